This is an optimization exercise on Yosys and OpenROAD, whose aim is small area and a short achievable clock period, not a production implementation. Function was checked by simulation only, so behaviour that the tests miss may differ from the original. The runs stand in the order in which they began. Some may have run side by side, so a run need not build on the results above it, and the first need not be the original design. The series may have gaps, and a smaller design here may also do less where the tests do not look. Power is estimated from default activity; no workload was simulated.

[design/flow/run.sh]
#!/bin/bash
# synth_recipe.tcl (not shown) runs the flow's synth.tcl, then flattens the netlist and writes it again
# the make line also repeats each setting of config.mk as NAME=value (left out here)
make -C /OpenROAD-flow-scripts/flow DESIGN_CONFIG=/design/flow/config.mk WORK_HOME=/design/flow/orfs CLKGATE_MAP_FILE= SYNTH_SCRIPT=/design/flow/synth_recipe.tcl finish
[design/flow/config.mk]
export PLATFORM = sky130hd
export DESIGN_NAME = spll
export DESIGN_NICKNAME = spll
export VERILOG_FILES = /design/flow/design.v
export SDC_FILE = /design/flow/constraint.sdc
export NUM_CORES = 4
export LEC_CHECK = 0
export CAP_MARGIN = 20
export CORE_MARGIN = 2
export CORE_UTILIZATION = 40
export SLEW_MARGIN = 20
[design/flow/constraint.sdc]
create_clock -name core_clock -period 6.0 [get_ports {i_clk}]
set_input_delay 1.2000 -clock core_clock [delete_from_list [all_inputs] [get_ports {i_clk}]]
set_output_delay 1.2000 -clock core_clock [all_outputs]
set_load 0.01 [all_outputs]
[design/flow/design.v]
module spll 
#(
		parameter	                  PHASE_BITS = 32,
		parameter	[0:0]	          OPT_TRACK_FREQUENCY = 1'b1,
		parameter	[PHASE_BITS-1:0]  INITIAL_PHASE_STEP  = 0,
		parameter	[0:0]	          OPT_GLITCHLESS      = 1'b1,
		localparam	                  MSB=PHASE_BITS-1
	)
(
		input	wire			       i_clk,
		input	wire			       i_reset,
		input	wire			       i_ld,
		input	wire [(MSB-1):0]       i_step,
		input	wire			       i_ce,
		input	wire			       i_input,
		input	wire [4:0]		       i_lgcoeff,
		output	wire [PHASE_BITS-1:0]  o_phase,
		output	reg	 [1:0]		       o_err,
		output	wire	 		       o_freq
	);
	reg		agreed_output, lead;	 
	wire		phase_err;
	reg	[MSB:0]	ctr, phase_correction, freq_correction, r_step;
	always @(posedge i_clk)
	if (i_reset)
		agreed_output <= 1'b0;
	else if (i_ce)
	begin
		if ((i_input)&&(ctr[MSB]))
			agreed_output <= 1'b1;
		else if ((!i_input)&&(!ctr[MSB]))
			agreed_output <= 1'b0;
	end
	always @(*)
	if (agreed_output)
		lead = (!ctr[MSB])&&(i_input);
	else
		lead = (ctr[MSB])&&(!i_input);
	assign	phase_err = (ctr[MSB] != i_input);
	always @(posedge i_clk)
		phase_correction <= {1'b1,{(MSB){1'b0}}} >> i_lgcoeff;
	always @(posedge i_clk)
	if (i_reset)
		ctr <= 0;
	else if (i_ce)
	begin
		if (!phase_err)
			ctr <= ctr + r_step;
		else if (lead)
		begin
			if (!OPT_GLITCHLESS || r_step > phase_correction)
				ctr <= ctr + r_step - phase_correction;
		end
		else  
			ctr <= ctr + r_step + phase_correction;
	end
	assign	o_phase = ctr;
	assign  o_freq  = ctr[31];
	always @(posedge i_clk)
		freq_correction <= { 3'b001, {(MSB-2){1'b0}} } >> (2*i_lgcoeff);
	always @(posedge i_clk)
	if (i_reset)
		r_step <= INITIAL_PHASE_STEP;
	else if (i_ld)
		r_step <= { 1'b0, i_step };
	else if ((i_ce)&&(OPT_TRACK_FREQUENCY)&&(phase_err))
	begin
		if (lead)
			r_step <= r_step - freq_correction;
		else
			r_step <= r_step + freq_correction;
	end
	always @(posedge i_clk)
	if (i_reset)
		o_err <= 2'h0;
	else if (i_ce)
		o_err <= (!phase_err) ? 2'b00 : ((lead) ? 2'b11 : 2'b01);
endmodule
==> results_dict.tcl, run 1 <==
set metrics [dict create \
    status "no timing/DRC/antenna violations" \
    p_per_area_nw_per_um2 466 \
    critPathKind "reg2reg" \
    report.final.slew_viol_count 0 \
    core_um2 25000 \
    hold_viol 0 \
    drtAntennaViolNets 0 \
    die_area_um2 26700 \
    overflow 0 \
    n_antenna_cell 0 \
    synth-edff-count 0 \
    crit_fanout 6 \
    cts_made_buffers 9 \
    dpl_cell_area_um2 11200 \
    avgSynthCellArea_um2 7.59 \
    clk_latency_ns 0.37 \
    rsz0062_at_grt "no" \
    cts_root_buf "clkbuf_16" \
    r2r.worst_path.cells 21 \
    grt_usage_pct 24.0 \
    n_fill_cell 2559 \
    period_share_pct 94.7 \
    post-route-cell-area_um2 11600 \
    fin_tns_setup_ns 0 \
    async_reset_ff_share_pct 0 \
    crit_required_ns 6.26 \
    post-route-min-period_ns 5.68 \
    cp.arrival_ns 5.94 \
    crit_path_start_kind "flop" \
    wl_mm 31.7 \
    ys_ff_latch 99 \
    drt-pass1-iter-count 5 \
    ir_drop_uv 198 \
    vias_per_cell 5.74 \
    drc 0 \
    vias 9894 \
    final_nets 1561 \
    post-cts-setup-buffers 0 \
    wl_per_cell_um 18.4 \
    synth_cells 1337 \
    hpwl_mm 25.1 \
    io_pins 76 \
    cts_hold_buf 0 \
    cts_sinks 99 \
    yosys_warnings 1 \
    htreeDepth 3 \
    max_freq_mhz 176 \
    max_slew_margin_pct 31.9 \
    tightest_slew_ns 1.02 \
    grt_pass1_vias 9316 \
    ff2ff_setup_slack_ns 0.32 \
    setup_violations 0 \
    worstSetupStartpoint "r_step[1]" \
    clk_path_buf_depth 2 \
    r2r_start "r_step[1]" \
    grt_start_max_net_pins 59 \
    start_util_pct 40.5 \
    cp-end-kind "flop" \
    die_h_um 163 \
    syn_nets 1510 \
    r2r_end "ctr[31]" \
    seq_area_frac_synth_pct 19.5 \
    antenna_found_initial 0 \
    port_buffers 75 \
    path_clk_slew_ns 0.08 \
    grt_pass1_wl_mm 50.5 \
    drtIter0Drc 524 \
    tritoncts "built" \
    post_cts_resized 0 \
    hold_path.class "reg2reg" \
    endpoint "ctr[31]" \
    row_count 58 \
    max_cap_violations 0 \
    area_growth_pct 14.2 \
    synth_area_um2 10100 \
    synth_flop_cell "dfxtp_1" \
    routabilityCongestion 0.916 \
    drive_gt1_share_pct 4.31 \
    ys_types 74 \
    dieWidth_um 163 \
    p_leak_nw 5.14 \
    skew_ns 0.0105 \
]
## flip-flops by register name (all words and copies together) (netlist names)
register	count
freq_correction	1
ctr	32
phase_correction	31
r_step	32
agreed_output	1
o_err	2
## stage by stage
stage / std cells / hold WS, ns / setup slack, ns / util (%) / power [mW]
after floorplan: 1337 / 0.467 / 0.917 / - / 3.70
after global placement: 1707 / 0.504 / 0.317 / 44.9 / 4.67
after detailed placement: 1707 / 0.508 / 0.346 / 44.9 / 4.67
after CTS: 1723 / 0.522 / 0.373 / 46.3 / 5.40
after global routing: 1723 / 0.534 / 0.0492 / 46.3 / 5.89
final: 1723 / 0.517 / 0.316 / 46.3 / 5.40
## routing by layer
layer / track usage (%) / up-vias / wire length, um
met3: 2.92 / 47 / 1270
met1: 31.0 / 4634 / 14400
li1: - / 4974 / -
met5: 0 / - / 0
met4: 7.56 / 0 / 838
met2: 41.5 / 239 / 15100
## kinds of logic after synthesis
logic type      count (synthesis)  synth area share, %
flops                          99                 19.5
simple gates                  435                 20.3
fa+ha+maj                     132                 16.4
mux                            16                 1.62
buf+inv                       111                 4.22
xor+xnor                      116                 10.2
compound gates                428                 27.7
## synth_stat cells (19+ instances only)
cell	n	area, um2
inv_1	56	210
nor3_1	25	125
ha_1	130	1630
nor2b_1	19	119
a21o_1	69	518
nor2_1	160	601
dfxtp_1	99	1980
nand2_1	100	375
a211oi_1	28	210
nand4_1	20	125
xnor2_1	85	744
nand3_1	28	140
xor2_1	29	254
a21oi_1	139	696
o21ai_0	62	310
clkbuf_1	48	180
## how the worst min path moves through the flow
| stage | start | endpoint | slack [ns] | cells after the start |
|---|---|---|---|---|
| global route | ctr[27] | ctr[27] | 0.53 | 2 |
| global placement | ctr[27] | ctr[27] | 0.50 | 2 |
| floorplan | agreed_output | agreed_output | 0.47 | 2 |
| CTS | ctr[27] | ctr[27] | 0.52 | 2 |
| finish | ctr[15] | ctr[15] | 0.52 | 2 |
| detailed placement | ctr[2] | ctr[2] | 0.51 | 2 |
## cell type report
class                      instances  area (um2)  share of cell area, %
multi-input combinational       1127        7750                   66.9
sequential                        99        1980                   17.1
timing repair buffer              94         888                   7.67
tap                              330         413                   3.56
clock buffer                      10         239                   2.06
inverter                          57         214                   1.85
clock inverter                     6         103                  0.885
## worst max-delay path: stages (launching register included)
cell	delay [ns]
dfxtp_1	0.52
ha_1	0.32
a211oi_1	0.29
o21ai_0	0.24
a2111oi_0	0.62
nor3_1	0.20
o21ai_0	0.31
buf_4	0.20
nand2_1	0.10
a31oi_1	0.22
xnor2_1	0.14
ha_1	0.32
nand2_1	0.05
o21ai_0	0.24
nor2_1	0.10
a21oi_1	0.20
o31ai_1	0.14
a211oi_1	0.37
mux2i_1	0.27
xnor3_1	0.32
nand2_1	0.08
mux2_1	0.32
## report_power, final
group | leakage, nW | switching (mW) | internal [mW]
combinational | 4.15 | 2.13 | 1.65
sequential | 0.814 | 0.152 | 0.768
clock | 0.169 | 0.310 | 0.389
## cells in the final DEF (no fill, tap or decap), types with 5 or more instances in the layout
master           count
inv_1               56
xor2_1              29
buf_4               19
nand2b_1            15
a21oi_1            139
clkbuf_16            9
nor2_1             160
or2_2                6
mux2i_1             12
a311oi_1            13
xnor2_1             85
nand3b_1             7
o21ai_0             62
and3_1              14
nand3_1             28
o211ai_1             8
o41ai_1              5
and4_1               5
o21bai_1             8
a31o_2               5
nand2_1            100
o21a_1              15
ha_1               130
a31oi_1             15
a21o_1              69
o211a_1             10
o31ai_1              9
nor3_1              25
a211oi_1            28
nand4_1             20
or3_1               12
dfxtp_1             99
and2_1               5
clkdlybuf4s50_1     74
nor2b_1             19
==> run 2, diff against run 1 <==
==> design/flow/design.v (replaced) <==
module spll
#(
		parameter	                  PHASE_BITS = 32,
		parameter	[0:0]	          OPT_TRACK_FREQUENCY = 1'b1,
		parameter	[PHASE_BITS-1:0]  INITIAL_PHASE_STEP  = 0,
		parameter	[0:0]	          OPT_GLITCHLESS      = 1'b1,
		localparam	                  MSB=PHASE_BITS-1
	)
(
		input	wire			       i_clk,
		input	wire			       i_reset,
		input	wire			       i_ld,
		input	wire [(MSB-1):0]       i_step,
		input	wire			       i_ce,
		input	wire			       i_input,
		input	wire [4:0]		       i_lgcoeff,
		output	wire [PHASE_BITS-1:0]  o_phase,
		output	reg	 [1:0]		       o_err,
		output	wire	 		       o_freq
	);
	reg	[4:0]	lg;
	reg		agreed_output;
	reg	[31:0]	ctr, r_step;
	always @(posedge i_clk)
		lg <= i_lgcoeff;
	wire	lead_e    = agreed_output ^ ctr[31];
	wire	phase_err = ctr[31] ^ i_input;
	wire	[31:0]	pc  = 32'h8000_0000 >> lg;
	wire	[31:0]	pcm = 32'hffff_ffff << (5'd31 - lg);
	wire	[31:0]	fc  = 32'h2000_0000 >> {lg, 1'b0};
	wire	[31:0]	sum0 = ctr + r_step;
	wire	[31:0]	sum1 = ctr + r_step + (lead_e ? pcm : pc);
	wire		hold = lead_e && !(r_step > pc);
	wire	[31:0]	alt  = hold ? ctr : sum1;
	always @(posedge i_clk)
	if (i_reset)
		ctr <= 0;
	else if (i_ce)
		ctr <= phase_err ? alt : sum0;
	wire	[31:0]	step1 = lead_e ? (r_step - fc) : (r_step + fc);
	always @(posedge i_clk)
	if (i_reset)
		r_step <= INITIAL_PHASE_STEP;
	else if (i_ld)
		r_step <= { 1'b0, i_step };
	else if (i_ce && phase_err)
		r_step <= step1;
	always @(posedge i_clk)
	if (i_reset)
		agreed_output <= 1'b0;
	else if (i_ce && !phase_err)
		agreed_output <= i_input;
	always @(posedge i_clk)
	if (i_reset)
		o_err <= 2'h0;
	else if (i_ce)
		o_err <= { phase_err && lead_e, phase_err };
	assign	o_phase = ctr;
	assign	o_freq  = ctr[31];
endmodule
==> results_dict.tcl, run 2 <==
set metrics [dict create \
    hold_path.class "reg2reg" \
    status "no timing/DRC/antenna violations" \
    cts_sinks 72 \
    syn_nets 1470 \
    cts_root_buf "clkbuf_16" \
    crit_path_start_kind "flop" \
    tritoncts "built" \
    synth_flop_cell "dfxtp_1" \
    htreeDepth 3 \
    r2r_end "ctr[28]" \
    critPathKind "reg2reg" \
    row_count 55 \
    crit_required_ns 6.22 \
    fin_tns_setup_ns 0 \
    final_nets 1511 \
    hpwl_mm 23.8 \
    tightest_slew_ns 0.936 \
    seqCellArea_um2 1440 \
    p_leak_nw 4.68 \
    yosysMostFrequentCell "nand2_1" \
    mostFrequentLayoutCell "nand2_1" \
    area_growth_pct 14.5 \
    cp-end-kind "flop" \
    die_h_um 157 \
    start_util_pct 41.1 \
    synth_simple_gate_area_share_pct 21.9 \
    crit_path_top_delay_cell "o31ai_2" \
    ff2ff_setup_slack_ns 0.78 \
    final_cells 1662 \
    max_freq_mhz 192 \
    multi_input_area_um2 7520 \
    synth_top_area_share_pct 16.6 \
    ys_types 84 \
    yosys.area.top_type "ha_1" \
    io_pins 76 \
    grt_pass1_wl_mm 48.3 \
    r2r_start "r_step[0]" \
    wl_mm 30.5 \
    n_antenna_cell 0 \
    period_share_pct 87.0 \
    cp_cell_sequence "ha_1 > inv_1 > fa_1 > nand2b_1 > a21o_1 > and2_1 > o21ai_0 > a21boi_0 > o21bai_1 > a21oi_1 > xnor2_1 > ha_1 > nand3_1 > or2_2 > o21ai_0 > nand2_1 > o31ai_2 > a31oi_1 > o31ai_1 > a21oi_1 > xor2_1 > o22ai_1" \
    ir_drop_uv 160 \
    n_fill_cell 2350 \
    dpl.cell_count 1646 \
    p_per_area_nw_per_um2 359 \
    clk_latency_ns 0.36 \
    crit_fanout 5 \
    port_buffers 75 \
    cp.arrival_ns 5.44 \
    drt-pass1-iter-count 7 \
    post-route-min-period_ns 5.22 \
    layout_common_cells "170 x nand2_1, 145 x a21oi_1, 130 x nor2_1" \
    post-cts-setup-buffers 0 \
    seq_area_frac_synth_pct 15.4 \
    report.final.slew_viol_count 0 \
    synthXorXnorAreaFrac_pct 9.20 \
    grt_usage_pct 24.9 \
    grt_pass1_vias 8755 \
    max_cap_violations 0 \
    hold_end "o_err[1]" \
    routabilityCongestion 0.957 \
    r2r.worst_path.cells 22 \
    synth_fa_ha_area_share_pct 17.1 \
    async_reset_ff_share_pct 0 \
    cts_hold_buf 0 \
    avgSynthCellArea_um2 7.18 \
    grt_start_max_net_pins 58 \
    synth_area_um2 9360 \
    rsz0062_at_grt "no" \
    synth_top_family_by_area "compound AO/OA/AOI/OAI gates" \
    hold_start "o_err[1]" \
    drtIter0Drc 534 \
    synthTopCellsByArea "ha_1 17%, dfxtp_1 15%, a21oi_1 7.8%" \
    synthMuxAreaShare_pct 0.882 \
    setup_violations 0 \
    synth-compound-area-share_pct 31.0 \
    vias 9545 \
    synth_cells 1303 \
    vias_per_cell 5.74 \
    drive_gt1_share_pct 5.26 \
    yosys_warnings 1 \
    cp_slowest_stage_delay_ns 0.42 \
    overflow 0 \
    wl_per_cell_um 18.4 \
    ys_top_cells_by_count "170 x nand2_1, 145 x a21oi_1, 130 x nor2_1" \
    antenna_found_initial 0 \
    reg.largest.list "ctr: 32 flops, r_step: 32 flops, lg: 5 flops" \
    skew_ns 0.00741 \
    drtAntennaViolNets 0 \
    max_slew_margin_pct 37.3 \
    die_area_um2 24600 \
    clk_path_buf_depth 2 \
    hold_viol 0 \
    p_total_mw 3.84 \
    cts_made_buffers 9 \
    synth-edff-count 0 \
    path_clk_slew_ns 0.06 \
    core_um2 22800 \
    dieWidth_um 157 \
    drc 0 \
    ys_ff_latch 72 \
    post_cts_resized 0 \
    holdPathStages 2 \
]
==> run 2: cell count changes in the layout (fill, tap and decap cells not counted), moves of 12 or more <==
cell	change
dfxtp_1	-27
inv_1	-16
xnor2_1	-31
nor2_1	-30
nand2_1	+70
o21ai_0	+18
a21o_1	-33
o21ai_1	+12
==> run 2: final cells by class <==
cell class	count	share of cell area [%]
well taps	313	3.65
clock inverters	6	0.864
multi-input cells	1124	70.1
flip-flops and latches	72	13.4
repair buffers	95	8.31
inverters	42	1.47
clock buffers	10	2.14
==> run 2: cells by family after synthesis <==
logic type      Yosys count
fa+ha+maj               127
buf+inv                 107
xor+xnor                 94
simple gates            453
flops                    72
mux                       7
compound gates          443
==> run 2: per-stage QoR <==
step | util (%) | setup slack (ns) | hold slack, ns | instance area, um2
after floorplan | - | 1.31 | 0.481 | 9360
after global placement | 45.6 | 0.988 | 0.453 | 10400
after detailed placement | 45.6 | 0.823 | 0.459 | 10400
after CTS | 47.1 | 0.808 | 0.468 | 10700
after global routing | 47.1 | 0.363 | 0.475 | 10700
final | 47.1 | 0.780 | 0.468 | 10700
==> run 2: where the power goes <==
part	leakage (nW)	internal [mW]	switching, mW	total, mW
sequential	0.596	0.574	0.138	0.711
combinational	3.93	1.06	1.45	2.51
clock	0.149	0.367	0.253	0.620
total	4.68	2.01	1.84	3.84
==> run 2: worst max path at each step <==
stage	startpoint	to	slack, ns	depth (start not counted)
after floorplan	lg[3]	ctr[25]	1.31	20
after CTS	r_step[0]	ctr[20]	0.81	21
after global routing	ctr[0]	ctr[24]	0.36	22
after detailed placement	r_step[0]	ctr[20]	0.82	21
final	r_step[0]	ctr[28]	0.78	22
after global placement	ctr[0]	ctr[31]	0.99	22
==> run 2: per-layer routing <==
| layer | GRT usage (%) | up-vias | routed length (um) |
|---|---|---|---|
| li1 | - | 4830 | - |
| met1 | 34.8 | 4458 | 14800 |
| met2 | 40.6 | 226 | 13800 |
| met3 | 2.31 | 31 | 1270 |
| met4 | 7.47 | 0 | 665 |
| met5 | 0 | - | 0 |
==> run 2: critical path: cells and delay by family, from the launching register on <==
kind	cells	cell delay (ns)
adder cells (fa/ha/maj)	3	0.98
XOR/XNOR	2	0.30
buffers and inverters	1	0.06
AND/OR/NAND/NOR	5	0.94
flip-flops	1	0.36
AO/OA/AOI/OAI	11	2.43
==> run 3, diff against run 2 <==
--- a/design/flow/design.v
+++ b/design/flow/design.v
@@ -26,10 +26,25 @@
 	wire	lead_e    = agreed_output ^ ctr[31];
 	wire	phase_err = ctr[31] ^ i_input;
-	wire	[31:0]	pc  = 32'h8000_0000 >> lg;
-	wire	[31:0]	pcm = 32'hffff_ffff << (5'd31 - lg);
-	wire	[31:0]	fc  = 32'h2000_0000 >> {lg, 1'b0};
-	wire	[31:0]	sum0 = ctr + r_step;
-	wire	[31:0]	sum1 = ctr + r_step + (lead_e ? pcm : pc);
-	wire		hold = lead_e && !(r_step > pc);
+	wire	[31:0]	pc, pm, fm;
+	genvar i;
+	generate for (i = 0; i < 32; i = i + 1) begin : g_dec
+		assign pc[i] = (lg == 31 - i);
+		assign pm[i] = (lg >= 31 - i);
+		if (i >= 29)
+			assign fm[i] = (lg <= 14);
+		else
+			assign fm[i] = (lg >= (30 - i) / 2) && (lg <= 14);
+	end endgenerate
+	wire	[31:0]	sum0;
+	prefix_add32 u_add (.a(ctr), .b(r_step), .s(sum0));
+	wire	[31:0]	sum1;
+	pm_step u_ps (.x(sum0), .m(pm), .d(lead_e), .y(sum1));
+	wire	[31:0]	step1;
+	pm_step u_fs (.x(r_step), .m(fm), .d(lead_e), .y(step1));
+	wire	rk    = |(r_step & pc);
+	wire	above = |(r_step & pm & ~pc);
+	wire	other = |(r_step & ~pc);
+	wire	gl    = rk ? other : above;
+	wire	hold  = lead_e && !gl;
 	wire	[31:0]	alt  = hold ? ctr : sum1;
 	always @(posedge i_clk)
@@ -38,5 +53,4 @@
 	else if (i_ce)
 		ctr <= phase_err ? alt : sum0;
-	wire	[31:0]	step1 = lead_e ? (r_step - fc) : (r_step + fc);
 	always @(posedge i_clk)
 	if (i_reset)
@@ -59,2 +73,46 @@
 	assign	o_freq  = ctr[31];
 endmodule
+module prefix_add32 (
+		input	wire	[31:0]	a, b,
+		output	wire	[31:0]	s
+	);
+	wire	[31:0]	g [0:5];
+	wire	[31:0]	p [0:5];
+	assign	g[0] = a & b;
+	assign	p[0] = a ^ b;
+	genvar l, i;
+	generate for (l = 0; l < 5; l = l + 1) begin : g_lvl
+		for (i = 0; i < 32; i = i + 1) begin : g_bit
+			if ((i >> l) & 1) begin
+				localparam integer j = ((i >> l) << l) - 1;
+				assign g[l+1][i] = g[l][i] | (p[l][i] & g[l][j]);
+				assign p[l+1][i] = p[l][i] & p[l][j];
+			end else begin
+				assign g[l+1][i] = g[l][i];
+				assign p[l+1][i] = p[l][i];
+			end
+		end
+	end endgenerate
+	assign	s = p[0] ^ { g[5][30:0], 1'b0 };
+endmodule
+module pm_step (
+		input	wire	[31:0]	x, m,
+		input	wire		d,
+		output	wire	[31:0]	y
+	);
+	wire	[31:0]	u = ~m | (x ^ {32{d}});
+	wire	[31:0]	a [0:5];
+	assign	a[0] = u;
+	genvar l, i;
+	generate for (l = 0; l < 5; l = l + 1) begin : g_lvl
+		for (i = 0; i < 32; i = i + 1) begin : g_bit
+			if ((i >> l) & 1) begin
+				localparam integer j = ((i >> l) << l) - 1;
+				assign a[l+1][i] = a[l][i] & a[l][j];
+			end else begin
+				assign a[l+1][i] = a[l][i];
+			end
+		end
+	end endgenerate
+	assign	y = x ^ (m & { a[5][30:0], 1'b1 });
+endmodule
==> results_dict.tcl, run 3 <==
set metrics [dict create \
    post_cts_resized 0 \
    area_growth_pct 15.7 \
    tightest_slew_ns 1.13 \
    synth_flop_cell "dfxtp_1" \
    drive_gt1_share_pct 6.03 \
    synth_simple_gate_area_share_pct 28.3 \
    synthMuxAreaShare_pct 3.93 \
    drt-pass1-iter-count 5 \
    yosys.area.top_type "dfxtp_1" \
    cts_root_buf "clkbuf_16" \
    syn_nets 1157 \
    status "no timing/DRC/antenna violations" \
    n_antenna_cell 0 \
    hold_start "ctr[7]" \
    cts_hold_buf 0 \
    routabilityCongestion 0.945 \
    cts_sinks 72 \
    max_freq_mhz 189 \
    hpwl_mm 20.2 \
    post-cts-setup-buffers 0 \
    synthXorXnorAreaFrac_pct 11.9 \
    hold_path.class "reg2reg" \
    worstSetupStartpoint "r_step[1]" \
    crit_fanout 8 \
    final_cells 1372 \
    cp-end-kind "flop" \
    n_fill_cell 1948 \
    drtAntennaViolNets 0 \
    grt_start_max_net_pins 69 \
    clk_path_buf_depth 2 \
    setup_violations 0 \
    period_share_pct 88.0 \
    synth_top_area_share_pct 18.6 \
    crit_required_ns 6.23 \
    drtIter0Drc 584 \
    grt_pass1_vias 7350 \
    dieWidth_um 143 \
    crit_path_start_kind "flop" \
    clk_latency_ns 0.35 \
    grt_usage_pct 26.2 \
    final_nets 1183 \
    port_buffers 75 \
    cts_made_buffers 9 \
    synth_area_um2 7770 \
    r2r_start "r_step[1]" \
    synthTopCellsByArea "dfxtp_1 19%, xnor2_1 7.9%, nor2_1 7.3%" \
    synth_cells 1081 \
    hold_viol 0 \
    critPathKind "reg2reg" \
    synth_fa_ha_area_share_pct 6.12 \
    post-route-min-period_ns 5.28 \
    ys_ff_latch 72 \
    wl_per_cell_um 19.6 \
    p_total_mw 2.42 \
    report.final.slew_viol_count 0 \
    mostFrequentLayoutCell "nor2_1" \
    synth-edff-count 0 \
    vias_per_cell 5.81 \
    antenna_found_initial 0 \
    dpl_cell_area_um2 8680 \
    tritoncts "built" \
    skew_ns 0.00663 \
    cp.arrival_ns 5.51 \
    yosys_warnings 3 \
    rsz0062_at_grt "no" \
    p_leak_nw 3.37 \
    post-route-cell-area_um2 8980 \
    reg.largest.list "ctr: 32 flops, r_step: 32 flops, lg: 5 flops" \
    die_area_um2 20500 \
    synth-compound-area-share_pct 25.5 \
    grt_pass1_wl_mm 41.8 \
    fin_tns_setup_ns 0 \
    p_per_area_nw_per_um2 269 \
    row_count 50 \
    htreeDepth 3 \
    path_clk_slew_ns 0.06 \
    fin_ws_ns 0.720 \
    core_um2 18900 \
    dpl.cell_count 1356 \
    synth_top_family_by_area "simple AND/OR/NAND/NOR gates" \
    start_util_pct 41.1 \
    wl_mm 26.8 \
    ir_drop_uv 138 \
    layout_common_cells "152 x nor2_1, 87 x nand2_1, 80 x a21oi_1" \
    drc 0 \
    overflow 0 \
    pre_cts_slack_ns 0.759 \
    async_reset_ff_share_pct 0 \
    io_pins 76 \
    max_cap_violations 0 \
    yosysMostFrequentCell "nor2_1" \
    ys_top_cells_by_count "152 x nor2_1, 87 x nand2_1, 80 x a21oi_1" \
    avgSynthCellArea_um2 7.18 \
    die_h_um 143 \
    max_slew_margin_pct 24.8 \
    vias 7973 \
    seq_area_frac_synth_pct 18.6 \
    ys_types 91 \
]
-- run 3: cell count changes after synthesis, sizes merged, moves of 14 or more --
cell   before  now
a21o       36   12
a21oi     153   80
ha        124   30
mux2i       6   26
nand2     170   87
nor2      130  153
nor3       26   54
o21ai      94   41
xnor2      57   71
-- run 3: per-stage QoR --
step                hold slack [ns]  utilization, %
floorplan                     0.492               -
global placement              0.473            46.0
detailed placement            0.474            46.0
CTS                           0.483            47.5
global route                  0.514            47.5
finish                        0.480            47.5
-- run 3: worst paths after layout --
check,to,slack [ns],depth (start not counted)
worst max-delay path,ctr[31],0.72,18
worst min-delay path,ctr[7],0.48,2
worst max register to register,ctr[31],0.72,18
worst min register to register,ctr[7],0.48,2
-- run 3: final cells by class --
cell class	count	area (um2)	area share (%)
well taps	260	325	3.62
clock inverters	5	56.3	0.627
clock buffers	11	243	2.70
multi-input cells	897	5900	65.7
inverters	31	116	1.30
repair buffers	96	898	10.0
flip-flops and latches	72	1440	16.0
-- run 3: where the power goes --
group | switching, mW | internal (mW)
Clock | 0.230 | 0.333
Sequential | 0.0841 | 0.525
Combinational | 0.719 | 0.528
-- run 3: logic make-up after synthesis --
logic type / Yosys count
flip-flops: 72
multiplexers: 28
XOR/XNOR: 101
adder cells (fa/ha/maj): 35
buffers and inverters: 112
AO/OA/AOI/OAI: 286
AND/OR/NAND/NOR: 447
-- run 3: critical path, stage by stage, from the launching register on --
cell	delay, ns
dfxtp_1	0.41
inv_1	0.13
fa_1	0.45
nand2b_1	0.24
a21oi_1	0.30
nor2_1	0.17
o21bai_1	0.15
a21oi_1	0.10
fa_1	0.39
xnor2_1	0.26
xnor2_1	0.16
o21ai_0	0.12
a211o_1	0.38
a2111o_1	0.38
nor4_4	0.52
nand4_4	0.21
nor2_4	0.16
mux2i_1	0.09
or4_1	0.52
-- run 3: metal layers --
metal | wire length, um | track usage [%]
met5 | 0 | 0
met4 | 459 | 7.43
met2 | 12200 | 41.5
met1 | 12600 | 37.3
met3 | 1580 | 3.57
==> run 4, diff against run 3 <==
--- a/design/flow/config.mk
+++ b/design/flow/config.mk
@@ -9,3 +9,4 @@
 export CORE_MARGIN = 2
 export CORE_UTILIZATION = 40
+export SETUP_SLACK_MARGIN = 3.5
 export SLEW_MARGIN = 20
==> results_dict.tcl, run 4 <==
set metrics [dict create \
    cp-end-kind "flop" \
    p_per_area_nw_per_um2 256 \
    rsz0062_at_grt "yes" \
    pre_cts_slack_ns 0.894 \
    yosys_warnings 3 \
    area_growth_pct 39.9 \
    vias_per_cell 6.07 \
    worstSetupStartpoint "r_step[0]" \
    overflow 0 \
    cts_root_buf "clkbuf_16" \
    clk_latency_ns 0.36 \
    start_util_pct 41.1 \
    antenna_found_initial 0 \
    setup_violations 0 \
    post-route-cell-area_um2 10900 \
    fin_util_pct 57.5 \
    p_leak_nw 4.37 \
    synth_top_area_share_pct 18.6 \
    r2r_start "r_step[0]" \
    die_h_um 143 \
    io_pins 76 \
    grt_pass1_vias 8019 \
    sequentialPowerShare_pct 21.8 \
    avgSynthCellArea_um2 7.18 \
    row_count 50 \
    max_slew_margin_pct 44.2 \
    synth_flop_cell "dfxtp_1" \
    grt_usage_pct 29.0 \
    holdWs_ns 0.493 \
    wl_mm 31.2 \
    yosys.area.top_type "dfxtp_1" \
    path_clk_slew_ns 0.06 \
    crit_fanout 4 \
    dpl.cell_count 1353 \
    drtAntennaViolNets 0 \
    drive_gt1_share_pct 25.8 \
    cts_made_buffers 9 \
    report.final.slew_viol_count 0 \
    cts_sinks 72 \
    tightest_slew_ns 0.837 \
    crit_path_start_kind "flop" \
    final_nets 1257 \
    wl_met1_mm 13.5 \
    grt_start_max_net_pins 69 \
    async_reset_ff_share_pct 0 \
    final_cells 1446 \
    synthTopCellsByArea "dfxtp_1 19%, xnor2_1 7.9%, nor2_1 7.3%" \
    ys_ff_latch 72 \
    hpwl_mm 20.4 \
    die_area_um2 20500 \
    reg.largest.list "ctr: 32 flops, r_step: 32 flops, lg: 5 flops" \
    ys_top_cells_by_count "152 x nor2_1, 87 x nand2_1, 80 x a21oi_1" \
    fin_ws_ns 1.39 \
    wl_met2_mm 14.4 \
    synth_cells 1081 \
    critPathKind "reg2reg" \
    port_buffers 75 \
    mostFrequentLayoutCell "nor2_1" \
    fin_tns_setup_ns 0 \
    max_cap_violations 0 \
    seq_area_frac_synth_pct 18.6 \
    core_um2 18900 \
    switching_share_pct 44.7 \
    drt-pass1-iter-count 6 \
    routabilityCongestion 0.975 \
    synth_area_um2 7770 \
    n_fill_cell 1815 \
    layout_common_cells "135 x nor2_1, 78 x nand2_1, 64 x a21oi_1" \
    synth-edff-count 0 \
    syn_nets 1157 \
    clk_path_buf_depth 2 \
    p_total_mw 2.78 \
    power.share.clock_pct 20.2 \
    dieWidth_um 143 \
    post-route-min-period_ns 4.61 \
    p_int_mw 1.54 \
    skew_ns 0.00461 \
    wl_per_cell_um 21.6 \
    cp.arrival_ns 4.85 \
    hold_path.class "reg2reg" \
    yosysMostFrequentCell "nor2_1" \
    tritoncts "built" \
    hold_viol 0 \
    htreeDepth 3 \
    drc 0 \
    status "no timing/DRC/antenna violations" \
    max_freq_mhz 217 \
    ys_types 91 \
    ir_drop_uv 222 \
    wl_met3_mm 2.34 \
    vias 8780 \
    power.switching_mw 1.24 \
    hold_start "o_err[0]" \
    dpl_cell_area_um2 8890 \
    highest_layer "met4" \
    drtIter0Drc 835 \
    crit_required_ns 6.24 \
    period_share_pct 76.9 \
    grt_pass1_wl_mm 45.9 \
    combPwrFrac_pct 57.9 \
    n_antenna_cell 0 \
]
==> run 4: cell count changes in the layout (fill, tap and decap cells not counted), moves of 13 or more <==
cell and delta:
buf_4 +35, nor2_1 -17, dfxtp_1 -19, a21oi_1 -16, dlymetal6s2s_1 +20, buf_6 +20, nor3_1 -13, clkdlybuf4s50_1 -31
==> run 4: final cells by class <==
cell class                      count  area [um2]  share of cell area, %
Timing Repair Buffer              169        1780                   16.4
Multi-Input combinational cell    898        6850                   63.1
Clock buffer                        9         225                   2.07
Inverter                           31         121                   1.12
Tap cell                          260         325                   2.99
Sequential cell                    72        1490                   13.7
Clock inverter                      7        72.6                  0.668
==> run 4: repair_timing <==
| action | CTS | global route |
|---|---|---|
| pin swaps | 47 | 62 |
| resized for setup | 146 | 118 |
| endpoints found under the setup margin | 73 | 83 |
| hold buffers | 0 | 0 |
| setup buffers | 34 | 36 |
| cloned | 4 | 3 |
==> run 4: metal layers <==
metal	vias up	track usage (%)
met1	4142	40.3
met3	75	4.33
met2	431	45.8
met5	-	0
li1	4132	-
met4	0	10.3
==> run 4: final timing paths <==
| check | to | cells past startpoint | slack (ns) |
|---|---|---|---|
| worst max-delay path | ctr[31] | 20 | 1.39 |
| worst min-delay path | o_err[0] | 2 | 0.49 |
| worst max register to register | ctr[31] | 20 | 1.39 |
| worst min register to register | o_err[0] | 2 | 0.49 |
==> run 4: power groups by stage <==
stage,Clock [mW],Combinational [mW],Sequential [mW]
after floorplan,0,0.991,0.587
after global placement,0,1.27,0.622
after detailed placement,0,1.28,0.622
after CTS,0.573,1.46,0.610
after global routing,0.594,1.73,0.615
final,0.562,1.61,0.607
==> run 4: cells by family (layout without fill, tap and decap cells) <==
logic type                 Yosys count  in the layout  share of synthesized area (%)
AOI/OAI and AO/OA                  286            286                           25.5
adders and majority gates           35             35                           6.12
xor gates and xnor gates           101            102                           11.9
and+or+nand+nor                    447            447                           28.3
muxes                               28             28                           3.93
DFF                                 72             72                           18.6
buffers and inverters              112            216                           5.66
==> run 4: critical path: stages (launching register included) <==
cell,delay [ns]
dfxtp_2,0.35
ha_4,0.13
inv_2,0.03
fa_2,0.39
nand2b_4,0.18
a21oi_4,0.19
nor2_4,0.07
o21bai_1,0.20
a21oi_2,0.10
fa_2,0.40
xnor2_2,0.21
xnor2_1,0.14
o21ai_1,0.10
a211o_1,0.34
a2111o_1,0.42
nor4_4,0.14
buf_4,0.18
nand4_4,0.15
nor2_4,0.20
nor4b_2,0.07
or4_1,0.50
==> run 5, diff against run 4 <==
==> design/flow/flow/run.sh (new file) <==
#!/bin/bash
# Own flow: the standard layout (standard.sh), but synthesis maps the logic
# with a plain delay-driven ABC script and without the full/half adder cells.
set -euo pipefail
export MY_WORK=$PWD
export MY_ABC_SCRIPT=$PWD/flow/abc.script
EXTRA=$(cat flow/extra.txt 2>/dev/null || true)
bash standard.sh SYNTH_SCRIPT=$PWD/flow/synth.tcl ADDER_MAP_FILE= $EXTRA finish > flow_make.log 2>&1
==> design/flow/flow/abc.script (new file) <==
strash
dch
map
topo
buffer -c
upsize -c
dnsize -c
==> design/flow/flow/extra.txt (new file) <==
ABC_CLOCK_PERIOD_IN_PS=2500
==> design/flow/flow/synth.tcl (new file) <==
# The standard synthesis (synth_recipe.tcl), with the ABC mapping script
# replaced by flow/abc.script
proc abc {args} {
  set i [lsearch -exact $args -script]
  if { $i >= 0 } { set args [lreplace $args [expr {$i+1}] [expr {$i+1}] $::env(MY_ABC_SCRIPT)] }
  yosys abc {*}$args
}
source $::env(MY_WORK)/synth_recipe.tcl
==> design/flow/standard.sh (new file) <==
#!/bin/bash
# synth_recipe.tcl (not shown) runs the flow's synth.tcl, then flattens the netlist and writes it again
# the make line also repeats each setting of config.mk as NAME=value (left out here)
make -C /OpenROAD-flow-scripts/flow DESIGN_CONFIG=/design/flow/config.mk WORK_HOME=/design/flow/orfs CLKGATE_MAP_FILE= SYNTH_SCRIPT=/design/flow/synth_recipe.tcl "${@:-finish}"
removed: design/flow/run.sh
==> results_dict.tcl, run 5 <==
set metrics [dict create \
    yosys_warnings 3 \
    drt-pass1-iter-count 6 \
    grt_usage_pct 33.6 \
    ys_types 73 \
    crit_fanout 11 \
    mostFrequentLayoutCell "nand2_1" \
    tritoncts "built" \
    clk_latency_ns 0.37 \
    wl_mm 41.6 \
    rsz0062_at_grt "yes" \
    core_um2 20400 \
    cts_made_buffers 9 \
    synth_cells 1394 \
    die_area_um2 22000 \
    area_growth_pct 63.7 \
    status "no timing/DRC/antenna violations" \
    cp_slowest_stage_delay_ns 0.36 \
    grt_pass1_wl_mm 58.0 \
    critPathTopFamily "simple AND/OR/NAND/NOR gates" \
    power.switching_mw 1.08 \
    layout_common_cells "199 x nand2_1, 157 x buf_4, 124 x nand3_1" \
    crit_path_start_kind "flop" \
    path_clk_slew_ns 0.07 \
    multi_input_area_um2 7580 \
    avgSynthCellArea_um2 5.98 \
    critical_path_buf_inv_count 5 \
    sequentialPowerShare_pct 24.0 \
    routabilityCongestion 0.986 \
    io_pins 76 \
    p_leak_nw 5.63 \
    p_int_mw 1.40 \
    start_util_pct 40.9 \
    tightest_slew_ns 0.498 \
    max_freq_mhz 328 \
    p_total_mw 2.48 \
    htreeDepth 3 \
    syn_nets 1435 \
    critPathKind "reg2reg" \
    crit_path_top_delay_cell "dfxtp_4" \
    die_h_um 148 \
    max_cap_violations 0 \
    cts_hold_buf 0 \
    cts_sinks 72 \
    max_slew_margin_pct 66.5 \
    setup_violations 0 \
    cp_cell_sequence "buf_6 > nor2_4 > inv_1 > nor2_4 > nor2_1 > nand2_1 > o2111ai_1 > nor4_4 > a31oi_2 > nor2_2 > a21oi_4 > buf_12 > buf_6 > buf_12 > o21ai_0 > a31oi_1" \
    cp-end-kind "flop" \
    ir_drop_uv 139 \
    skew_ns 0.0100 \
    crit_required_ns 6.25 \
    yosysMostFrequentCell "nand2_1" \
    period_share_pct 50.9 \
    combPwrFrac_pct 52.0 \
    grt_pass1_vias 10400 \
    synth_flop_cell "dfxtp_1" \
    antenna_found_initial 0 \
    wl_per_cell_um 21.7 \
    cts_root_buf "clkbuf_16" \
    n_antenna_cell 0 \
    report.final.slew_viol_count 0 \
    overflow 0 \
    grt_start_max_net_pins 40 \
    fin_tns_setup_ns 0 \
    port_buffers 75 \
    synth-edff-count 0 \
    vias 12000 \
    drc 0 \
    hold_viol 0 \
    switching_share_pct 43.6 \
    ys_ff_latch 72 \
    synth_area_um2 8330 \
    yosys.area.top_type "dfxtp_1" \
    synthTopCellsByArea "dfxtp_1 17%, nand2_1 11%, nand3_1 9.7%" \
    reg.largest.list "ctr: 32 flops, r_step: 32 flops, lg: 5 flops" \
    async_reset_ff_share_pct 0 \
    hpwl_mm 23.9 \
    drive_gt1_share_pct 38.4 \
    n_fill_cell 1628 \
    power.share.clock_pct 24.0 \
    ys_top_cells_by_count "247 x nand2_1, 162 x nand3_1, 140 x nor2_1" \
    row_count 52 \
    seq_area_frac_synth_pct 17.3 \
    dieWidth_um 148 \
    hold_path.class "reg2reg" \
    vias_per_cell 6.26 \
    synth_top_area_share_pct 17.3 \
    clk_path_buf_depth 2 \
    post-route-min-period_ns 3.05 \
    p_per_area_nw_per_um2 182 \
    cp.arrival_ns 3.31 \
    seqCellArea_um2 1580 \
    drtIter0Drc 1499 \
    final_nets 1682 \
    drtAntennaViolNets 0 \
]
-- run 5: cell count changes after synthesis, sizes merged, moves of 33 or more --
| cell | delta |
|---|---|
| xnor2 | -58 |
| nand2 | +167 |
| clkbuf | -40 |
| a21oi | +37 |
| inv | +115 |
| o21ai | +76 |
| nand3 | +134 |
| nand4 | +33 |
-- run 5: logic make-up (layout without fill, tap and decap cells) --
logic type / after synthesis / count (layout) / synth area share (%)
AO/OA/AOI/OAI: 387 / 388 / 29.1
XOR/XNOR: 44 / 44 / 4.90
buffers and inverters: 215 / 466 / 11.0
flip-flops: 72 / 72 / 17.3
AND/OR/NAND/NOR: 676 / 676 / 37.7
-- run 5: worst paths after layout --
| check | from | to | slack (ns) | cells after the start |
|---|---|---|---|---|
| max | lg[0] | ctr[22] | 2.95 | 16 |
| max reg2reg | lg[0] | ctr[22] | 2.95 | 16 |
| min reg2reg | r_step[8] | r_step[8] | 0.52 | 2 |
| min | r_step[8] | r_step[8] | 0.52 | 2 |
-- run 5: cell type report --
class / count / area share, %
well taps: 270 / 2.48
flip-flops and latches: 72 / 11.6
repair inverters: 1 / 0.0550
inverters: 146 / 4.69
multi-input cells: 1108 / 55.5
repair buffers: 303 / 23.4
clock buffers: 9 / 1.65
clock inverters: 7 / 0.578
-- run 5: per-layer routing --
layer / GRT usage [%] / vias to the layer above / routed length [um]
met2: 53.2 / 867 / 18400
met4: 17.2 / 0 / 2930
met5: 0 / - / 0
met1: 44.4 / 5483 / 15700
li1: - / 5400 / -
met3: 5.09 / 249 / 4510
-- run 5: power by group through the flow --
stage	clock [mW]	sequential (mW)	combinational, mW
6_report	0.596	0.594	1.29
5_1_grt	0.617	0.602	1.36
4_1_cts	0.592	0.587	1.06
3_5_place_dp	0	0.597	0.771
3_3_place_gp	0	0.596	0.770
2_1_floorplan	0	0.571	0.563
-- run 5: metrics by stage --
stage	setup WS (ns)	hold slack (ns)	util, %	cells	instance area, um2
final	2.95	0.518	67.0	1916	13600
after global routing	2.86	0.547	67.0	1916	13600
after CTS	3.08	0.510	59.6	1841	12100
after detailed placement	1.69	0.511	45.0	1680	9170
after global placement	1.69	0.489	45.0	1680	9170
after floorplan	3.51	0.488	-	1394	8360
-- run 5: worst min-delay path: cells and delay by family (launching register included) --
kind / cells / cell delay, ns
DFF: 1 / 0.36
and+or+nand+nor: 1 / 0.06
AOI/OAI and AO/OA: 1 / 0.06
-- run 5: what timing repair did --
item / CTS / global route
pin swaps: 80 / 119
gates cloned: 10 / 5
setup endpoints to repair: 93 / 73
hold endpoints to repair: 0 / 0
setup buffers: 135 / 70
gates resized for setup: 395 / 211
==> run 6, diff against run 5 <==
--- a/design/flow/config.mk
+++ b/design/flow/config.mk
@@ -9,4 +9,3 @@
 export CORE_MARGIN = 2
 export CORE_UTILIZATION = 40
-export SETUP_SLACK_MARGIN = 3.5
 export SLEW_MARGIN = 20
==> results_dict.tcl, run 6 <==
set metrics [dict create \
    status "no timing/DRC/antenna violations" \
    post-cts-setup-buffers 0 \
    post_cts_resized 0 \
    tritoncts "built" \
    htreeDepth 3 \
    synthTopCellsByArea "dfxtp_1 17%, nand2_1 11%, nand3_1 9.7%" \
    crit_path_start_kind "flop" \
    grt_usage_pct 27.9 \
    wl_per_cell_um 18.1 \
    yosys_warnings 3 \
    syn_nets 1435 \
    cts_made_buffers 9 \
    cts_root_buf "clkbuf_16" \
    combPwrFrac_pct 39.9 \
    max_slew_margin_pct 40.9 \
    layout_common_cells "247 x nand2_1, 162 x nand3_1, 139 x nor2_1" \
    synth_cells 1394 \
    ir_drop_uv 129 \
    vias 9998 \
    grt_pass1_wl_mm 48.8 \
    avgSynthCellArea_um2 5.98 \
    max_cap_violations 0 \
    vias_per_cell 5.89 \
    report.final.slew_viol_count 0 \
    async_reset_ff_share_pct 0 \
    overflow 0 \
    cp-end-kind "flop" \
    tightest_slew_ns 0.884 \
    crit_required_ns 6.25 \
    grt_pass1_vias 8900 \
    synth_top_area_share_pct 17.3 \
    hold_path.class "reg2reg" \
    seq_area_frac_synth_pct 17.3 \
    start_util_pct 40.9 \
    io_pins 76 \
    path_clk_slew_ns 0.07 \
    area_growth_pct 13.6 \
    row_count 52 \
    p_per_area_nw_per_um2 207 \
    ys_ff_latch 72 \
    drt-pass1-iter-count 5 \
    switching_share_pct 42.2 \
    setup_violations 0 \
    drc 0 \
    cts_hold_buf 0 \
    n_fill_cell 2144 \
    hpwl_mm 22.9 \
    max_freq_mhz 228 \
    drive_gt1_share_pct 7.99 \
    dieWidth_um 148 \
    ys_types 73 \
    drtIter0Drc 842 \
    yosys.area.top_type "dfxtp_1" \
    port_buffers 75 \
    antenna_found_initial 0 \
    mostFrequentLayoutCell "nand2_1" \
    core_um2 20400 \
    n_antenna_cell 0 \
    skew_ns 0.0132 \
    power.switching_mw 0.825 \
    die_area_um2 22000 \
    rsz0062_at_grt "no" \
    p_int_mw 1.13 \
    grt_start_max_net_pins 49 \
    clk_latency_ns 0.36 \
    synth-edff-count 0 \
    yosysMostFrequentCell "nand2_1" \
    power.share.clock_pct 30.1 \
    fin_util_pct 46.5 \
    clk_path_buf_depth 2 \
    hold_viol 0 \
    p_leak_nw 3.70 \
    fin_ws_ns 1.61 \
    reg.largest.list "ctr: 32 flops, r_step: 32 flops, lg: 5 flops" \
    period_share_pct 73.2 \
    die_h_um 148 \
    sequentialPowerShare_pct 30.0 \
    fin_tns_setup_ns 0 \
    final_nets 1463 \
    synth_flop_cell "dfxtp_1" \
    synth_area_um2 8330 \
    cp.arrival_ns 4.64 \
    cts_sinks 72 \
    post-route-min-period_ns 4.39 \
    drtAntennaViolNets 0 \
    crit_fanout 16 \
    critPathKind "reg2reg" \
    pre_cts_slack_ns 1.53 \
    ys_top_cells_by_count "247 x nand2_1, 162 x nand3_1, 140 x nor2_1" \
    routabilityCongestion 0.976 \
    wl_mm 30.8 \
]
run 6: power by group through the flow:
| stage | clock network (mW) | logic, mW | registers, mW |
|---|---|---|---|
| floorplan | 0 | 0.560 | 0.571 |
| detailed placement | 0 | 0.762 | 0.597 |
| CTS | 0.593 | 0.767 | 0.586 |
| finish | 0.589 | 0.780 | 0.587 |
| global placement | 0 | 0.759 | 0.597 |
| global route | 0.616 | 0.863 | 0.594 |
run 6: final cells by class:
cell class,count,area (um2),share of cell area [%]
Inverter,146,548,5.79
Multi-Input combinational cell,1107,6000,63.4
Tap cell,270,338,3.57
Sequential cell,72,1440,15.2
Clock buffer,9,225,2.38
Timing Repair Buffer,86,833,8.80
Clock inverter,7,78.8,0.833
run 6: critical path, stage by stage (launching register included):
cell and delay [ns]:
dfxtp_1 0.74, inv_2 0.24, nor2_2 0.28, nand2_1 0.18, nand2_2 0.31, inv_2 0.15
nand2_1 0.16, o21ai_1 0.13, nor3b_2 0.47, nand2_1 0.50, inv_1 0.41, nand3_1 0.24
nor2_1 0.18, nand3_1 0.11, o21ai_1 0.13, a21oi_1 0.05
run 6: metrics by stage:
| step | power [mW] | hold WS [ns] | instances | area (um2) |
|---|---|---|---|---|
| after floorplan | 1.13 | 0.488 | 1394 | 8330 |
| after global placement | 1.36 | 0.509 | 1681 | 9150 |
| after detailed placement | 1.36 | 0.488 | 1681 | 9150 |
| after CTS | 1.95 | 0.510 | 1697 | 9460 |
| after global routing | 2.07 | 0.518 | 1697 | 9460 |
| final | 1.96 | 0.502 | 1697 | 9460 |
run 6: metal layers:
layer  wire [um]  global-route usage, %  vias up  share of wire, %
met4        1000                   10.4        0               3.3
li1            -                      -     4918                 -
met2       13500                   42.6      423                44
met1       13900                   39.2     4593                45
met3        2420                   5.12       64               7.9
met5           0                      0        -                 0
run 6: cells by family after synthesis:
group	count (synthesis)	share of synthesized area [%]
AOI/OAI and AO/OA	387	29.1
xor gates and xnor gates	44	4.90
buffers and inverters	215	11.0
DFF	72	17.3
and+or+nand+nor	676	37.7
run 6: worst paths after layout:
check | cells past startpoint | from | end | slack [ns]
setup / recovery | 15 | lg[0] | r_step[31] | 1.61
hold / removal | 2 | o_err[0] | o_err[0] | 0.50
setup reg to reg | 15 | lg[0] | r_step[31] | 1.61
hold reg to reg | 2 | o_err[0] | o_err[0] | 0.50
==> run 7, diff against run 6 <==
==> design/flow/flow/run.sh (replaced) <==
#!/bin/bash
# Own flow: the standard layout (standard.sh) with these changes:
#  - synthesis maps the logic with a plain delay-driven ABC script
#    (flow/abc.script, via flow/synth.tcl) and without full/half adder cells;
#  - the delay cells are kept out of the design, so that the port buffers
#    are plain buffers.
set -euo pipefail
export MY_WORK=$PWD
export MY_ABC_SCRIPT=$PWD/flow/abc.script
DU="sky130_fd_sc_hd__probe_p_8 sky130_fd_sc_hd__probec_p_8 sky130_fd_sc_hd__lpflow_bleeder_1 sky130_fd_sc_hd__lpflow_clkbufkapwr_1 sky130_fd_sc_hd__lpflow_clkbufkapwr_16 sky130_fd_sc_hd__lpflow_clkbufkapwr_2 sky130_fd_sc_hd__lpflow_clkbufkapwr_4 sky130_fd_sc_hd__lpflow_clkbufkapwr_8 sky130_fd_sc_hd__lpflow_clkinvkapwr_1 sky130_fd_sc_hd__lpflow_clkinvkapwr_16 sky130_fd_sc_hd__lpflow_clkinvkapwr_2 sky130_fd_sc_hd__lpflow_clkinvkapwr_4 sky130_fd_sc_hd__lpflow_clkinvkapwr_8 sky130_fd_sc_hd__lpflow_decapkapwr_12 sky130_fd_sc_hd__lpflow_decapkapwr_3 sky130_fd_sc_hd__lpflow_decapkapwr_4 sky130_fd_sc_hd__lpflow_decapkapwr_6 sky130_fd_sc_hd__lpflow_decapkapwr_8 sky130_fd_sc_hd__lpflow_inputiso0n_1 sky130_fd_sc_hd__lpflow_inputiso0p_1 sky130_fd_sc_hd__lpflow_inputiso1n_1 sky130_fd_sc_hd__lpflow_inputiso1p_1 sky130_fd_sc_hd__lpflow_inputisolatch_1 sky130_fd_sc_hd__lpflow_isobufsrc_1 sky130_fd_sc_hd__lpflow_isobufsrc_16 sky130_fd_sc_hd__lpflow_isobufsrc_2 sky130_fd_sc_hd__lpflow_isobufsrc_4 sky130_fd_sc_hd__lpflow_isobufsrc_8 sky130_fd_sc_hd__lpflow_isobufsrckapwr_16 sky130_fd_sc_hd__lpflow_lsbuf_lh_hl_isowell_tap_1 sky130_fd_sc_hd__lpflow_lsbuf_lh_hl_isowell_tap_2 sky130_fd_sc_hd__lpflow_lsbuf_lh_hl_isowell_tap_4 sky130_fd_sc_hd__lpflow_lsbuf_lh_isowell_4 sky130_fd_sc_hd__lpflow_lsbuf_lh_isowell_tap_1 sky130_fd_sc_hd__lpflow_lsbuf_lh_isowell_tap_2 sky130_fd_sc_hd__lpflow_lsbuf_lh_isowell_tap_4  sky130_fd_sc_hd__clkdlybuf4s15_1 sky130_fd_sc_hd__clkdlybuf4s15_2 sky130_fd_sc_hd__clkdlybuf4s18_1 sky130_fd_sc_hd__clkdlybuf4s18_2 sky130_fd_sc_hd__clkdlybuf4s25_1 sky130_fd_sc_hd__clkdlybuf4s25_2 sky130_fd_sc_hd__clkdlybuf4s50_1 sky130_fd_sc_hd__clkdlybuf4s50_2 sky130_fd_sc_hd__dlygate4sd1_1 sky130_fd_sc_hd__dlygate4sd2_1 sky130_fd_sc_hd__dlygate4sd3_1 sky130_fd_sc_hd__dlymetal6s2s_1 sky130_fd_sc_hd__dlymetal6s4s_1 sky130_fd_sc_hd__dlymetal6s6s_1"
bash standard.sh SYNTH_SCRIPT=$PWD/flow/synth.tcl ADDER_MAP_FILE= ABC_CLOCK_PERIOD_IN_PS=2500 "DONT_USE_CELLS=$DU" finish > flow_make.log 2>&1
==> design/flow/flow/abc.script (replaced) <==
strash
dch
map -D 2500
topo
buffer -c
upsize -c
dnsize -c
--- a/design/flow/config.mk
+++ b/design/flow/config.mk
@@ -8,4 +8,4 @@
 export CAP_MARGIN = 20
 export CORE_MARGIN = 2
-export CORE_UTILIZATION = 40
+export CORE_UTILIZATION = 60
 export SLEW_MARGIN = 20
removed: design/flow/flow/extra.txt
==> results_dict.tcl, run 7 <==
set metrics [dict create \
    critical_path_buf_inv_count 4 \
    synth_area_um2 7460 \
    clk_latency_ns 0.35 \
    grt_usage_pct 38.1 \
    p_leak_nw 3.17 \
    worstSetupStartpoint "lg[4]" \
    mostFrequentLayoutCell "nor2_1" \
    hold_path.class "reg2reg" \
    n_antenna_cell 0 \
    routabilityCongestion 1.00 \
    r2r_start "lg[4]" \
    area_growth_pct 8.35 \
    post-cts-setup-buffers 0 \
    crit_fanout 50 \
    synth_cells 1224 \
    tritoncts "built" \
    r2r.worst_path.cells 15 \
    endpoint "ctr[11]" \
    max_slew_margin_pct 26.8 \
    synth_top_area_share_pct 19.3 \
    grt_pass1_vias 7817 \
    dpl_cell_area_um2 7780 \
    synth_flop_cell "dfxtp_1" \
    post_cts_resized 0 \
    vias_per_cell 5.91 \
    wl_per_cell_um 17.2 \
    grt_pass1_wl_mm 39.9 \
    seq_area_frac_synth_pct 19.3 \
    wl_mm 24.9 \
    start_util_pct 61.9 \
    async_reset_ff_share_pct 0 \
    final_cells 1445 \
    layout_common_cells "216 x nor2_1, 183 x nand2_1, 143 x inv_1" \
    p_per_area_nw_per_um2 221 \
    cts_hold_buf 0 \
    synth-edff-count 0 \
    io_pins 76 \
    drt-pass1-iter-count 5 \
    cp-end-kind "flop" \
    die_h_um 116 \
    setup_violations 0 \
    hold_viol 0 \
    port_buffers 75 \
    rsz0062_at_grt "no" \
    grt_start_max_net_pins 55 \
    ys_top_cells_by_count "217 x nor2_1, 183 x nand2_1, 144 x inv_1" \
    core_um2 12100 \
    cts_made_buffers 9 \
    report.final.slew_viol_count 0 \
    path_clk_slew_ns 0.06 \
    dpl.cell_count 1429 \
    crit_required_ns 6.21 \
    ff2ff_setup_slack_ns 1.10 \
    ys_types 75 \
    path_depth 15 \
    cp.arrival_ns 5.11 \
    crit_path_start_kind "flop" \
    clk_path_buf_depth 2 \
    reg.largest.list "ctr: 32 flops, r_step: 32 flops, lg: 5 flops" \
    critPathKind "reg2reg" \
    yosys.area.top_type "dfxtp_1" \
    ys_ff_latch 72 \
    drtAntennaViolNets 0 \
    max_freq_mhz 204 \
    fin_tns_setup_ns 0 \
    critPathTopFamily "simple AND/OR/NAND/NOR gates" \
    overflow 0 \
    cp_slowest_stage_delay_ns 0.69 \
    yosysMostFrequentCell "nor2_1" \
    ir_drop_uv 200 \
    cts_root_buf "clkbuf_16" \
    avgSynthCellArea_um2 6.10 \
    syn_nets 1265 \
    drtIter0Drc 895 \
    drive_gt1_share_pct 9.48 \
    max_cap_violations 0 \
    post-route-cell-area_um2 8090 \
    dieWidth_um 116 \
    vias 8533 \
    post-route-min-period_ns 4.90 \
    row_count 40 \
    htreeDepth 3 \
    die_area_um2 13300 \
    final_nets 1313 \
    synthTopCellsByArea "dfxtp_1 19%, nor2_1 11%, nand2_1 9.2%" \
    crit_path_top_delay_cell "dfxtp_1" \
    yosys_warnings 3 \
    period_share_pct 81.6 \
    hpwl_mm 18.6 \
    cts_sinks 72 \
    tightest_slew_ns 1.10 \
    antenna_found_initial 0 \
    status "no timing/DRC/antenna violations" \
    drc 0 \
    cp_cell_sequence "inv_1 > nor2_1 > inv_2 > nor2_1 > inv_1 > o21ai_0 > o2111ai_1 > nor4_1 > nand4_1 > a21oi_1 > nand3_1 > nand2_1 > inv_2 > o21ai_0 > a21oi_1" \
    r2r_end "ctr[11]" \
    skew_ns 0.0115 \
]
run 7: worst register-to-register path, cell delays in order (launching register included):
cell and delay (ns):
dfxtp_1 0.69, inv_1 0.37, nor2_1 0.64, inv_2 0.17
nor2_1 0.24, inv_1 0.13, o21ai_0 0.23, o2111ai_1 0.18
nor4_1 0.22, nand4_1 0.14, a21oi_1 0.17, nand3_1 0.09
nand2_1 0.56, inv_2 0.54, o21ai_0 0.34, a21oi_1 0.06
run 7: power breakdown:
group          total, mW  internal [mW]  switching, mW
Sequential         0.574          0.518         0.0561
Combinational      0.644          0.207          0.437
Clock              0.571          0.343          0.227
run 7: logic make-up after synthesis:
kind of cell	synth area share, %
DFF	19.3
buffers and inverters	11.6
and+or+nand+nor	34.0
adders and majority gates	0.184
AOI/OAI and AO/OA	25.3
xor gates and xnor gates	9.55
run 7: metal layers:
metal	global-route usage, %	share of wire [%]	vias up
met5	0	0	-
met4	15.3	2.9	0
met3	5.44	6.7	54
met2	63.7	47	379
met1	49.6	44	3931
li1	-	-	4169
run 7: area by class of cell:
cell class                 instances  area [um2]
inverter                         172         647
sequential                        72        1440
tap                              168         210
fill                            1165        3970
multi-input combinational        935        5170
clock inverter                     5        55.1
timing repair buffer              82         314
clock buffer                      11         253
run 7: through the flow:
step | worst slack, ns | power [mW] | util [%] | hold WS [ns]
3_5_place_dp | 1.31 | 1.21 | 64.5 | 0.486
6_report | 1.10 | 1.79 | 67.1 | 0.491
4_1_cts | 1.18 | 1.78 | 67.1 | 0.500
5_1_grt | 0.637 | 1.88 | 67.1 | 0.546
2_1_floorplan | 3.03 | 1.06 | - | 0.481
3_3_place_gp | 1.29 | 1.20 | 64.5 | 0.473
run 7: worst min path at each step:
stage | endpoint | from | cells past startpoint
after global placement | o_err[0] | o_err[0] | 2
after CTS | o_err[0] | o_err[0] | 2
after floorplan | r_step[22] | r_step[22] | 2
after global routing | ctr[29] | ctr[29] | 2
after detailed placement | o_err[0] | o_err[0] | 2
final | o_err[0] | o_err[0] | 2
==> run 8, diff against run 7 <==
--- a/design/flow/config.mk
+++ b/design/flow/config.mk
@@ -9,3 +9,4 @@
 export CORE_MARGIN = 2
 export CORE_UTILIZATION = 60
+export SETUP_SLACK_MARGIN = 2.5
 export SLEW_MARGIN = 20
==> results_dict.tcl, run 8 <==
set metrics [dict create \
    crit_required_ns 6.28 \
    syn_nets 1265 \
    holdWs_ns 0.493 \
    row_count 40 \
    overflow 0 \
    max_slew_margin_pct 25.3 \
    report.final.slew_viol_count 0 \
    period_share_pct 58.4 \
    grt_pass1_wl_mm 40.7 \
    r2r_end "ctr[24]" \
    vias_per_cell 5.98 \
    wl_per_cell_um 17.7 \
    p_leak_nw 3.47 \
    rsz0062_at_grt "yes" \
    yosys_warnings 3 \
    ff2ff_setup_slack_ns 2.50 \
    use_met3_pct 6.96 \
    wl_mm 26.7 \
    yosys.area.top_type "dfxtp_1" \
    port_buffers 75 \
    crit_path_start_kind "flop" \
    synth_flop_cell "dfxtp_1" \
    reg.largest.list "ctr: 32 flops, r_step: 32 flops, lg: 5 flops" \
    use_met1_pct 49.6 \
    synth-edff-count 0 \
    ys_ff_latch 72 \
    clk_path_buf_depth 2 \
    n_antenna_cell 0 \
    die_area_um2 13300 \
    drc 0 \
    ys_types 75 \
    drive_gt1_share_pct 17.4 \
    clk_latency_ns 0.36 \
    post-route-cell-area_um2 8910 \
    core_um2 12100 \
    die_h_um 116 \
    ys_top_cells_by_count "217 x nor2_1, 183 x nand2_1, 144 x inv_1" \
    max_cap_violations 0 \
    hold_end "o_err[0]" \
    n_fill_cell 1054 \
    grt_usage_pct 39.1 \
    setup_violations 0 \
    critPathKind "reg2reg" \
    antenna_found_initial 0 \
    crit_fanout 54 \
    synth_cells 1224 \
    cp.arrival_ns 3.79 \
    r2r_start "agreed_output" \
    layout_common_cells "195 x nor2_1, 178 x nand2_1, 139 x inv_1" \
    path_clk_slew_ns 0.07 \
    hpwl_mm 18.6 \
    async_reset_ff_share_pct 0 \
    cts_root_buf "clkbuf_16" \
    grt_start_max_net_pins 55 \
    seq_area_frac_synth_pct 19.3 \
    worstSetupStartpoint "agreed_output" \
    r2r.worst_path.cells 19 \
    post-route-min-period_ns 3.50 \
    start_util_pct 61.9 \
    holdPathStages 2 \
    synth_area_um2 7460 \
    fin_tns_setup_ns 0 \
    htreeDepth 3 \
    final_nets 1378 \
    p_total_mw 1.89 \
    gr-max-usage-layer "met2" \
    hold_path.class "reg2reg" \
    tightest_slew_ns 1.12 \
    dpl_cell_area_um2 7780 \
    yosysMostFrequentCell "nor2_1" \
    drtAntennaViolNets 0 \
    ir_drop_uv 201 \
    vias 9025 \
    p_per_area_nw_per_um2 212 \
    met2_usage_pct 64.4 \
    area_growth_pct 19.3 \
    dieWidth_um 116 \
    cts_sinks 72 \
    synthTopCellsByArea "dfxtp_1 19%, nor2_1 11%, nand2_1 9.2%" \
    max_freq_mhz 285 \
    io_pins 76 \
    hold_start "o_err[0]" \
    hold_viol 0 \
    cts_hold_buf 0 \
    synth_top_area_share_pct 19.3 \
    drtIter0Drc 1053 \
    tritoncts "built" \
    avgSynthCellArea_um2 6.10 \
    cts_made_buffers 9 \
    skew_ns 0.0120 \
    routabilityCongestion 1.00 \
    cp-end-kind "flop" \
    drt-pass1-iter-count 7 \
    status "no timing/DRC/antenna violations" \
    mostFrequentLayoutCell "nor2_1" \
    grt_pass1_vias 8001 \
]
run 8: changes by cell type in the layout (fill, tap and decap cells not counted), moves of 6 or more:
cell,delta
buf_2,+24
nor2_4,+12
dfxtp_1,-13
buf_6,+7
xnor2_2,+7
buf_1,+29
a21oi_2,+9
xnor2_1,-6
dfxtp_4,+6
a21oi_1,-10
nor2_1,-21
nor2_2,+9
dfxtp_2,+7
run 8: where the power goes:
part           leakage, nW  internal, mW  total, mW  switching, mW
registers            0.601         0.518      0.577         0.0589
logic                 2.72         0.248      0.735          0.487
clock network        0.148         0.343      0.575          0.232
total                 3.47          1.11       1.89          0.778
run 8: metrics by stage:
| stage | setup slack [ns] | std cells | util [%] |
|---|---|---|---|
| 2_1_floorplan | 3.03 | 1224 | - |
| 3_3_place_gp | 1.29 | 1429 | 64.5 |
| 3_5_place_dp | 1.31 | 1429 | 64.5 |
| 4_1_cts | 2.50 | 1456 | 68.5 |
| 5_1_grt | 2.33 | 1510 | 73.9 |
| 6_report | 2.50 | 1510 | 73.9 |
run 8: cell families after synthesis:
family | synth area share, %
flip-flops | 19.3
AND/OR/NAND/NOR | 34.0
XOR/XNOR | 9.55
buffers and inverters | 11.6
AO/OA/AOI/OAI | 25.3
adder cells (fa/ha/maj) | 0.184
run 8: final cells by class:
cell class                      instances  area [um2]  share of cell area [%]
Sequential cell                        72        1470                    16.5
Inverter                              172         674                    7.57
Clock inverter                          5        55.1                   0.618
Clock buffer                           11         253                    2.84
Timing Repair Buffer                  146         659                    7.40
Tap cell                              168         210                    2.36
Multi-Input combinational cell        936        5580                    62.7
run 8: how the worst max path moves through the flow:
stage	endpoint	slack [ns]
final	ctr[24]	2.50
after global routing	ctr[30]	2.33
after detailed placement	ctr[20]	1.31
after floorplan	ctr[27]	3.03
after CTS	ctr[31]	2.50
after global placement	ctr[23]	1.29
run 8: worst max-delay path, stage by stage, from the launching register on:
cell and delay [ns]:
dfxtp_2 0.39, xnor2_4 0.28, inv_8 0.16, o21ai_1 0.29, a21oi_1 0.17, a311oi_4 0.32, nand2_1 0.11, a21oi_2 0.14
a21boi_2 0.19, o21a_2 0.17, nand2_2 0.07, nor2_4 0.15, nand3_4 0.10, nor2_4 0.15, nand2_4 0.10, nor2_4 0.15
buf_6 0.13, buf_1 0.09, nand4_1 0.08, a21oi_1 0.16
run 8: what timing repair did:
item / 4_1_cts / 5_1_grt
cloned: 1 / 0
resized for setup: 30 / 106
setup buffers: 10 / 54
setup endpoints to repair: 56 / 44
pin swaps: 4 / 28
run 8: routing by layer:
metal,vias to the layer above,share of wire (%)
li1,4294,-
met5,-,0
met2,476,46
met3,111,8.4
met4,0,4.6
met1,4144,41
==> run 9, diff against run 8 <==
--- a/design/flow/design.v
+++ b/design/flow/design.v
@@ -20,9 +20,10 @@
 	);
 	reg	[4:0]	lg;
-	reg		agreed_output;
+	reg		lead_r;
 	reg	[31:0]	ctr, r_step;
 	always @(posedge i_clk)
 		lg <= i_lgcoeff;
-	wire	lead_e    = agreed_output ^ ctr[31];
+	wire	lead_e    = lead_r;
+	wire	agreed_output = lead_r ^ ctr[31];
 	wire	phase_err = ctr[31] ^ i_input;
 	wire	[31:0]	pc, pm, fm;
@@ -48,9 +49,7 @@
 	wire	hold  = lead_e && !gl;
 	wire	[31:0]	alt  = hold ? ctr : sum1;
+	wire	[31:0]	ctr_n = i_reset ? 32'h0 : (!i_ce) ? ctr : phase_err ? alt : sum0;
 	always @(posedge i_clk)
-	if (i_reset)
-		ctr <= 0;
-	else if (i_ce)
-		ctr <= phase_err ? alt : sum0;
+		ctr <= ctr_n;
 	always @(posedge i_clk)
 	if (i_reset)
@@ -60,9 +59,7 @@
 	else if (i_ce && phase_err)
 		r_step <= step1;
+	wire	agreed_n = i_reset ? 1'b0 : (i_ce && !phase_err) ? i_input : agreed_output;
 	always @(posedge i_clk)
-	if (i_reset)
-		agreed_output <= 1'b0;
-	else if (i_ce && !phase_err)
-		agreed_output <= i_input;
+		lead_r <= agreed_n ^ ctr_n[31];
 	always @(posedge i_clk)
 	if (i_reset)
--- a/design/flow/config.mk
+++ b/design/flow/config.mk
@@ -9,4 +9,4 @@
 export CORE_MARGIN = 2
 export CORE_UTILIZATION = 60
-export SETUP_SLACK_MARGIN = 2.5
+export SETUP_SLACK_MARGIN = 2.25
 export SLEW_MARGIN = 20
==> results_dict.tcl, run 9 <==
set metrics [dict create \
    drt-pass1-iter-count 6 \
    die_area_um2 13000 \
    antenna_found_initial 0 \
    cp_cell_sequence "nor2_4 > inv_1 > nor2_4 > inv_1 > nor2_2 > inv_1 > nand2_1 > o211ai_1 > nor4_1 > a31o_1 > nand3_1 > o21ai_1 > inv_1 > clkbuf_4 > o21ai_0 > a21oi_1" \
    wl_mm 25.5 \
    yosys_warnings 3 \
    skew_ns 0.00652 \
    row_count 40 \
    routabilityCongestion 1.04 \
    period_share_pct 60.7 \
    hold_path.class "reg2reg" \
    drive_gt1_share_pct 12.2 \
    io_pins 76 \
    clk_latency_ns 0.35 \
    crit_required_ns 6.23 \
    fin_util_pct 70.1 \
    hpwl_mm 18.5 \
    final_nets 1360 \
    cts_made_buffers 9 \
    avgSynthCellArea_um2 5.81 \
    hold_viol 0 \
    fin_tns_setup_ns 0 \
    synth_top_family_by_area "simple AND/OR/NAND/NOR gates" \
    cp-end-kind "flop" \
    vias 8798 \
    grt_usage_pct 38.2 \
    synth_fa_ha_area_share_pct 0 \
    report.final.slew_viol_count 0 \
    async_reset_ff_share_pct 0 \
    wl_per_cell_um 17.3 \
    status "no timing/DRC/antenna violations" \
    synth-edff-count 0 \
    drc 0 \
    cts_sinks 72 \
    die_h_um 114 \
    ys_ff_latch 72 \
    r2r.worst_path.cells 16 \
    p_leak_nw 3.45 \
    n_fill_cell 1106 \
    overflow 0 \
    crit_path_top_delay_cell "dfxtp_4" \
    area_growth_pct 14.6 \
    synth_simple_gate_area_share_pct 34.9 \
    port_buffers 75 \
    crit_path_start_kind "flop" \
    drtIter0Drc 895 \
    rsz0062_at_grt "yes" \
    cts_root_buf "clkbuf_16" \
    ys_top_cells_by_count "259 x nor2_1, 179 x nand2_1, 149 x inv_1" \
    ys_types 59 \
    dieWidth_um 114 \
    synth_flop_cell "dfxtp_1" \
    synth-compound-area-share_pct 24.0 \
    holdWs_ns 0.512 \
    vias_per_cell 5.98 \
    tightest_slew_ns 0.947 \
    holdPathStages 2 \
    max_slew_margin_pct 36.8 \
    grt_pass1_vias 7717 \
    cp.arrival_ns 3.87 \
    core_um2 11900 \
    ir_drop_uv 132 \
    max_freq_mhz 275 \
    tritoncts "built" \
    synth_area_um2 7290 \
    seq_area_frac_synth_pct 19.8 \
    reg.largest.list "ctr: 32 flops, r_step: 32 flops, lg: 5 flops" \
    synth_top_area_share_pct 19.8 \
    post-route-min-period_ns 3.64 \
    crit_fanout 23 \
    n_antenna_cell 0 \
    syn_nets 1294 \
    setup_violations 0 \
    grt_pass1_wl_mm 39.3 \
    critical_path_buf_inv_count 5 \
    layout_common_cells "244 x nor2_1, 176 x nand2_1, 146 x inv_1" \
    cp_slowest_stage_delay_ns 0.40 \
    synthTopCellsByArea "dfxtp_1 20%, nor2_1 13%, nand2_1 9.2%" \
    cts_hold_buf 0 \
    start_util_pct 61.2 \
    path_clk_slew_ns 0.06 \
    cp_common_cell "inv_1" \
    synth_cells 1253 \
    yosys.area.top_type "dfxtp_1" \
    critPathKind "reg2reg" \
    p_per_area_nw_per_um2 239 \
    yosysMostFrequentCell "nor2_1" \
    mostFrequentLayoutCell "nor2_1" \
    critPathTopFamily "simple AND/OR/NAND/NOR gates" \
    clk_path_buf_depth 2 \
    synthXorXnorAreaFrac_pct 9.72 \
    max_cap_violations 0 \
    drtAntennaViolNets 0 \
    grt_start_max_net_pins 37 \
    path_depth 16 \
    synthMuxAreaShare_pct 0 \
    htreeDepth 3 \
]
-- run 9: cell types whose count changed in the layout (fill, tap and decap cells not counted), sizes merged, moves of 6 or more --
cell,before,now
a21boi,4,11
buf,146,98
o21ai,80,93
nor2,240,273
a21oi,116,94
nand2,189,183
-- run 9: worst paths after layout --
path / from / endpoint / slack [ns]
setup / recovery: lg[4] / ctr[24] / 2.36
hold / removal: ctr[2] / ctr[2] / 0.51
setup reg to reg: lg[4] / ctr[24] / 2.36
hold reg to reg: ctr[2] / ctr[2] / 0.51
-- run 9: cell type report --
class	instances	area (um2)	area share (%)
Timing Repair Buffer	102	424	5.08
Inverter	173	663	7.94
Clock buffer	11	253	3.03
Sequential cell	72	1480	17.7
Clock inverter	5	78.8	0.944
Tap cell	147	184	2.20
Multi-Input combinational cell	961	5270	63.1
-- run 9: cell families (layout without fill, tap and decap cells) --
logic type / Yosys count / count (layout)
DFF: 72 / 72
AOI/OAI and AO/OA: 289 / 289
buffers and inverters: 220 / 291
and+or+nand+nor: 592 / 592
xor gates and xnor gates: 80 / 80
-- run 9: report_power, final --
part / switching (mW) / internal, mW / total (mW)
combinational: 0.527 / 0.259 / 0.787
clock: 0.228 / 0.386 / 0.614
sequential: 0.0711 / 0.523 / 0.594
total: 0.827 / 1.17 / 2.00
-- run 9: per-stage QoR --
stage               instance area, um2  cells  total power [mW]  setup WS, ns
finish                            8350   1471              2.00          2.36
global route                      8350   1471              2.10          2.19
CTS                               8010   1459              1.93          2.24
detailed placement                7620   1440              1.31          1.46
global placement                  7620   1440              1.31          1.40
floorplan                         7290   1253              1.14          2.90
-- run 9: worst reg2reg max path, delay by kind of cell, from the launching register on --
kind / cells / cell delay, ns
AND/OR/NAND/NOR: 6 / 1.27
AO/OA/AOI/OAI: 5 / 0.96
buffers and inverters: 5 / 0.88
flip-flops: 1 / 0.40
-- run 9: per-layer routing --
layer | share of wire [%] | track usage [%] | vias to the layer above
met3 | 9.7 | 4.92 | 85
met2 | 45 | 61.5 | 499
li1 | - | - | 4256
met5 | 0 | 0 | -
met4 | 4.3 | 17.9 | 0
met1 | 41 | 51.0 | 3958
-- run 9: what timing repair did --
item | in CTS | in global routing
setup endpoints to repair | 40 | 46
setup buffers | 3 | 12
resized for setup | 15 | 86
pin swaps | 1 | 14
==> run 10, diff against run 9 <==
--- a/design/flow/design.v
+++ b/design/flow/design.v
@@ -27,8 +27,7 @@
 	wire	agreed_output = lead_r ^ ctr[31];
 	wire	phase_err = ctr[31] ^ i_input;
-	wire	[31:0]	pc, pm, fm;
+	wire	[31:0]	pm, fm;
 	genvar i;
 	generate for (i = 0; i < 32; i = i + 1) begin : g_dec
-		assign pc[i] = (lg == 31 - i);
 		assign pm[i] = (lg >= 31 - i);
 		if (i >= 29)
@@ -43,8 +42,8 @@
 	wire	[31:0]	step1;
 	pm_step u_fs (.x(r_step), .m(fm), .d(lead_e), .y(step1));
-	wire	rk    = |(r_step & pc);
-	wire	above = |(r_step & pm & ~pc);
-	wire	other = |(r_step & ~pc);
-	wire	gl    = rk ? other : above;
+	wire	above = |(r_step & { pm[30:0], 1'b0 });	 
+	wire	atup  = |(r_step & pm);			 
+	wire	below = |(r_step & ~pm);		 
+	wire	gl    = above | (atup & below);
 	wire	hold  = lead_e && !gl;
 	wire	[31:0]	alt  = hold ? ctr : sum1;
--- a/design/flow/config.mk
+++ b/design/flow/config.mk
@@ -9,4 +9,6 @@
 export CORE_MARGIN = 2
 export CORE_UTILIZATION = 60
+export CTS_BUF_LIST = sky130_fd_sc_hd__clkbuf_8
+export CTS_CLUSTER_SIZE = 20
 export SETUP_SLACK_MARGIN = 2.25
 export SLEW_MARGIN = 20
==> results_dict.tcl, run 10 <==
set metrics [dict create \
    status "no timing/DRC/antenna violations" \
    grt_pass1_wl_mm 37.2 \
    start_util_pct 60.8 \
    grt_start_max_net_pins 45 \
    synth_top_area_share_pct 19.9 \
    seq_area_frac_synth_pct 19.9 \
    ir_drop_uv 125 \
    mostFrequentLayoutCell "nand2_1" \
    core_um2 11900 \
    crit_required_ns 6.27 \
    row_count 40 \
    crit_path_start_kind "flop" \
    yosysMostFrequentCell "nand2_1" \
    vias_per_cell 5.95 \
    p_total_mw 1.75 \
    p_leak_nw 3.28 \
    pre_cts_slack_ns 1.93 \
    cp_cell_sequence "inv_4 > nor2_8 > nor2_2 > a31oi_1 > o21ai_1 > nor2_2 > inv_2 > nand2_1 > nand2_4 > nand3_1 > nand2_1 > xnor2_1 > nand2_1 > nand3b_1 > nand2_1 > nor2_2 > nand4_2 > nand2b_4 > nor3_4 > nand4_1 > xor2_1 > a21oi_1" \
    cts_root_buf "clkbuf_8" \
    dpl.cell_count 1327 \
    crit_path_top_delay_cell "dfxtp_2" \
    synth_flop_cell "dfxtp_1" \
    grt_usage_pct 36.2 \
    antenna_found_initial 0 \
    p_per_area_nw_per_um2 219 \
    layout_common_cells "195 x nand2_1, 152 x nor2_1, 123 x inv_1" \
    cts_sinks 72 \
    routabilityCongestion 0.977 \
    critPathTopFamily "simple AND/OR/NAND/NOR gates" \
    crit_fanout 7 \
    synthTopCellsByArea "dfxtp_1 20%, nand2_1 10%, nor2_1 8.7%" \
    tritoncts "built" \
    die_area_um2 13000 \
    port_buffers 75 \
    max_freq_mhz 285 \
    die_h_um 114 \
    rsz0062_at_grt "no" \
    syn_nets 1187 \
    final_nets 1247 \
    synth-edff-count 0 \
    cp.arrival_ns 3.78 \
    fin_ws_ns 2.49 \
    wl_mm 23.5 \
    cts_made_buffers 9 \
    cp-end-kind "flop" \
    async_reset_ff_share_pct 0 \
    grt_pass1_vias 7454 \
    path_clk_slew_ns 0.08 \
    path_depth 22 \
    overflow 0 \
    max_cap_violations 0 \
    n_fill_cell 1193 \
    holdPathStages 2 \
    hpwl_mm 17.2 \
    critical_path_buf_inv_count 2 \
    avgSynthCellArea_um2 6.32 \
    critPathKind "reg2reg" \
    synth_cells 1146 \
    synth_area_um2 7240 \
    drc 0 \
    reg.largest.list "ctr: 32 flops, r_step: 32 flops, lg: 5 flops" \
    fin_util_pct 67.0 \
    cp_common_cell "nand2_1" \
    vias 8081 \
    ys_top_cells_by_count "195 x nand2_1, 167 x nor2_1, 122 x inv_1" \
    final_cells 1358 \
    area_growth_pct 10.2 \
    clk_latency_ns 0.39 \
    hold_viol 0 \
    ys_types 76 \
    drive_gt1_share_pct 13.4 \
    yosys.area.top_type "dfxtp_1" \
    fin_tns_setup_ns 0 \
    drtAntennaViolNets 0 \
    htreeDepth 3 \
    seqCellArea_um2 1470 \
    ys_ff_latch 72 \
    clk_path_buf_depth 2 \
    period_share_pct 58.5 \
    drt-pass1-iter-count 6 \
    io_pins 76 \
    setup_violations 0 \
    report.final.slew_viol_count 0 \
    dieWidth_um 114 \
    hold_path.class "reg2reg" \
    skew_ns 0.0164 \
    yosys_warnings 3 \
    n_antenna_cell 0 \
    drtIter0Drc 753 \
    cp_slowest_stage_delay_ns 0.45 \
    post-route-min-period_ns 3.51 \
    wl_per_cell_um 17.3 \
    multi_input_area_um2 5210 \
    r2r.worst_path.cells 22 \
    tightest_slew_ns 1.11 \
    max_slew_margin_pct 25.9 \
]
[run 10: kinds of logic (layout without fill, tap and decap cells)]
| kind of cell | after synthesis | count (layout) | synth area share [%] |
|---|---|---|---|
| flip-flops | 72 | 72 | 19.9 |
| XOR/XNOR | 100 | 100 | 13.4 |
| AO/OA/AOI/OAI | 261 | 261 | 23.3 |
| AND/OR/NAND/NOR | 525 | 525 | 33.1 |
| buffers and inverters | 188 | 253 | 10.4 |
[run 10: layout make-up]
cell class	instances	area share (%)
repair inverters	1	0.0940
well taps	147	2.30
flip-flops and latches	72	18.4
multi-input cells	886	65.3
clock buffers	10	1.72
inverters	138	6.65
clock inverters	6	0.361
repair buffers	98	5.19
[run 10: routing by layer]
metal | routed length, um | up-vias | GRT usage [%]
met4 | 794 | 0 | 16.1
li1 | - | 3934 | -
met1 | 9830 | 3710 | 47.1
met5 | 0 | - | 0
met2 | 11100 | 374 | 60.1
met3 | 1720 | 63 | 4.52
[run 10: final timing paths]
| kind | startpoint | endpoint | slack [ns] |
|---|---|---|---|
| worst max-delay path | r_step[5] | ctr[29] | 2.49 |
| worst min-delay path | ctr[8] | ctr[8] | 0.53 |
| worst max register to register | r_step[5] | ctr[29] | 2.49 |
| worst min register to register | ctr[8] | ctr[8] | 0.53 |
[run 10: repair_timing]
item,in CTS,in global routing
cloned,1,0
resized for setup,11,53
buffers inserted,1,13
endpoints found under the hold margin,0,0
pin swaps,0,4
hold buffers,0,0
setup endpoints to repair,33,45
[run 10: worst min-delay path: stages, from the launching register on]
cell      delay (ns)
dfxtp_1         0.33
inv_1           0.07
a221oi_1        0.07
[run 10: report_power, final]
group	switching, mW	internal [mW]	total (mW)
clock network	0.205	0.156	0.361
registers	0.0853	0.520	0.605
logic	0.508	0.274	0.781
[run 10: through the flow]
stage | area (um2) | hold WS (ns)
floorplan | 7240 | 0.485
global placement | 7520 | 0.511
detailed placement | 7520 | 0.516
CTS | 7730 | 0.531
global route | 7980 | 0.568
finish | 7980 | 0.530
==> run 11, diff against run 10 <==
--- a/design/flow/config.mk
+++ b/design/flow/config.mk
@@ -11,4 +11,4 @@
 export CTS_BUF_LIST = sky130_fd_sc_hd__clkbuf_8
 export CTS_CLUSTER_SIZE = 20
-export SETUP_SLACK_MARGIN = 2.25
+export SETUP_SLACK_MARGIN = 2.5
 export SLEW_MARGIN = 20
==> results_dict.tcl, run 11 <==
set metrics [dict create \
    yosys_warnings 3 \
    cts_made_buffers 9 \
    drtAntennaViolNets 0 \
    cp.arrival_ns 3.60 \
    setup_violations 0 \
    met2_usage_pct 60.5 \
    port_buffers 75 \
    n_antenna_cell 0 \
    area_growth_pct 15.9 \
    io_pins 76 \
    cts_root_buf "clkbuf_8" \
    report.final.slew_viol_count 0 \
    mostFrequentLayoutCell "nand2_1" \
    seq_area_frac_synth_pct 19.9 \
    avgSynthCellArea_um2 6.32 \
    use_met3_pct 4.46 \
    p_leak_nw 3.40 \
    drt-pass1-iter-count 5 \
    wl_per_cell_um 17.4 \
    dieWidth_um 114 \
    die_h_um 114 \
    gr-max-usage-layer "met2" \
    htreeDepth 3 \
    synth-edff-count 0 \
    core_um2 11900 \
    start_util_pct 60.8 \
    use_met1_pct 47.2 \
    row_count 40 \
    max_slew_margin_pct 36.4 \
    hold_path.class "reg2reg" \
    grt_pass1_wl_mm 37.4 \
    ir_drop_uv 126 \
    ys_types 76 \
    ys_ff_latch 72 \
    p_per_area_nw_per_um2 215 \
    vias_per_cell 5.95 \
    cts_sinks 72 \
    antenna_found_initial 0 \
    reg.largest.list "ctr: 32 flops, r_step: 32 flops, lg: 5 flops" \
    grt_pass1_vias 7497 \
    ys_top_cells_by_count "195 x nand2_1, 167 x nor2_1, 122 x inv_1" \
    grt_start_max_net_pins 45 \
    die_area_um2 13000 \
    fin_tns_setup_ns 0 \
    crit_fanout 21 \
    yosysMostFrequentCell "nand2_1" \
    synth_cells 1146 \
    post-route-cell-area_um2 8400 \
    drive_gt1_share_pct 19.0 \
    rsz0062_at_grt "yes" \
    max_cap_violations 0 \
    tightest_slew_ns 0.955 \
    syn_nets 1187 \
    path_clk_slew_ns 0.08 \
    hold_viol 0 \
    yosys.area.top_type "dfxtp_1" \
    synthTopCellsByArea "dfxtp_1 20%, nand2_1 10%, nor2_1 8.7%" \
    drtIter0Drc 747 \
    wl_mm 24.0 \
    final_nets 1270 \
    crit_path_start_kind "input port" \
    tritoncts "built" \
    holdWs_ns 0.519 \
    hpwl_mm 17.2 \
    critPathKind "in2reg" \
    cp-end-kind "flop" \
    synth_top_area_share_pct 19.9 \
    skew_ns 0.0188 \
    cp_common_cell "nor2_1" \
    status "no timing/DRC/antenna violations" \
    async_reset_ff_share_pct 0 \
    overflow 0 \
    max_freq_mhz 297 \
    cp_slowest_stage_delay_ns 0.56 \
    post-route-min-period_ns 3.37 \
    synth_flop_cell "dfxtp_1" \
    dpl_cell_area_um2 7520 \
    cp_cell_sequence "buf_1 > or2_2 > nand2_1 > nor2_1 > nor2_2 > buf_2 > nor2_1 > o21ai_0 > a21oi_1" \
    routabilityCongestion 0.977 \
    period_share_pct 56.1 \
    critical_path_buf_inv_count 2 \
    synth_area_um2 7240 \
    crit_path_top_delay_cell "buf_2" \
    drc 0 \
    grt_usage_pct 36.3 \
    layout_common_cells "186 x nand2_1, 135 x nor2_1, 118 x inv_1" \
    critPathTopFamily "simple AND/OR/NAND/NOR gates" \
    crit_required_ns 6.23 \
    clk_latency_ns 0.39 \
    vias 8222 \
    clk_path_buf_depth 2 \
]
[run 11: cell types whose count changed in the layout (fill, tap and decap cells not counted), sizes merged]
cell / before / now
clkinv: 4 / 3
clkbuf: 13 / 14
clkinvlp: 4 / 5
buf: 95 / 117
[run 11: final cells by class]
cell class / count / area (um2)
clock buffers: 10 / 138
clock inverters: 6 / 28.8
fillers: 1111 / 3510
inverters: 138 / 539
multi-input cells: 886 / 5450
flip-flops and latches: 72 / 1520
well taps: 147 / 184
repair buffers: 121 / 532
repair inverters: 1 / 7.51
[run 11: timing repair]
| action | in CTS | in global routing |
|---|---|---|
| resized for setup | 23 | 136 |
| buffers inserted | 4 | 33 |
| hold buffers | 0 | 0 |
| setup endpoints to repair | 51 | 46 |
| cloned | 1 | 0 |
| pin swaps | 1 | 32 |
[run 11: worst reg2reg max path, stage by stage (launching register included)]
cell and delay, ns:
dfxtp_4 0.38, nand2_2 0.08, o21ai_2 0.15, nand2_2 0.09, nand3_2 0.07, nand2_2 0.10
nor2_4 0.14, nor2_4 0.07, inv_4 0.09, nand3_4 0.09, a31oi_4 0.26, o21bai_4 0.10
xor2_2 0.18, nand2_1 0.09, nand3_1 0.11, nand3_2 0.12, nor3_4 0.27, buf_6 0.15
nand2b_4 0.07, nor3_4 0.20, nand4_1 0.13, xor2_1 0.24, a21oi_1 0.08
[run 11: path summary, 6_finish.rpt]
path	cells after the start	from	end	slack, ns
min reg2reg	2	r_step[10]	r_step[10]	0.52
min	2	r_step[10]	r_step[10]	0.52
max	9	i_input	r_step[13]	2.63
max reg2reg	22	r_step[0]	ctr[29]	2.65
[run 11: logic make-up (layout without fill, tap and decap cells)]
group | count (synthesis) | count (layout) | synth area share (%)
DFF | 72 | 72 | 19.9
xor gates and xnor gates | 100 | 100 | 13.4
AOI/OAI and AO/OA | 261 | 261 | 23.3
buffers and inverters | 188 | 276 | 10.4
and+or+nand+nor | 525 | 525 | 33.1
[run 11: where the power goes]
part / leakage [nW] / internal, mW / total [mW] / switching [mW]
Combinational: 2.70 / 0.302 / 0.850 / 0.548
Clock: 0.0958 / 0.156 / 0.358 / 0.203
Sequential: 0.610 / 0.520 / 0.594 / 0.0743
[run 11: per-stage QoR]
| step | setup WS, ns | std cells | util, % | power (mW) |
|---|---|---|---|---|
| floorplan | 2.87 | 1146 | - | 1.17 |
| detailed placement | 1.93 | 1327 | 63.2 | 1.34 |
| CTS | 2.48 | 1348 | 65.4 | 1.71 |
| finish | 2.63 | 1381 | 70.5 | 1.80 |
| global placement | 1.93 | 1327 | 63.2 | 1.33 |
| global route | 2.40 | 1381 | 70.5 | 1.92 |
[run 11: layer usage]
metal,vias to the layer above,share of wire [%]
met4,0,4.2
met5,-,0
met2,350,46
met1,3806,42
met3,79,7.1
li1,3987,-
==> run 12, diff against run 11 <==
--- a/design/flow/design.v
+++ b/design/flow/design.v
@@ -42,8 +42,5 @@
 	wire	[31:0]	step1;
 	pm_step u_fs (.x(r_step), .m(fm), .d(lead_e), .y(step1));
-	wire	above = |(r_step & { pm[30:0], 1'b0 });	 
-	wire	atup  = |(r_step & pm);			 
-	wire	below = |(r_step & ~pm);		 
-	wire	gl    = above | (atup & below);
+	wire	gl    = |(r_step & pm);
 	wire	hold  = lead_e && !gl;
 	wire	[31:0]	alt  = hold ? ctr : sum1;
==> design/flow/flow/run.sh (replaced) <==
#!/bin/bash
# Own flow: the standard layout (standard.sh) with these changes:
#  - synthesis maps the logic with a plain delay-driven ABC script
#    (flow/abc.script, via flow/synth.tcl) and without full/half adder cells;
#  - the delay cells are kept out of the design, so that the port buffers
#    are plain buffers;
#  - slow high-stack NOR/OR and wide AOI/OAI cells are kept out of
#    synthesis, so that ABC maps the adders to faster gates.
set -euo pipefail
export MY_WORK=$PWD
export MY_ABC_SCRIPT=$PWD/flow/abc.script
DU="sky130_fd_sc_hd__probe_p_8 sky130_fd_sc_hd__probec_p_8 sky130_fd_sc_hd__lpflow_bleeder_1 sky130_fd_sc_hd__lpflow_clkbufkapwr_1 sky130_fd_sc_hd__lpflow_clkbufkapwr_16 sky130_fd_sc_hd__lpflow_clkbufkapwr_2 sky130_fd_sc_hd__lpflow_clkbufkapwr_4 sky130_fd_sc_hd__lpflow_clkbufkapwr_8 sky130_fd_sc_hd__lpflow_clkinvkapwr_1 sky130_fd_sc_hd__lpflow_clkinvkapwr_16 sky130_fd_sc_hd__lpflow_clkinvkapwr_2 sky130_fd_sc_hd__lpflow_clkinvkapwr_4 sky130_fd_sc_hd__lpflow_clkinvkapwr_8 sky130_fd_sc_hd__lpflow_decapkapwr_12 sky130_fd_sc_hd__lpflow_decapkapwr_3 sky130_fd_sc_hd__lpflow_decapkapwr_4 sky130_fd_sc_hd__lpflow_decapkapwr_6 sky130_fd_sc_hd__lpflow_decapkapwr_8 sky130_fd_sc_hd__lpflow_inputiso0n_1 sky130_fd_sc_hd__lpflow_inputiso0p_1 sky130_fd_sc_hd__lpflow_inputiso1n_1 sky130_fd_sc_hd__lpflow_inputiso1p_1 sky130_fd_sc_hd__lpflow_inputisolatch_1 sky130_fd_sc_hd__lpflow_isobufsrc_1 sky130_fd_sc_hd__lpflow_isobufsrc_16 sky130_fd_sc_hd__lpflow_isobufsrc_2 sky130_fd_sc_hd__lpflow_isobufsrc_4 sky130_fd_sc_hd__lpflow_isobufsrc_8 sky130_fd_sc_hd__lpflow_isobufsrckapwr_16 sky130_fd_sc_hd__lpflow_lsbuf_lh_hl_isowell_tap_1 sky130_fd_sc_hd__lpflow_lsbuf_lh_hl_isowell_tap_2 sky130_fd_sc_hd__lpflow_lsbuf_lh_hl_isowell_tap_4 sky130_fd_sc_hd__lpflow_lsbuf_lh_isowell_4 sky130_fd_sc_hd__lpflow_lsbuf_lh_isowell_tap_1 sky130_fd_sc_hd__lpflow_lsbuf_lh_isowell_tap_2 sky130_fd_sc_hd__lpflow_lsbuf_lh_isowell_tap_4  sky130_fd_sc_hd__clkdlybuf4s15_1 sky130_fd_sc_hd__clkdlybuf4s15_2 sky130_fd_sc_hd__clkdlybuf4s18_1 sky130_fd_sc_hd__clkdlybuf4s18_2 sky130_fd_sc_hd__clkdlybuf4s25_1 sky130_fd_sc_hd__clkdlybuf4s25_2 sky130_fd_sc_hd__clkdlybuf4s50_1 sky130_fd_sc_hd__clkdlybuf4s50_2 sky130_fd_sc_hd__dlygate4sd1_1 sky130_fd_sc_hd__dlygate4sd2_1 sky130_fd_sc_hd__dlygate4sd3_1 sky130_fd_sc_hd__dlymetal6s2s_1 sky130_fd_sc_hd__dlymetal6s4s_1 sky130_fd_sc_hd__dlymetal6s6s_1 sky130_fd_sc_hd__nor3_1 sky130_fd_sc_hd__nor3_2 sky130_fd_sc_hd__nor3_4 sky130_fd_sc_hd__nor3b_1 sky130_fd_sc_hd__nor3b_2 sky130_fd_sc_hd__nor3b_4 sky130_fd_sc_hd__nor4_1 sky130_fd_sc_hd__nor4_2 sky130_fd_sc_hd__nor4_4 sky130_fd_sc_hd__nor4b_1 sky130_fd_sc_hd__nor4b_2 sky130_fd_sc_hd__nor4b_4 sky130_fd_sc_hd__nor4bb_1 sky130_fd_sc_hd__nor4bb_2 sky130_fd_sc_hd__nor4bb_4 sky130_fd_sc_hd__or4_1 sky130_fd_sc_hd__or4_2 sky130_fd_sc_hd__or4_4 sky130_fd_sc_hd__or4b_1 sky130_fd_sc_hd__or4b_2 sky130_fd_sc_hd__or4b_4 sky130_fd_sc_hd__or4bb_1 sky130_fd_sc_hd__or4bb_2 sky130_fd_sc_hd__or4bb_4 sky130_fd_sc_hd__a2111oi_0 sky130_fd_sc_hd__a2111oi_1 sky130_fd_sc_hd__a2111oi_2 sky130_fd_sc_hd__a2111oi_4 sky130_fd_sc_hd__o2111ai_1 sky130_fd_sc_hd__o2111ai_2 sky130_fd_sc_hd__o2111ai_4 sky130_fd_sc_hd__a2111o_1 sky130_fd_sc_hd__a2111o_2 sky130_fd_sc_hd__a2111o_4 sky130_fd_sc_hd__o41ai_1 sky130_fd_sc_hd__o41ai_2 sky130_fd_sc_hd__o41ai_4 sky130_fd_sc_hd__o41a_1 sky130_fd_sc_hd__o41a_2 sky130_fd_sc_hd__o41a_4 sky130_fd_sc_hd__o311ai_0 sky130_fd_sc_hd__o311ai_1 sky130_fd_sc_hd__o311ai_2 sky130_fd_sc_hd__o311ai_4"
bash standard.sh SYNTH_SCRIPT=$PWD/flow/synth.tcl ADDER_MAP_FILE= ABC_CLOCK_PERIOD_IN_PS=2500 "DONT_USE_CELLS=$DU" finish > flow_make.log 2>&1
==> results_dict.tcl, run 12 <==
set metrics [dict create \
    skew_ns 0.00739 \
    holdWs_ns 0.512 \
    async_reset_ff_share_pct 0 \
    r2r.worst_path.cells 20 \
    synth_cells 1115 \
    grt_start_max_net_pins 50 \
    antenna_found_initial 0 \
    n_antenna_cell 0 \
    die_area_um2 12500 \
    cp.arrival_ns 3.63 \
    routabilityCongestion 0.938 \
    cts_root_buf "clkbuf_8" \
    path_clk_slew_ns 0.08 \
    ys_top_cells_by_count "203 x nand2_1, 172 x nor2_1, 105 x inv_1" \
    synth_flop_cell "dfxtp_1" \
    setup_violations 0 \
    status "no timing/DRC/antenna violations" \
    avgSynthCellArea_um2 6.23 \
    pre_cts_slack_ns 1.61 \
    grt_pass1_vias 7069 \
    combPwrFrac_pct 41.7 \
    tritoncts "built" \
    use_met3_pct 5.17 \
    drt-pass1-iter-count 5 \
    p_leak_nw 3.15 \
    hold_viol 0 \
    wl_mm 23.0 \
    post-route-cell-area_um2 7870 \
    r2r_end "lead_r" \
    vias 7884 \
    cts_hold_buf 0 \
    synth_top_area_share_pct 20.8 \
    syn_nets 1156 \
    wl_per_cell_um 17.3 \
    ys_types 62 \
    sequentialPowerShare_pct 32.6 \
    crit_required_ns 6.27 \
    cts_made_buffers 9 \
    use_met1_pct 49.8 \
    met2_usage_pct 57.4 \
    synth-edff-count 0 \
    power.share.clock_pct 25.7 \
    report.final.slew_viol_count 0 \
    r2r_start "ctr[7]" \
    seq_area_frac_synth_pct 20.8 \
    crit_path_start_kind "flop" \
    hpwl_mm 16.2 \
    vias_per_cell 5.92 \
    fin_tns_setup_ns 0 \
    p_per_area_nw_per_um2 229 \
    power.switching_mw 0.767 \
    rsz0062_at_grt "yes" \
    crit_fanout 4 \
    ir_drop_uv 206 \
    synthTopCellsByArea "dfxtp_1 21%, nand2_1 11%, nor2_1 9.3%" \
    port_buffers 75 \
    worstSetupStartpoint "ctr[7]" \
    critPathKind "reg2reg" \
    hold_path.class "reg2reg" \
    drive_gt1_share_pct 17.6 \
    switching_share_pct 42.5 \
    area_growth_pct 13.4 \
    clk_path_buf_depth 2 \
    overflow 0 \
    drc 0 \
    ff2ff_setup_slack_ns 2.64 \
    htreeDepth 3 \
    tightest_slew_ns 1.10 \
    hold_end "r_step[7]" \
    dieWidth_um 112 \
    die_h_um 112 \
    io_pins 76 \
    start_util_pct 61.1 \
    max_slew_margin_pct 26.6 \
    holdPathStages 2 \
    fin_ws_ns 2.64 \
    core_um2 11400 \
    p_total_mw 1.80 \
    max_cap_violations 0 \
    drtAntennaViolNets 0 \
    max_freq_mhz 298 \
    dpl_cell_area_um2 7230 \
    ys_ff_latch 72 \
    yosys.area.top_type "dfxtp_1" \
    grt_pass1_wl_mm 36.0 \
    final_nets 1225 \
    period_share_pct 56.0 \
    mostFrequentLayoutCell "nand2_1" \
    gr-max-usage-layer "met2" \
    clk_latency_ns 0.39 \
    yosysMostFrequentCell "nand2_1" \
    synth_area_um2 6940 \
    yosys_warnings 3 \
    reg.largest.list "ctr: 32 flops, r_step: 32 flops, lg: 5 flops" \
    grt_usage_pct 36.0 \
    cts_sinks 72 \
    drtIter0Drc 819 \
    p_int_mw 1.04 \
    row_count 39 \
    post-route-min-period_ns 3.36 \
    cp-end-kind "flop" \
    hold_start "r_step[7]" \
    layout_common_cells "203 x nand2_1, 152 x nor2_1, 102 x inv_1" \
]
==> run 12: critical path: stages (launching register included) <==
cell and delay, ns:
dfxtp_1 0.37, inv_1 0.08, nor2_2 0.18, nor2_2 0.09, a21oi_1 0.17, o21ai_2 0.12
nor2_4 0.21, nor2_4 0.07, a21boi_4 0.28, o221ai_2 0.18, xnor2_1 0.26, nand2_1 0.08
nand3_1 0.12, nand3_2 0.12, a31o_4 0.25, nor2_2 0.10, nand4_1 0.18, nand3_1 0.13
nand2_1 0.08, nand4_1 0.08, nand2_1 0.08
==> run 12: timing repair <==
| item | in CTS | in global routing |
|---|---|---|
| pin swaps | 1 | 6 |
| gates cloned | 1 | 0 |
| setup buffers | 5 | 18 |
| endpoints found under the setup margin | 40 | 46 |
| gates resized for setup | 8 | 82 |
==> run 12: how the worst max path moves through the flow <==
stage	end	slack [ns]	cells after the start
2_1_floorplan	ctr[18]	3.14	20
3_3_place_gp	ctr[22]	1.78	12
3_5_place_dp	ctr[25]	1.61	12
4_1_cts	ctr[20]	2.48	18
5_1_grt	lead_r	2.39	23
6_report	lead_r	2.64	20
==> run 12: routing by layer <==
layer  vias to the layer above  wire (um)
met3                        49       1840
met4                         0        671
met2                       345      10400
met1                      3656      10100
li1                       3834          -
met5                         -          0
==> run 12: layout make-up <==
cell class	count	area, um2
clock buffers	15	206
clock inverters	1	30.0
fillers	1075	3500
inverters	133	512
multi-input cells	863	5020
flip-flops and latches	72	1490
well taps	143	179
repair buffers	104	427
repair inverters	1	5.00
==> run 12: per-stage QoR <==
stage	cells	util, %
floorplan	1115	-
global placement	1292	63.6
CTS	1314	66.1
detailed placement	1292	63.6
global route	1332	69.2
finish	1332	69.2
==> run 12: logic make-up (layout without fill, tap and decap cells) <==
kind of cell,count (synthesis),count (layout),synth area share [%]
xor+xnor,79,79,10.4
compound gates,262,262,24.2
simple gates,522,522,34.4
buf+inv,180,254,10.2
flops,72,72,20.8
==> run 12: power by group through the flow <==
| stage | Sequential (mW) | Clock (mW) | Combinational [mW] |
|---|---|---|---|
| 6_report | 0.588 | 0.463 | 0.753 |
| 5_1_grt | 0.595 | 0.482 | 0.826 |
| 4_1_cts | 0.590 | 0.463 | 0.689 |
| 3_5_place_dp | 0.599 | 0 | 0.676 |
| 3_3_place_gp | 0.599 | 0 | 0.672 |
| 2_1_floorplan | 0.575 | 0 | 0.545 |
==> run 13, diff against run 12 <==
--- a/design/flow/config.mk
+++ b/design/flow/config.mk
@@ -11,4 +11,4 @@
 export CTS_BUF_LIST = sky130_fd_sc_hd__clkbuf_8
 export CTS_CLUSTER_SIZE = 20
-export SETUP_SLACK_MARGIN = 2.5
+export SETUP_SLACK_MARGIN = 2.25
 export SLEW_MARGIN = 20
==> results_dict.tcl, run 13 <==
set metrics [dict create \
    status "no timing/DRC/antenna violations" \
    synth_area_um2 6940 \
    row_count 39 \
    fin_util_pct 66.7 \
    post-route-min-period_ns 3.55 \
    async_reset_ff_share_pct 0 \
    fin_tns_setup_ns 0 \
    setup_violations 0 \
    ys_ff_latch 72 \
    hold_viol 0 \
    drtAntennaViolNets 0 \
    synthTopCellsByArea "dfxtp_1 21%, nand2_1 11%, nor2_1 9.3%" \
    crit_required_ns 6.32 \
    clk_path_buf_depth 2 \
    max_slew_margin_pct 27.3 \
    synth_flop_cell "dfxtp_1" \
    core_um2 11400 \
    post-route-cell-area_um2 7580 \
    port_buffers 75 \
    drt-pass1-iter-count 5 \
    vias 7780 \
    critPathKind "reg2reg" \
    start_util_pct 61.1 \
    cp.arrival_ns 3.87 \
    max_cap_violations 0 \
    io_pins 76 \
    crit_path_start_kind "flop" \
    cp-end-kind "flop" \
    final_nets 1208 \
    clk_latency_ns 0.38 \
    cts_sinks 72 \
    die_area_um2 12500 \
    grt_usage_pct 36.0 \
    drc 0 \
    antenna_found_initial 0 \
    r2r_start "lg[2]" \
    cts_made_buffers 9 \
    htreeDepth 3 \
    grt_pass1_vias 7047 \
    dieWidth_um 112 \
    grt_pass1_wl_mm 36.0 \
    skew_ns 0.00372 \
    tightest_slew_ns 1.09 \
    period_share_pct 59.2 \
    synth_cells 1115 \
    n_fill_cell 1127 \
    drive_gt1_share_pct 13.1 \
    drtIter0Drc 820 \
    grt_start_max_net_pins 50 \
    p_leak_nw 3.08 \
    synth-edff-count 0 \
    hold_end "ctr[2]" \
    vias_per_cell 5.92 \
    ys_types 62 \
    tritoncts "built" \
    ir_drop_uv 230 \
    worstSetupStartpoint "lg[2]" \
    hold_start "ctr[2]" \
    overflow 0 \
    mostFrequentLayoutCell "nand2_1" \
    syn_nets 1156 \
    layout_common_cells "203 x nand2_1, 166 x nor2_1, 102 x inv_1" \
    crit_fanout 7 \
    dpl_cell_area_um2 7230 \
    die_h_um 112 \
    p_per_area_nw_per_um2 232 \
    reg.largest.list "ctr: 32 flops, r_step: 32 flops, lg: 5 flops" \
    yosys.area.top_type "dfxtp_1" \
    holdPathStages 2 \
    seq_area_frac_synth_pct 20.8 \
    hold_path.class "reg2reg" \
    wl_per_cell_um 16.9 \
    rsz0062_at_grt "yes" \
    avgSynthCellArea_um2 6.23 \
    path_clk_slew_ns 0.08 \
    cts_root_buf "clkbuf_8" \
    hpwl_mm 16.2 \
    ys_top_cells_by_count "203 x nand2_1, 172 x nor2_1, 105 x inv_1" \
    yosys_warnings 3 \
    n_antenna_cell 0 \
    r2r_end "r_step[31]" \
    r2r.worst_path.cells 22 \
    ff2ff_setup_slack_ns 2.45 \
    wl_mm 22.2 \
    yosysMostFrequentCell "nand2_1" \
    routabilityCongestion 0.938 \
    report.final.slew_viol_count 0 \
    max_freq_mhz 281 \
    synth_top_area_share_pct 20.8 \
    area_growth_pct 9.15 \
]
## run 13: changes by cell type in the layout (fill, tap and decap cells not counted), moves of 5 or more
| cell | before | now |
|---|---|---|
| buf_1 | 85 | 76 |
| buf_2 | 12 | 7 |
| dfxtp_1 | 48 | 64 |
| dfxtp_2 | 16 | 7 |
| dfxtp_4 | 8 | 1 |
| nor2_1 | 152 | 166 |
| nor2_2 | 28 | 19 |
| nor2_4 | 12 | 7 |
| xor2_1 | 43 | 48 |
| xor2_2 | 7 | 2 |
## run 13: worst max-delay path: stages, from the launching register on
cell      delay, ns
dfxtp_1        0.37
inv_2          0.14
nor2_1         0.06
inv_1          0.09
nor2_1         0.05
nor2_1         0.41
inv_2          0.13
buf_2          0.17
buf_4          0.16
nor2_1         0.33
nand3_1        0.20
nand4_1        0.14
nor2_1         0.05
nand2_1        0.17
inv_2          0.12
nand2_1        0.18
nor2_2         0.07
o211ai_1       0.18
a21oi_2        0.08
buf_1          0.12
nand4_1        0.07
nand3_1        0.07
nor2_1         0.12
## run 13: per-layer routing
layer	track usage [%]	part of all wire, %
met3	5.06	9.0
met2	57.4	44
met4	13.1	2.7
met1	49.8	44
met5	0	0
## run 13: worst max path at each step
stage	end	slack, ns	depth (start not counted)
2_1_floorplan	ctr[18]	3.14	20
4_1_cts	r_step[30]	2.38	20
5_1_grt	r_step[31]	2.22	23
6_report	r_step[31]	2.45	22
3_5_place_dp	ctr[25]	1.61	12
3_3_place_gp	ctr[22]	1.78	12
## run 13: kinds of logic after synthesis
family | count (synthesis) | share of synthesized area [%]
compound gates | 262 | 24.2
xor+xnor | 79 | 10.4
buf+inv | 180 | 10.2
flops | 72 | 20.8
simple gates | 522 | 34.4
## run 13: area by class of cell
type | count | area, um2 | area share, %
Sequential cell | 72 | 1450 | 19.2
Tap cell | 143 | 179 | 2.36
Inverter | 133 | 509 | 6.72
Clock inverter | 1 | 30.0 | 0.396
Timing Repair inverter | 1 | 5.00 | 0.0660
Timing Repair Buffer | 87 | 345 | 4.56
Multi-Input combinational cell | 863 | 4850 | 64.0
Clock buffer | 15 | 206 | 2.72
## run 13: power breakdown
part	switching [mW]	total (mW)	internal, mW
registers	0.0739	0.594	0.520
logic	0.468	0.705	0.237
clock network	0.201	0.461	0.261
total	0.742	1.76	1.02
## run 13: repair_timing
action	in CTS	in global routing
resized for setup	4	22
setup buffers	5	1
gates cloned	1	0
setup endpoints to repair	33	26
hold buffers	0	0
pin swaps	1	0
## run 13: stage by stage
stage          power [mW]  std cells  setup WS (ns)  hold slack, ns
4_1_cts              1.74       1314           2.38           0.516
2_1_floorplan        1.12       1115           3.14           0.492
5_1_grt              1.86       1315           2.22           0.558
3_5_place_dp         1.28       1292           1.61           0.497
3_3_place_gp         1.27       1292           1.78           0.492
6_report             1.76       1315           2.45           0.519
==> run 14, diff against run 13 <==
--- a/design/flow/config.mk
+++ b/design/flow/config.mk
@@ -8,7 +8,7 @@
 export CAP_MARGIN = 20
 export CORE_MARGIN = 2
-export CORE_UTILIZATION = 60
+export CORE_UTILIZATION = 70
 export CTS_BUF_LIST = sky130_fd_sc_hd__clkbuf_8
 export CTS_CLUSTER_SIZE = 20
-export SETUP_SLACK_MARGIN = 2.25
+export SETUP_SLACK_MARGIN = 2.5
 export SLEW_MARGIN = 20
==> results_dict.tcl, run 14 <==
set metrics [dict create \
    htreeDepth 3 \
    clk_path_buf_depth 2 \
    rsz0062_at_grt "yes" \
    path_clk_slew_ns 0.08 \
    synth_area_um2 6940 \
    area_growth_pct 12.3 \
    r2r.worst_path.cells 24 \
    grt_start_max_net_pins 50 \
    max_slew_margin_pct 24.2 \
    wl_per_cell_um 17.3 \
    grt_usage_pct 40.3 \
    ys_types 62 \
    crit_path_top_delay_cell "dfxtp_2" \
    hold_viol 0 \
    synth-edff-count 0 \
    die_area_um2 10700 \
    cp-end-kind "flop" \
    cp.arrival_ns 3.69 \
    skew_ns 0.0141 \
    p_leak_nw 3.17 \
    cp_slowest_stage_delay_ns 0.36 \
    overflow 0 \
    vias_per_cell 6.14 \
    final_nets 1225 \
    grt_pass1_wl_mm 35.6 \
    mostFrequentLayoutCell "nand2_1" \
    period_share_pct 57.3 \
    yosysMostFrequentCell "nand2_1" \
    status "no timing/DRC/antenna violations" \
    yosys_warnings 3 \
    row_count 36 \
    reg.largest.list "ctr: 32 flops, r_step: 32 flops, lg: 5 flops" \
    synth_flop_cell "dfxtp_1" \
    drtAntennaViolNets 0 \
    drc 0 \
    cts_sinks 72 \
    tightest_slew_ns 1.14 \
    seq_area_frac_synth_pct 20.8 \
    synth_cells 1115 \
    tritoncts "built" \
    dieWidth_um 104 \
    setup_violations 0 \
    ys_top_cells_by_count "203 x nand2_1, 172 x nor2_1, 105 x inv_1" \
    n_antenna_cell 0 \
    post-route-cell-area_um2 7800 \
    start_util_pct 71.7 \
    drive_gt1_share_pct 16.4 \
    synthTopCellsByArea "dfxtp_1 21%, nand2_1 11%, nor2_1 9.3%" \
    grt_pass1_vias 7351 \
    die_h_um 104 \
    port_buffers 75 \
    core_um2 9680 \
    antenna_found_initial 0 \
    drtIter0Drc 952 \
    ir_drop_uv 162 \
    cts_hold_buf 0 \
    p_per_area_nw_per_um2 224 \
    crit_path_start_kind "flop" \
    synth_top_area_share_pct 20.8 \
    fin_tns_setup_ns 0 \
    ys_ff_latch 72 \
    max_cap_violations 0 \
    hold_path.class "reg2reg" \
    routabilityCongestion 1.02 \
    syn_nets 1156 \
    drt-pass1-iter-count 6 \
    crit_fanout 8 \
    yosys.area.top_type "dfxtp_1" \
    clk_latency_ns 0.37 \
    cts_made_buffers 9 \
    cts_root_buf "clkbuf_8" \
    report.final.slew_viol_count 0 \
    post-route-min-period_ns 3.44 \
    p_total_mw 1.75 \
    layout_common_cells "200 x nand2_1, 156 x nor2_1, 102 x inv_1" \
    critPathKind "reg2reg" \
    wl_mm 22.9 \
    avgSynthCellArea_um2 6.23 \
    vias 8117 \
    io_pins 76 \
    dpl_cell_area_um2 7220 \
    cp_cell_sequence "inv_2 > nor2_1 > nor2_1 > nand2_2 > nand3_2 > nand2_2 > nor2_4 > o21ai_2 > a31oi_2 > nand2_1 > nand2_2 > xor2_2 > nand2_1 > nand3_1 > nand2_2 > nor2_4 > nand4_4 > nor2_8 > buf_2 > nand3_1 > nand2_1 > a31oi_2 > o21ai_1 > nand2_1" \
    crit_required_ns 6.25 \
    async_reset_ff_share_pct 0 \
    holdPathStages 2 \
    hpwl_mm 16.0 \
    max_freq_mhz 291 \
]
==> run 14: metal layers <==
metal	track usage (%)	routed length (um)
met1	55.1	9210
met4	13.9	738
met5	0	0
met3	5.73	2620
met2	65.0	10300
==> run 14: area by class of cell <==
type / count / area, um2
clock buffers: 14 / 193
inverters: 133 / 526
fillers: 752 / 1880
well taps: 133 / 166
flip-flops and latches: 72 / 1470
multi-input cells: 863 / 5000
repair buffers: 105 / 437
clock inverters: 2 / 10.0
==> run 14: metrics by stage <==
step | util, % | worst slack [ns] | hold WS [ns] | std cells
global placement | 74.5 | 2.20 | 0.486 | 1283
global route | 80.6 | 2.41 | 0.536 | 1322
finish | 80.6 | 2.56 | 0.513 | 1322
detailed placement | 74.5 | 2.12 | 0.495 | 1283
CTS | 76.7 | 2.50 | 0.506 | 1299
floorplan | - | 3.14 | 0.492 | 1115
==> run 14: worst paths after layout <==
check | endpoint | startpoint | slack (ns)
max reg2reg | lead_r | r_step[2] | 2.56
max | lead_r | r_step[2] | 2.56
min | r_step[7] | r_step[7] | 0.51
min reg2reg | r_step[7] | r_step[7] | 0.51
==> run 14: cells by family after synthesis <==
group,share of synthesized area (%)
AND/OR/NAND/NOR,34.4
flip-flops,20.8
XOR/XNOR,10.4
AO/OA/AOI/OAI,24.2
buffers and inverters,10.2
==> run 14: timing repair <==
action                                  4_1_cts  5_1_grt
pin swaps                                     0       15
gates resized for setup                       5       72
cloned                                        0        0
endpoints found under the setup margin       38       43
setup buffers                                 0       23
==> run 14: power by group <==
part | internal [mW] | total, mW | switching [mW]
logic | 0.257 | 0.750 | 0.493
registers | 0.521 | 0.592 | 0.0712
clock network | 0.206 | 0.404 | 0.198
==> run 14: critical path: cells and delay by family (launching register included) <==
kind,cells,cell delay (ns)
AOI/OAI and AO/OA,4,0.61
xor gates and xnor gates,1,0.16
buffers and inverters,2,0.23
DFF,1,0.36
and+or+nand+nor,17,1.94
==> run 15, diff against run 14 <==
--- a/design/flow/config.mk
+++ b/design/flow/config.mk
@@ -11,4 +11,4 @@
 export CTS_BUF_LIST = sky130_fd_sc_hd__clkbuf_8
 export CTS_CLUSTER_SIZE = 20
-export SETUP_SLACK_MARGIN = 2.5
+export SETUP_SLACK_MARGIN = 2.25
 export SLEW_MARGIN = 20
==> results_dict.tcl, run 15 <==
set metrics [dict create \
    crit_path_top_delay_cell "dfxtp_1" \
    power.share.clock_pct 23.7 \
    vias_per_cell 6.05 \
    holdPathStages 2 \
    path_depth 21 \
    seqCellArea_um2 1450 \
    ys_top_cells_by_count "203 x nand2_1, 172 x nor2_1, 105 x inv_1" \
    seq_area_frac_synth_pct 20.8 \
    holdWs_ns 0.514 \
    path_clk_slew_ns 0.08 \
    row_count 36 \
    drtAntennaViolNets 0 \
    n_antenna_cell 0 \
    status "no timing/DRC/antenna violations" \
    rsz0062_at_grt "yes" \
    p_per_area_nw_per_um2 226 \
    pre_cts_slack_ns 2.12 \
    synth_area_um2 6940 \
    io_pins 76 \
    synthTopCellsByArea "dfxtp_1 21%, nand2_1 11%, nor2_1 9.3%" \
    cts_root_buf "clkbuf_8" \
    start_util_pct 71.7 \
    clk_path_buf_depth 2 \
    ys_ff_latch 72 \
    multi_input_area_um2 4830 \
    crit_fanout 15 \
    vias 7872 \
    routabilityCongestion 1.02 \
    report.final.slew_viol_count 0 \
    cts_sinks 72 \
    cp_slowest_stage_delay_ns 0.51 \
    drive_gt1_share_pct 11.9 \
    r2r_end "r_step[30]" \
    drc 0 \
    synth_cells 1115 \
    ys_types 62 \
    hold_path.class "reg2reg" \
    grt_pass1_wl_mm 35.6 \
    post-route-min-period_ns 3.52 \
    period_share_pct 58.7 \
    p_leak_nw 3.07 \
    tritoncts "built" \
    grt_usage_pct 40.3 \
    p_int_mw 0.962 \
    core_um2 9680 \
    yosysMostFrequentCell "nand2_1" \
    max_slew_margin_pct 26.2 \
    reg.largest.list "ctr: 32 flops, r_step: 32 flops, lg: 5 flops" \
    die_h_um 104 \
    area_growth_pct 7.82 \
    ff2ff_setup_slack_ns 2.48 \
    endpoint "r_step[30]" \
    wl_met1_mm 9.15 \
    r2r.worst_path.cells 21 \
    clk_latency_ns 0.37 \
    fin_util_pct 77.3 \
    htreeDepth 3 \
    highest_layer "met4" \
    grt_start_max_net_pins 50 \
    yosys.area.top_type "dfxtp_1" \
    port_buffers 75 \
    wl_met2_mm 9.63 \
    skew_ns 0.0133 \
    drt-pass1-iter-count 8 \
    dieWidth_um 104 \
    async_reset_ff_share_pct 0 \
    crit_required_ns 6.27 \
    drtIter0Drc 873 \
    max_cap_violations 0 \
    cp-end-kind "flop" \
    cp.arrival_ns 3.79 \
    avgSynthCellArea_um2 6.23 \
    critPathTopFamily "simple AND/OR/NAND/NOR gates" \
    worstSetupStartpoint "lg[3]" \
    tightest_slew_ns 1.11 \
    syn_nets 1156 \
    synth_top_area_share_pct 20.8 \
    max_freq_mhz 284 \
    synth-edff-count 0 \
    n_fill_cell 811 \
    overflow 0 \
    wl_met3_mm 2.28 \
    hold_viol 0 \
    mostFrequentLayoutCell "nand2_1" \
    critPathKind "reg2reg" \
    crit_path_start_kind "flop" \
    combPwrFrac_pct 41.0 \
    synth_flop_cell "dfxtp_1" \
    power.switching_mw 0.729 \
    fin_ws_ns 2.48 \
    layout_common_cells "203 x nand2_1, 170 x nor2_1, 104 x inv_1" \
    cp_cell_sequence "inv_2 > nor2_1 > inv_1 > nor2_1 > nor2_1 > inv_4 > nor2_1 > o211ai_1 > nand2_1 > a31oi_1 > nand2_1 > inv_2 > nand2_1 > inv_2 > nand2_1 > nor2_1 > o211ai_1 > a21oi_2 > xor2_1 > nand2_1 > a21oi_1" \
    switching_share_pct 43.1 \
    wl_per_cell_um 16.6 \
    hpwl_mm 16.0 \
    die_area_um2 10700 \
    cts_made_buffers 9 \
    final_nets 1204 \
    grt_pass1_vias 7354 \
    setup_violations 0 \
    fin_tns_setup_ns 0 \
    yosys_warnings 3 \
    wl_mm 21.6 \
    ir_drop_uv 170 \
    r2r_start "lg[3]" \
    sequentialPowerShare_pct 35.3 \
    antenna_found_initial 0 \
    critical_path_buf_inv_count 5 \
]
## run 15: cell type report
class                           count  share of cell area (%)
Sequential cell                    72                    19.4
Timing Repair Buffer               84                    4.46
Clock buffer                       14                    2.57
Multi-Input combinational cell    863                    64.5
Inverter                          133                    6.78
Tap cell                          133                    2.22
Clock inverter                      2                   0.134
## run 15: how the worst min path moves through the flow
stage	start	to	slack, ns
final	ctr[2]	ctr[2]	0.51
after global placement	ctr[2]	ctr[2]	0.49
after global routing	ctr[29]	ctr[29]	0.54
after detailed placement	ctr[2]	ctr[2]	0.50
after CTS	ctr[2]	ctr[2]	0.51
after floorplan	r_step[28]	r_step[28]	0.49
## run 15: through the flow
step / power (mW) / instance area, um2 / instances
finish: 1.69 / 7490 / 1301
global route: 1.79 / 7490 / 1301
CTS: 1.66 / 7420 / 1299
detailed placement: 1.27 / 7220 / 1283
global placement: 1.26 / 7220 / 1283
floorplan: 1.12 / 6940 / 1115
## run 15: kinds of logic (layout without fill, tap and decap cells)
kind of cell | count (synthesis) | after routing | share of synthesized area (%)
buf+inv | 180 | 233 | 10.2
flops | 72 | 72 | 20.8
compound gates | 262 | 262 | 24.2
xor+xnor | 79 | 79 | 10.4
simple gates | 522 | 522 | 34.4
## run 15: tightest hold or removal path: stages (launching register included)
cell and delay, ns:
dfxtp_1 0.34, inv_1 0.08, a21oi_1 0.06
## run 15: power groups by stage
stage	Combinational, mW	Clock [mW]	Sequential, mW
final	0.694	0.401	0.596
after global routing	0.769	0.413	0.603
after CTS	0.673	0.394	0.592
after detailed placement	0.666	0	0.603
after global placement	0.656	0	0.601
after floorplan	0.545	0	0.575
## run 15: metal layers
layer,vias up,GRT usage [%]
met5,-,0
met4,0,13.8
met3,71,5.98
met2,447,65.0
met1,3559,55.0
li1,3795,-
## run 15: what timing repair did
item                       CTS  global route
resized for setup            2            18
pin swaps                    0             1
hold buffers                 0             0
setup buffers                0             2
setup endpoints to repair    5            36

[static timing again, ports no longer ideal]
No port has a modelled driver above. Below, the same layouts with a new extraction and two added sets of constraints.
Step 1 (the two cells are an assumption about what drives the block):
set clk [get_ports {i_clk}]
set_driving_cell -lib_cell sky130_fd_sc_hd__clkbuf_16 $clk
set_driving_cell -lib_cell sky130_fd_sc_hd__buf_2 [delete_from_list [all_inputs] $clk]
Step 2 also shifts input and output timing later by t, the mid clock arrival at the registers, as if the neighbouring blocks saw the same clock.
Three values: ideal ports, drivers, drivers and shift; two values: the first two.
run	shift t [ns]	setup slack, ns	hold WS [ns]	slew at the worst register clock pin (ns)	worst data-port slew with drivers (ns)
run 1	0.412	0.316 / 0.316 / 0.244	0.517 / 0.517 / 0.517	0.08 / 0.08	0.05
run 2	0.398	0.780 / 0.780 / 0.780	0.468 / 0.468 / 0.468	0.07 / 0.07	0.04
run 3	0.397	0.720 / 0.720 / 0.720	0.480 / 0.480 / 0.480	0.06 / 0.06	0.04
run 4	0.402	1.389 / 1.389 / 1.389	0.493 / 0.493 / 0.493	0.06 / 0.06	0.05
run 5	0.408	2.947 / 2.947 / 2.947	0.518 / 0.518 / 0.518	0.08 / 0.08	0.06
run 6	0.402	1.605 / 1.605 / 1.353	0.502 / 0.502 / 0.502	0.07 / 0.07	0.06
run 7	0.390	1.101 / 1.101 / 1.101	0.491 / 0.491 / 0.491	0.06 / 0.06	0.05
run 8	0.395	2.497 / 2.497 / 2.413	0.493 / 0.493 / 0.493	0.07 / 0.07	0.04
run 9	0.393	2.358 / 2.358 / 2.045	0.512 / 0.512 / 0.512	0.06 / 0.06	0.04
run 10	0.417	2.490 / 2.490 / 2.165	0.530 / 0.530 / 0.530	0.09 / 0.09	0.04
run 11	0.418	2.633 / 2.647 / 2.229	0.519 / 0.519 / 0.519	0.09 / 0.09	0.04
run 12	0.418	2.640 / 2.641 / 2.254	0.512 / 0.512 / 0.512	0.08 / 0.08	0.04
run 13	0.416	2.446 / 2.446 / 2.047	0.519 / 0.519 / 0.519	0.08 / 0.08	0.04
run 14	0.399	2.565 / 2.565 / 2.320	0.513 / 0.513 / 0.513	0.09 / 0.09	0.04
run 15	0.398	2.481 / 2.481 / 2.267	0.514 / 0.514 / 0.514	0.09 / 0.09	0.04
After both steps setup and hold are still met in every run listed. For run 11, which loses most, drivers alone change the setup slack by +0.014 ns; drivers and shift together by -0.404 ns.
